This is an optimization exercise on Yosys and OpenROAD, whose aim is small area, not a production implementation. In this exercise RTL edits were held to simulation tests only and were not proved equivalent to the original. Runs are listed by start time; runs that overlapped did not see each other's results, and the first one shown may already differ from the original design. Some runs may be left out. An edit can pass the tests and still lose a function that they never use. In runs 11 to 15 the design's own scripts or RTL, not TritonCTS, make the clock network. The clock port is modelled as an ideal driver, which makes a skipped or thinned clock tree look cheaper than it is; a real chip needs a root buffer or a tree.

==> flow/design.v <==
module motor_driver (
    input wire clk,
    input wire rst,
    input wire fwd_in,
    input wire bwd_in,
    input wire left_in,
    input wire right_in,
    input wire stop_in,
    input wire ld_left,
    input wire ld_right,
    output reg [3:0] m1_out,   
    output reg [3:0] m2_out,   
    output reg [2:0] state
);
  localparam STOP = 0, FORWARD = 1, BACKWARD = 2, LEFT = 3, RIGHT = 4;
  always @(posedge clk) begin
    if (rst == 1) begin
      state <= STOP;
    end else if (stop_in == 1) begin
      state <= STOP;
    end else if (fwd_in == 1) begin
      if (ld_left == 1) begin
        state <= RIGHT;
      end else if (ld_right == 1) begin
        state <= LEFT;
      end else begin
        state <= FORWARD;
      end
    end else if (bwd_in == 1) begin
      state <= BACKWARD;
    end else if (right_in == 1) begin
      state <= RIGHT;
    end else if (left_in == 1) begin
      state <= LEFT;
    end else begin
      state <= STOP;
    end
  end
  localparam M_FWD = 4'b1010;
  localparam M_BWD = 4'b0101;
  localparam M_STOP = 4'b0000;
  always @(state) begin
    case (state)
      FORWARD: begin
        m1_out = M_FWD;
        m2_out = M_FWD;
      end
      BACKWARD: begin
        m1_out = M_BWD;
        m2_out = M_BWD;
      end
      LEFT: begin
        m1_out = M_STOP;
        m2_out = M_FWD;
      end
      RIGHT: begin
        m1_out = M_FWD;
        m2_out = M_STOP;
      end
      STOP: begin
        m1_out = M_STOP;
        m2_out = M_STOP;
      end
      default: begin
        m1_out = M_STOP;
        m2_out = M_STOP;
      end
    endcase
  end
endmodule
module parking_sensor (
    input  wire clk,
    input  wire rst,
    input  wire mode,
    input  wire echo,
    output reg  trig,
    output reg  signal
);
  localparam PS_MODE_STOP = 0, PS_MODE_BEEP = 1;
  localparam CLK_FREQ = 500000;
  localparam CYCLES_PER_CM = 29;
  localparam DIST_CONST = 10 * CYCLES_PER_CM;
  localparam DIST_FAST = 15 * CYCLES_PER_CM;
  localparam DIST_SLOW = 20 * CYCLES_PER_CM;
  localparam DIST_STOP = 30 * CYCLES_PER_CM;
  localparam TIME_1S = CLK_FREQ;
  localparam TIME_500MS = CLK_FREQ / 2;
  localparam TIME_250MS = CLK_FREQ / 4;
  localparam TIME_125MS = CLK_FREQ / 8;
  localparam TIME_DETECT = TIME_125MS;
  localparam TIME_HOLD = 2 * TIME_1S;
  localparam TIME_COOLDOWN = 5 * TIME_1S;
  reg [21:0] trig_timer;
  reg [21:0] echo_width;
  reg [21:0] last_dist;
  reg [27:0] toggle_timer;
  reg detectable;
  always @(posedge clk) begin
   if (rst) begin
    trig_timer <= 0;
    echo_width <= 0;
    last_dist <= 0;
    toggle_timer <= 0;
    detectable <= 1;
    trig <= 0;
    signal <= 0;
   end else begin
    if (trig_timer < CLK_FREQ * 2 / 25) trig_timer <= trig_timer + 1;
    else trig_timer <= 0;
    trig <= (trig_timer > 0 && trig_timer < CLK_FREQ / 100000);
    if (echo == 1) echo_width <= echo_width + 1;
    else if (echo == 0 && echo_width > 0) begin
      last_dist  <= echo_width;
      echo_width <= 0;
    end
    if (toggle_timer < CLK_FREQ) toggle_timer <= toggle_timer + 1;
    else toggle_timer <= 0;
    if (mode == PS_MODE_STOP) begin
      if (detectable == 1) begin
        if (last_dist > DIST_STOP || last_dist == 0) begin
          signal <= 0;
          toggle_timer <= 0;
        end else begin
          if (signal == 0) begin
            if (toggle_timer > TIME_DETECT) begin
              signal <= 1;
              toggle_timer <= 0;
            end else begin
              toggle_timer <= toggle_timer + 1;
            end
          end else begin
            if (toggle_timer > TIME_HOLD) begin
              signal <= 0;
              detectable <= 0;
              toggle_timer <= 0;
            end else begin
              toggle_timer <= toggle_timer + 1;
            end
          end
        end
      end else begin
        if (toggle_timer > TIME_COOLDOWN) begin
          detectable   <= 1;
          toggle_timer <= 0;
        end else begin
          toggle_timer <= toggle_timer + 1;
        end
      end
    end else if (mode == PS_MODE_BEEP) begin
      if (last_dist > DIST_SLOW || last_dist == 0) begin
        signal <= 0;
      end else if (last_dist > DIST_FAST) begin
        signal <= (toggle_timer < TIME_500MS) ? 1 : 0;
      end else if (last_dist > DIST_CONST) begin
        signal <= (toggle_timer % (TIME_250MS * 2) < TIME_250MS) ? 1 : 0;
      end else begin
        signal <= 1;
      end
    end else begin
      signal <= 0;
    end
   end
  end
endmodule
module main (
    input wire clk,
    input wire rst,
    input wire fwd_in,
    input wire bwd_in,
    input wire left_in,
    input wire right_in,
    input wire stoplight_in,
    input wire stopsign_in,
    input wire failsafe_in,
    output wire [3:0] m1_out,
    output wire [3:0] m2_out,
    output wire [2:0] md_state,
    input  wire echo_fwd,
    output wire trig_fwd,
    input  wire echo_bwd1,
    output wire trig_bwd1,
    input  wire echo_bwd2,
    output wire trig_bwd2,
    output wire beep_bwd1,
    output wire beep_bwd2,
    input  wire buzzer_in,
    output wire buzzer,
    input wire ld_left,
    input wire ld_right
);
  localparam PS_MODE_STOP = 0, PS_MODE_BEEP = 1;
  wire ps_mode_fwd = PS_MODE_STOP;
  wire ps_mode_bwd1 = PS_MODE_BEEP;
  wire ps_mode_bwd2 = PS_MODE_BEEP;
  wire stop_in, ps_signal_fwd, ps_signal_bwd1, ps_signal_bwd2;
  assign stop_in = stopsign_in | stoplight_in | failsafe_in | ps_signal_fwd;
  assign buzzer  = buzzer_in | ps_signal_fwd;
  assign beep_bwd1 = ps_signal_bwd1;
  assign beep_bwd2 = ps_signal_bwd2;
  motor_driver md (
      .clk(clk),
      .rst(rst),
      .fwd_in(fwd_in),
      .bwd_in(bwd_in),
      .left_in(left_in),
      .right_in(right_in),
      .stop_in(stop_in),
      .ld_left(ld_left),
      .ld_right(ld_right),
      .m1_out(m1_out),
      .m2_out(m2_out),
      .state(md_state)
  );
  parking_sensor ps_fwd (
      .clk(clk),
      .rst(rst),
      .echo(echo_fwd),
      .trig(trig_fwd),
      .mode(ps_mode_fwd),
      .signal(ps_signal_fwd)
  );
  parking_sensor ps_bwd1 (
      .clk(clk),
      .rst(rst),
      .echo(echo_bwd1),
      .trig(trig_bwd1),
      .mode(ps_mode_bwd1),
      .signal(ps_signal_bwd1)
  );
  parking_sensor ps_bwd2 (
      .clk(clk),
      .rst(rst),
      .echo(echo_bwd2),
      .trig(trig_bwd2),
      .mode(ps_mode_bwd2),
      .signal(ps_signal_bwd2)
  );
endmodule
==> flow/run.sh <==
#!/bin/bash
# synth_recipe.tcl (not shown) runs the flow's synth.tcl, then flattens the netlist and writes it again
# the make line also repeats each setting of config.mk as NAME=value (left out here)
make -C /OpenROAD-flow-scripts/flow DESIGN_CONFIG=/design/flow/config.mk WORK_HOME=/design/flow/orfs CLKGATE_MAP_FILE= SYNTH_SCRIPT=/design/flow/synth_recipe.tcl finish
==> flow/config.mk <==
export PLATFORM = sky130hd
export DESIGN_NAME = main
export DESIGN_NICKNAME = main
export VERILOG_FILES = /design/flow/design.v
export SDC_FILE = /design/flow/constraint.sdc
export NUM_CORES = 4
export LEC_CHECK = 0
export CAP_MARGIN = 20
export CORE_MARGIN = 2
export CORE_UTILIZATION = 40
export SLEW_MARGIN = 20
==> flow/constraint.sdc <==
create_clock -name core_clock -period 20.0 [get_ports {clk}]
set_input_delay 4.0000 -clock core_clock [delete_from_list [all_inputs] [get_ports {clk}]]
set_output_delay 4.0000 -clock core_clock [all_outputs]
set_load 0.01 [all_outputs]
==> results.py, run 1 <==
metrics = {
    "outcome": {
        "run_status": "no timing/DRC/antenna violations",
    },
    "yosys": {
        "avgSynthCellArea_um2": 7.28,
        "syn_inst": 3215,
        "synth_edf_count": 0,
        "ys_ff_latch": 292,
        "synth-main-ff-cell": "dfxtp_1",
        "yosysWarnings": 2,
        "async_flop_share_pct": 0,
        "syn_area_um2": 23400,
        "ys_types": 135,
        "ys_seq_area_share_pct": 25.0,
    },
    "timing": {
        "tns_ps": 0,
        "slew_headroom_pct": 31.0,
        "rsz0062_at_grt": "no",
        "finalHoldViolCount": 0,
        "fin_crit_sh_pct": 76.3,
        "finClkSkew_ps": 14.1,
        "period_minus_slack_ps": 15250,
        "report.final.slew_viol_count": 0,
        "max_clock_freq_mhz": 65.6,
        "tightest_slew_ps": 1030,
        "setup_violations": 0,
    },
    "grt": {
        "grt_pass1_wl_um": 103000,
        "grt_pass1_vias": 20683,
        "grt_max_degree": 65,
        "antenna_found_initial": 0,
        "grt.overflow.total": 0,
        "gr-usage-all-layers_pct": 19.7,
    },
    "clocking": {
        "cts_buffer_depth": 3,
        "cts_tree": "done",
        "clk_latency_ps": 550,
        "cts_resized": 0,
        "clock_sinks": 292,
        "cts_buffers": 36,
        "cts-root-buf": "clkbuf_16",
        "h-tree-depth": 2,
        "cts_hold_buf": 0,
        "clk_pin_slew_ps": 60,
        "cts_setup_buffers": 0,
    },
    "die": {
        "core-area_um2": 57800,
        "io_pins": 32,
        "num_rows": 88,
        "die_x_um": 246,
        "initial_core_util_pct": 40.5,
        "die_h_um": 246,
        "dieArea_um2": 60400,
    },
    "routing": {
        "drc_errors": 0,
        "drtAntennaViolNets": 0,
        "dr.pass1.iters": 6,
        "drt_iter0_markers": 1727,
        "vias": 23143,
        "via_per_inst": 5.82,
        "wl_per_cell_um": 15.4,
        "routed_wl_um": 61200,
    },
    "critical_path": {
        "worst-setup-path-type": "reg2reg",
        "worst_setup_path_end_kind": "flip-flop",
        "r2r_end": "ps_bwd1.signal",
        "cp.arrival_ps": 15730,
        "slowest_delay_ps": 820,
        "critPathLaunchType": "flip-flop",
        "r2r_slack_ps": 4750,
        "reg2reg_depth": 42,
        "timing.rr.start": "ps_bwd1.toggle_timer[15]",
        "cp_max_fo": 18,
        "critPathRequiredTime_ps": 20480,
        "crit_slowest_cell": "a21oi_1",
    },
    "layout": {
        "mostFrequentLayoutCell": "nor2_1",
        "syn_to_final_growth_pct": 8.79,
        "final_cell_mix": "nor2_1, nand2_1, dfxtp_1",
        "top_regs": "ps_bwd1.toggle_timer x28, ps_bwd2.toggle_timer x28, ps_fwd.toggle_timer x28",
        "diodes": 0,
        "final_cells": 3975,
        "drive_gt1_share_pct": 6.51,
        "fin_nets": 3220,
    },
    "placement": {
        "gp_congestion": 0.885,
        "port_buffers": 31,
        "dp_cells": 3911,
        "dp_hpwl_um": 45000,
    },
    "hold_path": {
        "holdPathEnd": "ps_bwd2.last_dist[13]",
        "whs_path_depth": 2,
        "hold_path.class": "reg2reg",
        "hold_start": "ps_bwd2.last_dist[13]",
    },
    "run": {
        "drv_cap": 0,
    },
}
## stage by stage
stage	setup WS, ps	util, %	hold WS, ps	instance area, um^2
2_1_floorplan	7840	-	426	23500
3_3_place_gp	5370	42.0	441	24300
3_5_place_dp	5080	42.0	448	24300
4_1_cts	5040	44.0	457	25400
5_1_grt	3340	44.0	469	25400
6_report	4750	44.0	455	25400
## synth_stat cells, types with 34 or more instances
master / n / area share, %
and3_1: 53 / 1.4
xnor2_1: 129 / 4.8
xor2_1: 80 / 3.0
clkbuf_1: 119 / 1.9
nor4_1: 62 / 1.7
or3_1: 41 / 1.1
and2_1: 34 / 0.91
o211ai_1: 45 / 1.4
mux2i_1: 35 / 1.5
or2_2: 43 / 1.2
a21oi_1: 239 / 5.1
nor2_1: 400 / 6.4
nor3_1: 99 / 2.1
a21o_1: 34 / 1.1
inv_1: 59 / 0.95
o21a_1: 38 / 1.2
nand2_1: 371 / 6.0
dfxtp_1: 292 / 25
nand4_1: 47 / 1.3
o21ai_0: 130 / 2.8
nand3_1: 174 / 3.7
a31oi_1: 37 / 0.99
## worst max-delay path: cells and delay by family, from the launching register on
family	cells	cell delay, ps
simple gates	14	4000
flops	1	500
mux	2	560
fa+ha+maj	1	370
compound gates	24	9390
xor+xnor	1	360
## layout make-up
cell class	instances	area (um^2)
clock buffer	51	1020
clock inverter	13	168
fill	5932	32400
inverter	65	244
multi-input combinational	2745	16800
sequential	292	5850
tap	765	957
timing repair buffer	44	405
## worst max-delay path by stage
| stage | to | slack, ps | cells after the start | from |
|---|---|---|---|---|
| finish | ps_bwd1.signal | 4750 | 42 | ps_bwd1.toggle_timer[15] |
| global route | ps_bwd1.signal | 3340 | 42 | ps_bwd1.toggle_timer[15] |
| CTS | ps_bwd1.signal | 5040 | 42 | ps_bwd1.toggle_timer[15] |
| detailed placement | ps_bwd1.signal | 5080 | 42 | ps_bwd1.toggle_timer[15] |
| global placement | ps_bwd1.signal | 5370 | 42 | ps_bwd1.toggle_timer[15] |
| floorplan | ps_bwd2.signal | 7840 | 48 | ps_bwd2.toggle_timer[0] |
## logic make-up after synthesis
group                      after synthesis  synth area share (%)
AOI/OAI and AO/OA                      923                  28.0
and+or+nand+nor                       1475                  30.8
buffers and inverters                  219                  3.81
adders and majority gates               42                  2.03
DFF                                    292                  25.0
other                                    1                0.0160
muxes                                   51                  2.32
xor gates and xnor gates               212                  8.03
## metal layers
layer	wire length, um	track usage, %
met1	30500	28.2
met2	27200	31.5
met3	2590	2.22
met4	918	4.30
met5	0	0
Power of run 1 is not shown: the default activity estimate is doubtful for this run.
==> run 2, diff against run 1 <==
==> flow/design.v (replaced) <==
module motor_driver (
    input wire clk,
    input wire rst,
    input wire fwd_in,
    input wire bwd_in,
    input wire left_in,
    input wire right_in,
    input wire stop_in,
    input wire ld_left,
    input wire ld_right,
    output wire [3:0] m1_out,   
    output wire [3:0] m2_out,   
    output reg  [2:0] state
);
  localparam STOP = 0, FORWARD = 1, BACKWARD = 2, LEFT = 3, RIGHT = 4;
  always @(posedge clk) begin
    if (rst == 1) begin
      state <= STOP;
    end else if (stop_in == 1) begin
      state <= STOP;
    end else if (fwd_in == 1) begin
      if (ld_left == 1) begin
        state <= RIGHT;
      end else if (ld_right == 1) begin
        state <= LEFT;
      end else begin
        state <= FORWARD;
      end
    end else if (bwd_in == 1) begin
      state <= BACKWARD;
    end else if (right_in == 1) begin
      state <= RIGHT;
    end else if (left_in == 1) begin
      state <= LEFT;
    end else begin
      state <= STOP;
    end
  end
  wire m1_fwd = state[2] | (state[0] & ~state[1]);   
  wire m2_fwd = state[0];                             
  wire m_bwd  = state[1] & ~state[0];                 
  assign m1_out = {m1_fwd, m_bwd, m1_fwd, m_bwd};
  assign m2_out = {m2_fwd, m_bwd, m2_fwd, m_bwd};
endmodule
module parking_sensor #(
    parameter MODE = 0
) (
    input  wire clk,
    input  wire rst,
    input  wire echo,
    input  wire slow_on,   
    input  wire fast_on,   
    output reg  signal
);
  localparam PS_MODE_STOP = 0, PS_MODE_BEEP = 1;
  localparam CYCLES_PER_CM = 29;
  localparam DIST_CONST = 10 * CYCLES_PER_CM;
  localparam DIST_FAST = 15 * CYCLES_PER_CM;
  localparam DIST_SLOW = 20 * CYCLES_PER_CM;
  localparam DIST_STOP = 30 * CYCLES_PER_CM;
  reg [21:0] echo_width;
  always @(posedge clk) begin
    if (rst | ~echo) echo_width <= 0;
    else echo_width <= echo_width + 1'b1;
  end
  wire hi_zero = ~|echo_width[21:10];
  wire [9:0] lo = echo_width[9:0];
  wire measure = ~echo & (~hi_zero | (|lo));
  generate
    if (MODE == PS_MODE_STOP) begin : g_stop
      reg near;
      always @(posedge clk) begin
        if (rst) near <= 0;
        else if (measure) near <= hi_zero & (lo <= DIST_STOP);
      end
      reg [21:0] timer;
      reg detectable;
      wire detect_end   = &(timer | ~22'd62501);
      wire hold_end     = &(timer | ~22'd1000001);
      wire cooldown_end = &(timer | ~22'd2500001);
      always @(posedge clk) begin
        if (rst) begin
          timer <= 0;
          detectable <= 1;
          signal <= 0;
        end else if (detectable) begin
          if (~near) begin
            signal <= 0;
            timer  <= 0;
          end else if (~signal) begin
            if (detect_end) begin
              signal <= 1;
              timer  <= 0;
            end else timer <= timer + 1'b1;
          end else begin
            if (hold_end) begin
              signal <= 0;
              detectable <= 0;
              timer <= 0;
            end else timer <= timer + 1'b1;
          end
        end else begin
          if (cooldown_end) begin
            detectable <= 1;
            timer <= 0;
          end else timer <= timer + 1'b1;
        end
      end
    end else begin : g_beep
      reg [1:0] cls;
      always @(posedge clk) begin
        if (rst) cls <= 0;
        else if (measure) begin
          if (~hi_zero | lo > DIST_SLOW) cls <= 0;
          else if (lo > DIST_FAST) cls <= 1;
          else if (lo > DIST_CONST) cls <= 2;
          else cls <= 3;
        end
      end
      always @(posedge clk) begin
        if (rst) signal <= 0;
        else
          case (cls)
            2'd0: signal <= 0;
            2'd1: signal <= slow_on;
            2'd2: signal <= fast_on;
            default: signal <= 1;
          endcase
      end
    end
  endgenerate
endmodule
module main (
    input wire clk,
    input wire rst,
    input wire fwd_in,
    input wire bwd_in,
    input wire left_in,
    input wire right_in,
    input wire stoplight_in,
    input wire stopsign_in,
    input wire failsafe_in,
    output wire [3:0] m1_out,
    output wire [3:0] m2_out,
    output wire [2:0] md_state,
    input  wire echo_fwd,
    output wire trig_fwd,
    input  wire echo_bwd1,
    output wire trig_bwd1,
    input  wire echo_bwd2,
    output wire trig_bwd2,
    output wire beep_bwd1,
    output wire beep_bwd2,
    input  wire buzzer_in,
    output wire buzzer,
    input wire ld_left,
    input wire ld_right
);
  localparam PS_MODE_STOP = 0, PS_MODE_BEEP = 1;
  wire stop_in, ps_signal_fwd, ps_signal_bwd1, ps_signal_bwd2;
  assign stop_in = stopsign_in | stoplight_in | failsafe_in | ps_signal_fwd;
  assign buzzer  = buzzer_in | ps_signal_fwd;
  assign beep_bwd1 = ps_signal_bwd1;
  assign beep_bwd2 = ps_signal_bwd2;
  reg [15:0] trig_timer;
  wire trig_wrap = trig_timer[15] & trig_timer[12] & trig_timer[11] &
                   trig_timer[10] & trig_timer[6];
  always @(posedge clk) begin
    if (rst | trig_wrap) trig_timer <= 0;
    else trig_timer <= trig_timer + 1'b1;
  end
  wire trig = ~|trig_timer[15:3] & (trig_timer[2] ^ trig_timer[1]);
  assign trig_fwd  = trig;
  assign trig_bwd1 = trig;
  assign trig_bwd2 = trig;
  reg [18:0] beep_timer;
  wire beep_wrap = beep_timer[18] & beep_timer[17] & beep_timer[16] &
                   beep_timer[15] & beep_timer[13] & beep_timer[8] &
                   beep_timer[5];
  always @(posedge clk) begin
    if (rst | beep_wrap) beep_timer <= 0;
    else beep_timer <= beep_timer + 1'b1;
  end
  wire slow_on = beep_timer < 19'd250000;
  wire fast_on = (beep_timer < 19'd125000) |
                 (beep_timer >= 19'd250000 & beep_timer < 19'd375000) |
                 beep_wrap;
  motor_driver md (
      .clk(clk),
      .rst(rst),
      .fwd_in(fwd_in),
      .bwd_in(bwd_in),
      .left_in(left_in),
      .right_in(right_in),
      .stop_in(stop_in),
      .ld_left(ld_left),
      .ld_right(ld_right),
      .m1_out(m1_out),
      .m2_out(m2_out),
      .state(md_state)
  );
  parking_sensor #(.MODE(PS_MODE_STOP)) ps_fwd (
      .clk(clk),
      .rst(rst),
      .echo(echo_fwd),
      .slow_on(slow_on),
      .fast_on(fast_on),
      .signal(ps_signal_fwd)
  );
  parking_sensor #(.MODE(PS_MODE_BEEP)) ps_bwd1 (
      .clk(clk),
      .rst(rst),
      .echo(echo_bwd1),
      .slow_on(slow_on),
      .fast_on(fast_on),
      .signal(ps_signal_bwd1)
  );
  parking_sensor #(.MODE(PS_MODE_BEEP)) ps_bwd2 (
      .clk(clk),
      .rst(rst),
      .echo(echo_bwd2),
      .slow_on(slow_on),
      .fast_on(fast_on),
      .signal(ps_signal_bwd2)
  );
endmodule
==> run 2 against run 1 <==
  * Register-to-register slack gained 13000 ps
  * Synthesized cell count shrank 76%
  * Critical path depth shrank 39
  * Area after synthesis shrank 73%
  * Design area shrank 71%
  * Worst hold slack gained 8.6 ps
  * Via count shrank 78%
  * Sequential share of layout area grew 14 points
  * Largest cell class unchanged
==> results.py, run 2 <==
metrics = {
    "outcome": {
        "run_status": "no timing/DRC/antenna violations",
    },
    "routing": {
        "vias": 5079,
        "wl_per_cell_um": 12.2,
        "routed_wl_um": 12300,
        "drt_iter0_markers": 195,
        "drc_errors": 0,
        "dr.pass1.iters": 4,
        "drtAntennaViolNets": 0,
        "via_per_inst": 5.04,
    },
    "clocking": {
        "h-tree-depth": 4,
        "clock_sinks": 135,
        "cts_setup_buffers": 0,
        "cts_hold_buf": 0,
        "cts_tree": "done",
        "cts_buffer_depth": 2,
        "cts_resized": 0,
        "cts_buffers": 17,
        "clk_latency_ps": 410,
        "cts-root-buf": "clkbuf_16",
        "clk_pin_slew_ps": 50,
    },
    "layout": {
        "fillCellCount": 1548,
        "fin_nets": 807,
        "diodes": 0,
        "syn_to_final_growth_pct": 15.1,
        "final_cell_mix": "nor2_1, dfxtp_1, xor2_1",
        "mostFrequentLayoutCell": "nor2_1",
        "final_cells": 1007,
        "drive_gt1_share_pct": 5.69,
    },
    "timing": {
        "rsz0062_at_grt": "no",
        "setup_ws_ps": 10870,
        "max_clock_freq_mhz": 110,
        "report.final.slew_viol_count": 0,
        "setup_violations": 0,
        "fin_crit_sh_pct": 45.7,
        "tightest_slew_ps": 862,
        "slew_headroom_pct": 42.3,
        "finClkSkew_ps": 7.08,
        "finalHoldViolCount": 0,
        "period_minus_slack_ps": 9130,
        "tns_ps": 0,
    },
    "yosys": {
        "synth_area_leaders": "dfxtp_1, nor2_1, xor2_1",
        "ys_ff_latch": 135,
        "netlist.area_leader.share_pct": 42.2,
        "syn_area_um2": 6410,
        "avgSynthCellArea_um2": 8.43,
        "syn_inst": 760,
        "ys_types": 54,
        "synth_top_cell_by_area": "dfxtp_1",
        "yosysMostFrequentCell": "nor2_1",
        "ys_seq_area_share_pct": 42.2,
        "async_flop_share_pct": 0,
        "synthTopCellsByCount": "nor2_1, dfxtp_1, xor2_1",
        "synth-main-ff-cell": "dfxtp_1",
        "synth_edf_count": 0,
        "yosysWarnings": 4,
    },
    "critical_path": {
        "cp_max_fo": 1,
        "critPathMostFrequentCell": "clkdlybuf4s50_1",
        "cp.arrival_ps": 5130,
        "slowest_delay_ps": 480,
        "worstPathCellList": "clkdlybuf4s50_1, or2_2, clkdlybuf4s50_1",
        "crit_slowest_cell": "clkdlybuf4s50_1",
        "critPathLaunchType": "input port",
        "critPathRequiredTime_ps": 16000,
        "worst-setup-path-type": "in2out",
        "worst_setup_path_end_kind": "output pin",
    },
    "grt": {
        "gr-usage-all-layers_pct": 15.4,
        "grt_pass1_vias": 4793,
        "antenna_found_initial": 0,
        "grt.overflow.total": 0,
        "grt_max_degree": 24,
        "grt_pass1_wl_um": 21300,
    },
    "run": {
        "drv_cap": 0,
    },
    "die": {
        "die_x_um": 131,
        "num_rows": 46,
        "die_h_um": 131,
        "core-area_um2": 15800,
        "io_pins": 32,
        "initial_core_util_pct": 40.6,
        "dieArea_um2": 17000,
    },
    "placement": {
        "port_buffers": 31,
        "gp_congestion": 0.805,
        "dp_cells": 976,
        "dp_hpwl_um": 8570,
        "pre_cts_ws_ps": 10870,
    },
    "hold_path": {
        "hold_path.class": "reg2reg",
    },
}
## run 2: changes by cell type after synthesis, moves of 72 or more
cell      before  now
nand2_1      371   42
xnor2_1      129   47
nand3_1      174   48
clkbuf_1     119   11
nor2_1       400  140
nor3_1        99   27
o21ai_0      130   19
dfxtp_1      292  135
a21oi_1      239   23
## run 2: worst max-delay path, delay by kind of cell
| kind | cells | cell delay, ps |
|---|---|---|
| buffers and inverters | 2 | 870 |
| and+or+nand+nor | 1 | 260 |
## run 2: cells by family after synthesis
group | synth area share, %
AND/OR/NAND/NOR | 29.7
flip-flops | 42.2
XOR/XNOR | 13.3
AO/OA/AOI/OAI | 7.44
buffers and inverters | 4.92
adder cells (fa/ha/maj) | 2.54
## run 2: path summary, 6_finish.rpt
path                                from                       to  slack [ps]  cells after the start
hold / removal     ps_bwd2.echo_width[0]    ps_bwd2.echo_width[0]         460                      1
hold reg to reg    ps_bwd2.echo_width[0]    ps_bwd2.echo_width[0]         460                      1
setup / recovery               buzzer_in                   buzzer       10870                      3
setup reg to reg  ps_fwd.g_stop.timer[5]  ps_fwd.g_stop.timer[12]       17980                      6
## run 2: final cells by class
cell class              instances  area (um^2)  share of cell area (%)
clock buffers                  23          488                    6.61
clock inverters                 8         72.6                   0.984
inverters                      34          128                    1.73
multi-input cells             558         3390                    46.0
flip-flops and latches        135         2700                    36.6
well taps                     216          270                    3.66
repair buffers                 33          325                    4.41
## run 2: metal layers
layer / wire length, um / part of all wire (%) / track usage, %
met5: 0 / 0 / 0
met4: 146 / 1.2 / 5.26
met3: 301 / 2.5 / 4.36
met2: 5740 / 47 / 25.2
met1: 6070 / 49 / 19.5
## run 2: per-stage QoR
step	hold slack [ps]	instance area, um^2	util, %
2_1_floorplan	426	6410	-
3_3_place_gp	439	6820	43.2
4_1_cts	469	7380	46.8
6_report	463	7380	46.8
5_1_grt	506	7380	46.8
3_5_place_dp	455	6820	43.2
Power of run 2 is not shown: the default activity estimate is doubtful for this run.
==> run 3, diff against run 2 <==
--- a/flow/design.v
+++ b/flow/design.v
@@ -52,6 +52,30 @@
     input  wire fast_on,   
     output reg  signal
 );
+  function [21:0] inc;
+    input [21:0] q;
+    integer i;
+    reg c;
+    begin
+      c = 1'b1;
+      for (i = 0; i < 22; i = i + 1) begin
+        inc[i] = q[i] ^ c;
+        c = c & q[i];
+      end
+    end
+  endfunction
+  function lt;
+    input [21:0] x;
+    input [21:0] k;
+    integer i;
+    reg r;
+    begin
+      r = 1'b0;
+      for (i = 0; i < 22; i = i + 1)
+        r = k[i] ? (~x[i] | r) : (~x[i] & r);
+      lt = r;
+    end
+  endfunction
   localparam PS_MODE_STOP = 0, PS_MODE_BEEP = 1;
   localparam CYCLES_PER_CM = 29;
   localparam DIST_CONST = 10 * CYCLES_PER_CM;
@@ -61,7 +85,7 @@
   reg [21:0] echo_width;
   always @(posedge clk) begin
     if (rst | ~echo) echo_width <= 0;
-    else echo_width <= echo_width + 1'b1;
+    else echo_width <= inc(echo_width);
   end
   wire hi_zero = ~|echo_width[21:10];
   wire [9:0] lo = echo_width[9:0];
@@ -71,13 +95,14 @@
       reg near;
       always @(posedge clk) begin
         if (rst) near <= 0;
-        else if (measure) near <= hi_zero & (lo <= DIST_STOP);
+        else if (measure) near <= hi_zero & lt(lo, DIST_STOP + 1);
       end
       reg [21:0] timer;
       reg detectable;
-      wire detect_end   = &(timer | ~22'd62501);
-      wire hold_end     = &(timer | ~22'd1000001);
-      wire cooldown_end = &(timer | ~22'd2500001);
+      wire [21:0] timer_next = {timer[20:0], ~(timer[21] ^ timer[20])};
+      wire detect_end   = &(~(timer ^ 22'h0c7a40) | ~22'h25ce7b);   
+      wire hold_end     = &(~(timer ^ 22'h300600) | ~22'h3efbfd);   
+      wire cooldown_end = &(~(timer ^ 22'h2f0273) | ~22'h3dffff);   
       always @(posedge clk) begin
         if (rst) begin
           timer <= 0;
@@ -91,19 +116,19 @@
             if (detect_end) begin
               signal <= 1;
               timer  <= 0;
-            end else timer <= timer + 1'b1;
+            end else timer <= timer_next;
           end else begin
             if (hold_end) begin
               signal <= 0;
               detectable <= 0;
               timer <= 0;
-            end else timer <= timer + 1'b1;
+            end else timer <= timer_next;
           end
         end else begin
           if (cooldown_end) begin
             detectable <= 1;
             timer <= 0;
-          end else timer <= timer + 1'b1;
+          end else timer <= timer_next;
         end
       end
     end else begin : g_beep
@@ -111,9 +136,9 @@
       always @(posedge clk) begin
         if (rst) cls <= 0;
         else if (measure) begin
-          if (~hi_zero | lo > DIST_SLOW) cls <= 0;
-          else if (lo > DIST_FAST) cls <= 1;
-          else if (lo > DIST_CONST) cls <= 2;
+          if (~hi_zero | ~lt(lo, DIST_SLOW + 1)) cls <= 0;
+          else if (~lt(lo, DIST_FAST + 1)) cls <= 1;
+          else if (~lt(lo, DIST_CONST + 1)) cls <= 2;
           else cls <= 3;
         end
       end
@@ -163,28 +188,29 @@
   assign beep_bwd1 = ps_signal_bwd1;
   assign beep_bwd2 = ps_signal_bwd2;
   reg [15:0] trig_timer;
-  wire trig_wrap = trig_timer[15] & trig_timer[12] & trig_timer[11] &
-                   trig_timer[10] & trig_timer[6];
+  wire trig_wrap = &(~(trig_timer ^ 16'h20da) | ~16'hffbf);
   always @(posedge clk) begin
     if (rst | trig_wrap) trig_timer <= 0;
-    else trig_timer <= trig_timer + 1'b1;
-  end
-  wire trig = ~|trig_timer[15:3] & (trig_timer[2] ^ trig_timer[1]);
+    else trig_timer <= {trig_timer[14:0], ~(trig_timer[15] ^ trig_timer[6])};
+  end
+  wire trig = ~|trig_timer[15:5] & trig_timer[1] & trig_timer[0] &
+              (~trig_timer[4] | trig_timer[2]);
   assign trig_fwd  = trig;
   assign trig_bwd1 = trig;
   assign trig_bwd2 = trig;
-  reg [18:0] beep_timer;
-  wire beep_wrap = beep_timer[18] & beep_timer[17] & beep_timer[16] &
-                   beep_timer[15] & beep_timer[13] & beep_timer[8] &
-                   beep_timer[5];
-  always @(posedge clk) begin
-    if (rst | beep_wrap) beep_timer <= 0;
-    else beep_timer <= beep_timer + 1'b1;
-  end
-  wire slow_on = beep_timer < 19'd250000;
-  wire fast_on = (beep_timer < 19'd125000) |
-                 (beep_timer >= 19'd250000 & beep_timer < 19'd375000) |
-                 beep_wrap;
+  reg [16:0] beep_timer;
+  reg [1:0] beep_quarter;
+  reg beep_last;
+  wire beep_step_end = &(~(beep_timer ^ 17'h18e84) | ~17'h1fffb);
+  always @(posedge clk) begin
+    if (rst | beep_step_end | beep_last) beep_timer <= 0;
+    else beep_timer <= {beep_timer[15:0], ~(beep_timer[16] ^ beep_timer[13])};
+    if (rst | beep_last) beep_quarter <= 0;
+    else if (beep_step_end & ~&beep_quarter) beep_quarter <= beep_quarter + 1'b1;
+    beep_last <= ~rst & beep_step_end & (&beep_quarter);
+  end
+  wire slow_on = ~beep_quarter[1];
+  wire fast_on = ~beep_quarter[0] | beep_last;
   motor_driver md (
       .clk(clk),
       .rst(rst),
--- a/flow/config.mk
+++ b/flow/config.mk
@@ -7,5 +7,7 @@
 export LEC_CHECK = 0
 export CAP_MARGIN = 20
 export CORE_MARGIN = 2
-export CORE_UTILIZATION = 40
+export CORE_UTILIZATION = 75
+export CTS_BUF_LIST = sky130_fd_sc_hd__clkbuf_4
+export CTS_CLUSTER_SIZE = 12
 export SLEW_MARGIN = 20
==> run 3 against run 2 <==
  * Die area shrank 53%
  * Area after synthesis fell by 15%
  * Final cell count decreased by 36%
  * Via count is 30% lower
  * Maximum frequency barely moved
  * Flip-flop and latch count increased by 1
  * Sequential share of layout area is 8.1 points higher
  * Wire length is 27% lower
  * Critical path depth is the same
  * Core utilization increased by 38 points
  * Global-route usage rose by 8.7 points
  * Worst setup slack improved by 1.4 ps
==> results.py, run 3 <==
metrics = {
    "outcome": {
        "run_status": "no timing/DRC/antenna violations",
    },
    "timing": {
        "tns_ps": 0,
        "rsz0062_at_grt": "no",
        "period_minus_slack_ps": 9130,
        "slew_headroom_pct": 37.6,
        "report.final.slew_viol_count": 0,
        "finalHoldViolCount": 0,
        "max_clock_freq_mhz": 110,
        "setup_ws_ps": 10870,
        "finClkSkew_ps": 15.8,
        "tightest_slew_ps": 934,
        "fin_crit_sh_pct": 45.7,
        "setup_violations": 0,
    },
    "clocking": {
        "clk_latency_ps": 510,
        "cts_buffer_depth": 2,
        "cts_tree": "done",
        "cts_buffers": 17,
        "cts_hold_buf": 0,
        "cts_setup_buffers": 0,
        "cts_resized": 0,
        "h-tree-depth": 4,
        "cts-root-buf": "clkbuf_4",
        "clk_pin_slew_ps": 110,
        "clock_sinks": 136,
    },
    "layout": {
        "fin_area_um2": 6080,
        "drive_gt1_share_pct": 8.23,
        "syn_to_final_growth_pct": 11.3,
        "mostFrequentLayoutCell": "dfxtp_1",
        "diodes": 0,
        "final_cell_mix": "dfxtp_1, and2_1, ha_1",
        "fin_nets": 616,
    },
    "grt": {
        "gr-usage-all-layers_pct": 24.0,
        "grt.overflow.total": 0,
        "grt_use_met2_pct": 41.6,
        "grt_pass1_vias": 3439,
        "grt_pass1_wl_um": 14600,
        "antenna_found_initial": 0,
        "grt_max_degree": 28,
        "use_met3_pct": 7.94,
        "met1_usage_pct": 27.8,
        "top_usage_layer": "met2",
    },
    "placement": {
        "pre_cts_ws_ps": 10860,
        "dpl-instance-area_um2": 5770,
        "dp_hpwl_um": 6220,
        "gp_congestion": 0.834,
        "port_buffers": 31,
    },
    "die": {
        "core-area_um2": 7140,
        "num_rows": 31,
        "die_h_um": 89.4,
        "initial_core_util_pct": 76.6,
        "dieArea_um2": 7980,
        "die_x_um": 89.4,
        "io_pins": 32,
    },
    "critical_path": {
        "critical-path-top-delay-family": "buffers and inverters",
        "critPathRequiredTime_ps": 16000,
        "r2r_slack_ps": 15230,
        "cp.buffers_inverters": 2,
        "critPathLaunchType": "input port",
        "worst_setup_path_end_kind": "output pin",
        "critPathMostFrequentCell": "clkdlybuf4s50_1",
        "cp_max_fo": 1,
        "cp.arrival_ps": 5130,
        "worstPathCellList": "clkdlybuf4s50_1, or2_2, clkdlybuf4s50_1",
        "slowest_delay_ps": 470,
        "worst-setup-path-type": "in2out",
        "crit_slowest_cell": "clkdlybuf4s50_1",
    },
    "yosys": {
        "yosysWarnings": 4,
        "ys_seq_area_share_pct": 49.8,
        "synth_area_leaders": "dfxtp_1, ha_1, and2_1",
        "synth_top_cell_by_area": "dfxtp_1",
        "syn_area_um2": 5460,
        "synth-main-ff-cell": "dfxtp_1",
        "avgSynthCellArea_um2": 10.8,
        "yosysMostFrequentCell": "dfxtp_1",
        "synthTopCellsByCount": "dfxtp_1, and2_1, ha_1",
        "netlist.area_leader.share_pct": 49.8,
        "ys_ff_latch": 136,
        "synth_edf_count": 0,
        "async_flop_share_pct": 0,
        "syn_inst": 506,
        "ys_types": 54,
    },
    "routing": {
        "via_per_inst": 5.52,
        "vias": 3568,
        "routed_wl_um": 8890,
        "dr.pass1.iters": 4,
        "drt_iter0_markers": 170,
        "drc_errors": 0,
        "drtAntennaViolNets": 0,
        "wl_per_cell_um": 13.8,
    },
    "hold_path": {
        "hold_path.class": "reg2reg",
    },
    "run": {
        "drv_cap": 0,
    },
}
run 3: logic make-up (layout without fill, tap and decap cells):
logic type / after synthesis / count (layout) / synth area share [%]
and+or+nand+nor: 222 / 222 / 25.7
DFF: 136 / 136 / 49.8
adders and majority gates: 67 / 67 / 15.3
buffers and inverters: 42 / 83 / 3.78
AOI/OAI and AO/OA: 31 / 31 / 4.08
xor gates and xnor gates: 7 / 7 / 1.12
muxes: 1 / 1 / 0.183
run 3: path summary, 6_finish.rpt:
check / start / endpoint / cells past startpoint
worst max-delay path: buzzer_in / buzzer / 3
worst max register to register: ps_bwd2.echo_width[0] / ps_bwd2.echo_width[21] / 22
worst min-delay path: ps_fwd.g_stop.timer[8] / ps_fwd.g_stop.timer[9] / 1
worst min register to register: ps_fwd.g_stop.timer[8] / ps_fwd.g_stop.timer[9] / 1
run 3: per-layer routing:
layer  share of wire [%]  wire length (um)  vias to the layer above
met5                   0                 0                        -
met4                 1.3               118                        0
met3                 4.2               374                       12
met2                  49              4370                       77
met1                  45              4020                     1674
li1                    -                 -                     1805
run 3: final cells by class:
class	instances	area (um^2)
Inverter	19	71.3
Multi-Input combinational cell	328	2540
Clock buffer	17	128
Timing Repair Buffer	32	318
Fill cell	440	1060
Sequential cell	136	2720
Tap cell	99	124
Clock inverter	15	178
run 3: stage by stage:
stage,hold slack [ps],cells,utilization [%]
2_1_floorplan,417,506,-
3_3_place_gp,431,614,80.9
3_5_place_dp,435,614,80.9
4_1_cts,469,646,85.1
5_1_grt,479,646,85.2
6_report,460,646,85.2
Power of run 3 is not shown: the default activity estimate is doubtful for this run.
==> run 4, diff against run 3 <==
--- a/flow/config.mk
+++ b/flow/config.mk
@@ -8,6 +8,5 @@
 export CAP_MARGIN = 20
 export CORE_MARGIN = 2
 export CORE_UTILIZATION = 75
-export CTS_BUF_LIST = sky130_fd_sc_hd__clkbuf_4
-export CTS_CLUSTER_SIZE = 12
+export CTS_BUF_LIST = sky130_fd_sc_hd__clkbuf_8
 export SLEW_MARGIN = 20
==> run 4 against run 3 <==
  * Clock skew shrank 3.3 ps
  * Wire length grew 8.9%
  * Still clean
  * Flip-flop and latch count is the same
  * Core utilization grew 1.8 points
  * Critical path depth is the same
  * Synthesized cell count is the same
  * Critical endpoint unchanged
  * Worst hold slack lost 6.9 ps
  * Die area is the same
==> results.py, run 4 <==
metrics = {
    "timing": {
        "setup_violations": 0,
        "period_minus_slack_ps": 9130,
        "rsz0062_at_grt": "no",
        "slew_headroom_pct": 34.3,
        "fin_crit_sh_pct": 45.6,
        "tns_ps": 0,
        "report.final.slew_viol_count": 0,
        "finClkSkew_ps": 12.5,
        "tightest_slew_ps": 984,
        "max_clock_freq_mhz": 110,
        "finalHoldViolCount": 0,
        "hold_slack_ps": 453,
    },
    "critical_path": {
        "slowest_delay_ps": 470,
        "cp_max_fo": 1,
        "critPathRequiredTime_ps": 16000,
        "worst-setup-path-type": "in2out",
        "cp.arrival_ps": 5130,
        "cp-startpoint": "buzzer_in",
        "critical-path-top-delay-family": "buffers and inverters",
        "critPathMostFrequentCell": "clkdlybuf4s50_1",
        "worstPathCellList": "clkdlybuf4s50_1, or2_2, clkdlybuf4s50_1",
        "r2r_slack_ps": 15240,
        "worst_setup_path_end_kind": "output pin",
        "cp.buffers_inverters": 2,
        "timing.rr.start": "ps_bwd2.echo_width[0]",
        "crit_slowest_cell": "clkdlybuf4s50_1",
        "critPathLaunchType": "input port",
    },
    "clocking": {
        "clk_pin_slew_ps": 70,
        "cts_buffer_depth": 2,
        "h-tree-depth": 4,
        "cts_buffers": 17,
        "clk_latency_ps": 430,
        "clock_sinks": 136,
        "cts_hold_buf": 0,
        "cts_resized": 0,
        "cts-root-buf": "clkbuf_8",
        "cts_tree": "done",
        "cts_setup_buffers": 0,
    },
    "yosys": {
        "synth_area_leaders": "dfxtp_1, ha_1, and2_1",
        "netlist.area_leader.share_pct": 49.8,
        "yosysWarnings": 4,
        "synthTopCellsByCount": "dfxtp_1, and2_1, ha_1",
        "ys_seq_area_share_pct": 49.8,
        "ys_ff_latch": 136,
        "synth_top_cell_by_area": "dfxtp_1",
        "syn_area_um2": 5460,
        "async_flop_share_pct": 0,
        "syn_inst": 506,
        "avgSynthCellArea_um2": 10.8,
        "synth_edf_count": 0,
        "synth-main-ff-cell": "dfxtp_1",
        "ys_types": 54,
        "yosysMostFrequentCell": "dfxtp_1",
    },
    "die": {
        "core-area_um2": 7140,
        "die_h_um": 89.4,
        "die_x_um": 89.4,
        "dieArea_um2": 7980,
        "io_pins": 32,
        "initial_core_util_pct": 76.6,
        "num_rows": 31,
    },
    "routing": {
        "drt_iter0_markers": 143,
        "drtAntennaViolNets": 0,
        "routed_wl_um": 9680,
        "dr.pass1.iters": 5,
        "wl_per_cell_um": 15.0,
        "drc_errors": 0,
        "vias": 3618,
        "via_per_inst": 5.60,
    },
    "run": {
        "drv_cap": 0,
    },
    "hold_path": {
        "hold_start": "ps_fwd.g_stop.timer[8]",
        "hold_path.class": "reg2reg",
    },
    "grt": {
        "antenna_found_initial": 0,
        "grt_max_degree": 28,
        "grt.overflow.total": 0,
        "gr-usage-all-layers_pct": 25.7,
        "grt_pass1_vias": 3548,
        "grt_pass1_wl_um": 15500,
    },
    "placement": {
        "dp_hpwl_um": 6220,
        "gp_congestion": 0.834,
        "dp_cells": 614,
        "port_buffers": 31,
    },
    "layout": {
        "seqCellArea_um2": 2720,
        "multi_input_area_um2": 2540,
        "fin_nets": 616,
        "diodes": 0,
        "final_cells": 646,
        "fillCellCount": 404,
        "mostFrequentLayoutCell": "dfxtp_1",
        "drive_gt1_share_pct": 8.59,
        "syn_to_final_growth_pct": 13.6,
        "final_cell_mix": "dfxtp_1, and2_1, ha_1",
    },
    "outcome": {
        "run_status": "no timing/DRC/antenna violations",
    },
}
run 4: cell types whose count changed in the layout (fill, tap and decap cells not counted), sizes merged:
cell and change:
clkbuf +2, clkinv -2
run 4: stage by stage:
step	util (%)	cell area, um^2	worst slack [ps]
5_1_grt	87.0	6210	10830
3_3_place_gp	80.9	5770	10870
6_report	87.0	6210	10870
4_1_cts	86.9	6200	10870
3_5_place_dp	80.9	5770	10860
2_1_floorplan	-	5460	11710
run 4: logic make-up after synthesis:
kind of cell	Yosys count	synth area share, %
compound gates	31	4.08
xor+xnor	7	1.12
fa+ha+maj	67	15.3
buf+inv	42	3.78
flops	136	49.8
mux	1	0.183
simple gates	222	25.7
run 4: path summary, 6_finish.rpt:
check / cells after the start / to
worst min register to register: 1 / ps_fwd.g_stop.timer[9]
worst max register to register: 22 / ps_bwd2.echo_width[21]
worst min-delay path: 1 / ps_fwd.g_stop.timer[9]
worst max-delay path: 3 / buzzer
run 4: metal layers:
metal	GRT usage, %	up-vias	wire (um)
met1	28.7	1703	4100
met5	0	-	0
met3	8.03	23	421
met2	46.2	89	4970
met4	8.82	0	179
li1	-	1803	-
run 4: area by class of cell:
| class | count | area share, % |
|---|---|---|
| flip-flops and latches | 136 | 43.9 |
| multi-input cells | 328 | 40.9 |
| well taps | 99 | 2.00 |
| clock buffers | 19 | 4.21 |
| repair buffers | 32 | 5.12 |
| inverters | 19 | 1.15 |
| clock inverters | 13 | 2.74 |
Power of run 4 is not shown: the default activity estimate is doubtful for this run.
==> run 5, diff against run 4 <==
==> flow/flow/run.sh (new file) <==
#!/bin/bash
# The standard layout (standard.sh: standard synthesis, floorplan, power
# grid, placement, routing), with two changes:
#  - the port buffers are the smallest buffer, buf_1;
#  - clock tree synthesis uses clkbuf_8 and larger sink clusters, and adds no
#    dummy loads.
# make's full output goes to flow.log; each ORFS step also keeps its own log
# under orfs/logs/.
set -euo pipefail
bash standard.sh \
  "CTS_ARGS=-sink_clustering_enable -repair_clock_nets -dont_use_dummy_load -buf_list sky130_fd_sc_hd__clkbuf_8 -sink_clustering_size 30 -sink_clustering_max_diameter 60" \
  "BUFFER_PORTS_ARGS=-buffer_cell sky130_fd_sc_hd__buf_1" \
  finish > flow.log 2>&1
==> flow/standard.sh (new file) <==
#!/bin/bash
# synth_recipe.tcl (not shown) runs the flow's synth.tcl, then flattens the netlist and writes it again
# the make line also repeats each setting of config.mk as NAME=value (left out here)
make -C /OpenROAD-flow-scripts/flow DESIGN_CONFIG=/design/flow/config.mk WORK_HOME=/design/flow/orfs CLKGATE_MAP_FILE= SYNTH_SCRIPT=/design/flow/synth_recipe.tcl "${@:-finish}"
removed: flow/run.sh
==> run 5 against run 4 <==
  * Largest cell class unchanged
  * Die area stayed put
  * Design area is 6.3% lower
  * Global-route usage decreased by 2.9 points
  * Critical path depth stayed put
==> results.py, run 5 <==
metrics = {
    "timing": {
        "report.final.slew_viol_count": 0,
        "finClkSkew_ps": 18.2,
        "tightest_slew_ps": 936,
        "max_clock_freq_mhz": 118,
        "tns_ps": 0,
        "finalHoldViolCount": 0,
        "rsz0062_at_grt": "no",
        "setup_violations": 0,
        "period_minus_slack_ps": 8450,
        "fin_crit_sh_pct": 42.3,
        "slew_headroom_pct": 37.5,
    },
    "critical_path": {
        "critPathLaunchType": "input port",
        "cp_max_fo": 1,
        "cp.arrival_ps": 4450,
        "critPathRequiredTime_ps": 16000,
        "worst_setup_path_end_kind": "output pin",
        "worst-setup-path-type": "in2out",
    },
    "die": {
        "num_rows": 31,
        "core-area_um2": 7140,
        "initial_core_util_pct": 76.6,
        "io_pins": 32,
        "dieArea_um2": 7980,
        "die_h_um": 89.4,
        "die_x_um": 89.4,
    },
    "routing": {
        "via_per_inst": 5.42,
        "wl_per_cell_um": 13.0,
        "vias": 3422,
        "drc_errors": 0,
        "dr.pass1.iters": 4,
        "routed_wl_um": 8230,
        "drtAntennaViolNets": 0,
        "drt_iter0_markers": 100,
    },
    "placement": {
        "port_buffers": 31,
        "dp_hpwl_um": 5800,
        "gp_congestion": 0.779,
    },
    "yosys": {
        "synth-main-ff-cell": "dfxtp_1",
        "synth_adder_area_share_pct": 15.3,
        "synth_area_leaders": "dfxtp_1, ha_1, and2_1",
        "synth_top_family_by_area": "simple AND/OR/NAND/NOR gates",
        "yosysMostFrequentCell": "dfxtp_1",
        "ys_seq_area_share_pct": 49.8,
        "async_flop_share_pct": 0,
        "synth_edf_count": 0,
        "synth_compound_area_share_pct": 4.08,
        "synth_top_cell_by_area": "dfxtp_1",
        "synthTopCellsByCount": "dfxtp_1, and2_1, ha_1",
        "syn_area_um2": 5460,
        "avgSynthCellArea_um2": 10.8,
        "synth_xor_area_share_pct": 1.12,
        "yosysWarnings": 4,
        "netlist.area_leader.share_pct": 49.8,
        "syn_inst": 506,
        "synthMuxAreaShare_pct": 0.183,
        "synth_simple_gate_area_share_pct": 25.7,
        "ys_types": 54,
        "ys_ff_latch": 136,
    },
    "clocking": {
        "clk_pin_slew_ps": 60,
        "clk_latency_ps": 410,
        "h-tree-depth": 4,
        "cts_tree": "done",
        "cts_setup_buffers": 0,
        "cts_hold_buf": 0,
        "cts_buffers": 17,
        "cts_resized": 0,
        "cts-root-buf": "clkbuf_8",
        "cts_buffer_depth": 2,
        "clock_sinks": 136,
    },
    "layout": {
        "syn_to_final_growth_pct": 6.43,
        "fillCellCount": 452,
        "mostFrequentLayoutCell": "dfxtp_1",
        "diodes": 0,
        "drive_gt1_share_pct": 6.02,
        "final_cell_mix": "dfxtp_1, and2_1, ha_1",
        "fin_nets": 616,
    },
    "grt": {
        "grt_pass1_wl_um": 13900,
        "grt_max_degree": 28,
        "antenna_found_initial": 0,
        "grt.overflow.total": 0,
        "gr-usage-all-layers_pct": 22.8,
        "grt_pass1_vias": 3289,
    },
    "hold_path": {
        "hold_path.class": "reg2reg",
    },
    "outcome": {
        "run_status": "no timing/DRC/antenna violations",
    },
    "run": {
        "drv_cap": 0,
    },
}
run 5: changes by cell type in the layout (fill, tap and decap cells not counted):
cell / change
clkinv_4: -5
bufinv_16: -3
clkinv_2: -1
clkinvlp_4: -3
clkdlybuf4s50_1: -31
buf_1: +31
clkbuf_8: -2
inv_6: -1
run 5: path summary, 6_finish.rpt:
path                           startpoint                       to  slack [ps]  depth (start not counted)
setup / recovery                buzzer_in                   buzzer       11550                          3
hold / removal    ps_fwd.g_stop.timer[12]  ps_fwd.g_stop.timer[13]         440                          1
setup reg to reg    ps_bwd2.echo_width[0]   ps_bwd2.echo_width[21]       15330                         22
hold reg to reg   ps_fwd.g_stop.timer[12]  ps_fwd.g_stop.timer[13]         440                          1
run 5: worst max-delay path, cell delays in order:
cell and delay [ps]:
buf_1 70, or2_2 260, buf_1 130
run 5: layout make-up:
cell class | count | area (um^2) | share of cell area [%]
flip-flops and latches | 136 | 2720 | 46.8
multi-input cells | 328 | 2540 | 43.7
clock buffers | 17 | 234 | 4.02
repair buffers | 32 | 124 | 2.13
well taps | 99 | 124 | 2.13
inverters | 19 | 71.3 | 1.23
run 5: cell families (layout without fill, tap and decap cells):
logic type               count (synthesis)  after routing
multiplexers                             1              1
flip-flops                             136            136
AO/OA/AOI/OAI                           31             31
XOR/XNOR                                 7              7
buffers and inverters                   42             68
AND/OR/NAND/NOR                        222            222
adder cells (fa/ha/maj)                 67             67
run 5: metrics by stage:
stage                     setup slack (ps)  cell area [um^2]  utilization, %  hold slack (ps)  std cells
after global routing                 11530              5820            81.5              478        631
final                                11550              5820            81.5              443        631
after CTS                            11540              5810            81.4              443        631
after floorplan                      11710              5460               -              417        506
after detailed placement             11540              5580            78.1              441        614
after global placement               11550              5580            78.1              427        614
run 5: metal layers:
| metal | up-vias | global-route usage, % | routed length (um) |
|---|---|---|---|
| met4 | 0 | 7.06 | 99 |
| met3 | 11 | 7.39 | 289 |
| met2 | 49 | 39.7 | 4030 |
| li1 | 1774 | - | - |
| met1 | 1588 | 26.8 | 3810 |
| met5 | - | 0 | 0 |
Power of run 5 is not shown: the default activity estimate is doubtful for this run.
==> run 6, diff against run 5 <==
--- a/flow/flow/run.sh
+++ b/flow/flow/run.sh
@@ -8,6 +8,6 @@
 # under orfs/logs/.
 set -euo pipefail
 bash standard.sh \
-  "CTS_ARGS=-sink_clustering_enable -repair_clock_nets -dont_use_dummy_load -buf_list sky130_fd_sc_hd__clkbuf_8 -sink_clustering_size 30 -sink_clustering_max_diameter 60" \
+  "CTS_ARGS=-sink_clustering_enable -repair_clock_nets -dont_use_dummy_load -buf_list sky130_fd_sc_hd__clkbuf_16 -sink_clustering_size 64 -sink_clustering_max_diameter 300 -distance_between_buffers 200" \
   "BUFFER_PORTS_ARGS=-buffer_cell sky130_fd_sc_hd__buf_1" \
   finish > flow.log 2>&1
==> run 6 against run 5 <==
  * Flip-flop and latch count unchanged
  * Synthesized cell count did not move
  * Final cell count stayed put
  * Largest cell class unchanged
==> results.py, run 6 <==
metrics = {
    "outcome": {
        "run_status": "no timing/DRC/antenna violations",
    },
    "yosys": {
        "avgSynthCellArea_um2": 10.8,
        "yosysWarnings": 4,
        "synthTopCellsByCount": "dfxtp_1, and2_1, ha_1",
        "ys_ff_latch": 136,
        "synth_edf_count": 0,
        "syn_area_um2": 5460,
        "synth_area_leaders": "dfxtp_1, ha_1, and2_1",
        "netlist.area_leader.share_pct": 49.8,
        "yosysMostFrequentCell": "dfxtp_1",
        "synth_top_cell_by_area": "dfxtp_1",
        "synth-main-ff-cell": "dfxtp_1",
        "ys_types": 54,
        "syn_inst": 506,
        "ys_seq_area_share_pct": 49.8,
        "async_flop_share_pct": 0,
    },
    "routing": {
        "via_per_inst": 5.54,
        "drc_errors": 0,
        "wl_per_cell_um": 14.0,
        "drt_iter0_markers": 117,
        "dr.pass1.iters": 4,
        "vias": 3496,
        "drtAntennaViolNets": 0,
        "routed_wl_um": 8830,
    },
    "critical_path": {
        "worst-setup-path-type": "in2out",
        "cp.arrival_ps": 4460,
        "timing.rr.start": "ps_bwd2.echo_width[0]",
        "critPathLaunchType": "input port",
        "reg2reg_depth": 22,
        "r2r_slack_ps": 15290,
        "critPathRequiredTime_ps": 16000,
        "r2r_end": "ps_bwd2.echo_width[21]",
        "worst_setup_path_end_kind": "output pin",
        "cp_max_fo": 1,
    },
    "grt": {
        "antenna_found_initial": 0,
        "gr-usage-all-layers_pct": 24.0,
        "grt_pass1_wl_um": 14400,
        "grt_max_degree": 28,
        "grt_pass1_vias": 3318,
        "grt.overflow.total": 0,
    },
    "clocking": {
        "cts-root-buf": "clkbuf_16",
        "cts_buffers": 17,
        "cts_buffer_depth": 2,
        "cts_resized": 0,
        "clock_sinks": 136,
        "cts_setup_buffers": 0,
        "clk_pin_slew_ps": 50,
        "cts_tree": "done",
        "cts_hold_buf": 0,
        "h-tree-depth": 4,
        "clk_latency_ps": 400,
    },
    "die": {
        "num_rows": 31,
        "dieArea_um2": 7980,
        "initial_core_util_pct": 76.6,
        "die_h_um": 89.4,
        "die_x_um": 89.4,
        "core-area_um2": 7140,
        "io_pins": 32,
    },
    "hold_path": {
        "whs_path_depth": 1,
        "hold_start": "ps_fwd.g_stop.timer[12]",
        "holdPathEnd": "ps_fwd.g_stop.timer[13]",
        "hold_path.class": "reg2reg",
    },
    "timing": {
        "finClkSkew_ps": 12.8,
        "slew_headroom_pct": 33.9,
        "tns_ps": 0,
        "max_clock_freq_mhz": 118,
        "report.final.slew_viol_count": 0,
        "finalHoldViolCount": 0,
        "setup_violations": 0,
        "fin_crit_sh_pct": 42.3,
        "rsz0062_at_grt": "no",
        "period_minus_slack_ps": 8460,
        "tightest_slew_ps": 990,
    },
    "layout": {
        "syn_to_final_growth_pct": 9.94,
        "final_cell_mix": "dfxtp_1, and2_1, ha_1",
        "mostFrequentLayoutCell": "dfxtp_1",
        "drive_gt1_share_pct": 6.02,
        "fillCellCount": 417,
        "diodes": 0,
        "fin_nets": 616,
    },
    "placement": {
        "gp_congestion": 0.779,
        "port_buffers": 31,
        "dp_hpwl_um": 5800,
    },
    "run": {
        "drv_cap": 0,
    },
}
==> run 6: logic make-up after synthesis <==
family,count (synthesis),share of synthesized area (%)
and+or+nand+nor,222,25.7
buffers and inverters,42,3.78
xor gates and xnor gates,7,1.12
adders and majority gates,67,15.3
AOI/OAI and AO/OA,31,4.08
DFF,136,49.8
muxes,1,0.183
==> run 6: stage by stage <==
stage                     util (%)  setup slack, ps  hold slack [ps]  area (um^2)  instances
after floorplan                  -            11710              417         5460        506
after global placement        78.1            11550              427         5580        614
after detailed placement      78.1            11540              441         5580        614
after CTS                     84.1            11540              452         6000        631
after global routing          84.2            11530              466         6010        631
final                         84.2            11540              446         6010        631
==> run 6: critical path: stages <==
cell and delay, ps:
buf_1 70, or2_2 260, buf_1 130
==> run 6: worst max path at each step <==
stage               endpoint  depth (start not counted)  slack [ps]  startpoint
floorplan             buzzer                          1       11710   buzzer_in
global placement      buzzer                          3       11550   buzzer_in
detailed placement    buzzer                          3       11540   buzzer_in
CTS                   buzzer                          3       11540   buzzer_in
global route          buzzer                          3       11530   buzzer_in
finish                buzzer                          3       11540   buzzer_in
==> run 6: routing by layer <==
layer  part of all wire (%)  global-route usage [%]  vias up
met1                     46                    28.4     1649
met4                    1.1                    10.2        0
met2                     50                    41.0       62
met3                    3.1                    6.46        9
li1                       -                       -     1776
met5                      0                       0        -
==> run 6: final cells by class <==
cell class                      instances  area [um^2]  area share (%)
Clock buffer                           17          425            7.08
Inverter                               19         71.3            1.19
Multi-Input combinational cell        328         2540            42.3
Sequential cell                       136         2720            45.3
Tap cell                               99          124            2.06
Timing Repair Buffer                   32          124            2.06
Power of run 6 is not shown: the default activity estimate is doubtful for this run.
==> run 7, diff against run 6 <==
--- a/flow/flow/run.sh
+++ b/flow/flow/run.sh
@@ -8,6 +8,6 @@
 # under orfs/logs/.
 set -euo pipefail
 bash standard.sh \
-  "CTS_ARGS=-sink_clustering_enable -repair_clock_nets -dont_use_dummy_load -buf_list sky130_fd_sc_hd__clkbuf_16 -sink_clustering_size 64 -sink_clustering_max_diameter 300 -distance_between_buffers 200" \
+  "CTS_ARGS=-sink_clustering_enable -repair_clock_nets -dont_use_dummy_load -buf_list sky130_fd_sc_hd__clkbuf_8 -root_buf sky130_fd_sc_hd__clkbuf_8 -sink_clustering_size 40 -sink_clustering_max_diameter 200 -sink_clustering_levels 1" \
   "BUFFER_PORTS_ARGS=-buffer_cell sky130_fd_sc_hd__buf_1" \
   finish > flow.log 2>&1
==> run 7 against run 6 <==
  * Critical path depth unchanged
  * Register-to-register slack improved by 40 ps
  * Non-clock buffer count unchanged
  * Synthesized cell count is the same
==> results.py, run 7 <==
metrics = {
    "outcome": {
        "run_status": "no timing/DRC/antenna violations",
    },
    "clocking": {
        "clk_latency_ps": 410,
        "cts_tree": "done",
        "cts_resized": 0,
        "clock_sinks": 136,
        "cts_hold_buf": 0,
        "h-tree-depth": 4,
        "clk_pin_slew_ps": 60,
        "cts-root-buf": "clkbuf_8",
        "cts_buffer_depth": 2,
        "cts_buffers": 17,
        "cts_setup_buffers": 0,
    },
    "yosys": {
        "yosysWarnings": 4,
        "ys_seq_area_share_pct": 49.8,
        "syn_area_um2": 5460,
        "synth-main-ff-cell": "dfxtp_1",
        "ys_ff_latch": 136,
        "ys_types": 54,
        "synth_top_cell_by_area": "dfxtp_1",
        "synth_area_leaders": "dfxtp_1, ha_1, and2_1",
        "syn_inst": 506,
        "avgSynthCellArea_um2": 10.8,
        "yosysMostFrequentCell": "dfxtp_1",
        "synth_edf_count": 0,
        "netlist.area_leader.share_pct": 49.8,
        "async_flop_share_pct": 0,
        "synthTopCellsByCount": "dfxtp_1, and2_1, ha_1",
    },
    "hold_path": {
        "hold_path.class": "reg2reg",
        "whs_path_depth": 1,
        "holdPathEnd": "ps_fwd.g_stop.timer[13]",
        "hold_start": "ps_fwd.g_stop.timer[12]",
    },
    "die": {
        "die_h_um": 89.4,
        "num_rows": 31,
        "io_pins": 32,
        "die_x_um": 89.4,
        "core-area_um2": 7140,
        "initial_core_util_pct": 76.6,
        "dieArea_um2": 7980,
    },
    "critical_path": {
        "critPathLaunchType": "input port",
        "r2r_slack_ps": 15330,
        "reg2reg_depth": 22,
        "timing.rr.start": "ps_bwd2.echo_width[0]",
        "cp.arrival_ps": 4450,
        "worst_setup_path_end_kind": "output pin",
        "r2r_end": "ps_bwd2.echo_width[21]",
        "critPathRequiredTime_ps": 16000,
        "cp_max_fo": 1,
        "worst-setup-path-type": "in2out",
    },
    "grt": {
        "grt.overflow.total": 0,
        "grt_pass1_wl_um": 13900,
        "grt_pass1_vias": 3289,
        "antenna_found_initial": 0,
        "grt_max_degree": 28,
        "gr-usage-all-layers_pct": 22.8,
    },
    "placement": {
        "dpl-instance-area_um2": 5580,
        "port_buffers": 31,
        "dp_hpwl_um": 5800,
        "gp_congestion": 0.779,
    },
    "routing": {
        "vias": 3422,
        "dr.pass1.iters": 4,
        "via_per_inst": 5.42,
        "drt_iter0_markers": 100,
        "wl_per_cell_um": 13.0,
        "drtAntennaViolNets": 0,
        "routed_wl_um": 8230,
        "drc_errors": 0,
    },
    "layout": {
        "multi_input_area_um2": 2540,
        "mostFrequentLayoutCell": "dfxtp_1",
        "fin_nets": 616,
        "fillCellCount": 452,
        "syn_to_final_growth_pct": 6.43,
        "drive_gt1_share_pct": 6.02,
        "seqCellArea_um2": 2720,
        "fin_area_um2": 5820,
        "final_cell_mix": "dfxtp_1, and2_1, ha_1",
        "diodes": 0,
    },
    "timing": {
        "report.final.slew_viol_count": 0,
        "tns_ps": 0,
        "tightest_slew_ps": 936,
        "rsz0062_at_grt": "no",
        "period_minus_slack_ps": 8450,
        "max_clock_freq_mhz": 118,
        "hold_slack_ps": 443,
        "finalHoldViolCount": 0,
        "setup_violations": 0,
        "slew_headroom_pct": 37.5,
        "fin_crit_sh_pct": 42.3,
        "finClkSkew_ps": 18.2,
    },
    "run": {
        "drv_cap": 0,
    },
}
run 7: changes by cell type in the layout (fill, tap and decap cells not counted):
cell       delta
clkbuf_16    -17
clkbuf_8     +17
run 7: cell families after synthesis:
| kind of cell | synth area share (%) |
|---|---|
| fa+ha+maj | 15.3 |
| flops | 49.8 |
| compound gates | 4.08 |
| mux | 0.183 |
| simple gates | 25.7 |
| buf+inv | 3.78 |
| xor+xnor | 1.12 |
run 7: cell type report:
| cell class | instances | area share (%) |
|---|---|---|
| clock buffer | 17 | 4.02 |
| inverter | 19 | 1.23 |
| multi-input combinational | 328 | 43.7 |
| sequential | 136 | 46.8 |
| tap | 99 | 2.13 |
| timing repair buffer | 32 | 2.13 |
run 7: worst max path at each step:
stage	slack, ps	cells after the start	startpoint	endpoint
floorplan	11710	1	buzzer_in	buzzer
global placement	11550	3	buzzer_in	buzzer
detailed placement	11540	3	buzzer_in	buzzer
CTS	11540	3	buzzer_in	buzzer
global route	11530	3	buzzer_in	buzzer
finish	11550	3	buzzer_in	buzzer
run 7: per-layer routing:
metal,global-route usage [%],wire length [um],share of wire [%],vias to the layer above
li1,-,-,-,1774
met1,26.8,3810,46,1588
met2,39.7,4030,49,49
met3,7.39,289,3.5,11
met4,7.06,99,1.2,0
met5,0,0,0,-
run 7: critical path, cell delays in order:
cell and delay, ps:
buf_1 70, or2_2 260, buf_1 130
run 7: stage by stage:
step	util (%)	instances	setup WS, ps
2_1_floorplan	-	506	11710
3_3_place_gp	78.1	614	11550
3_5_place_dp	78.1	614	11540
4_1_cts	81.4	631	11540
5_1_grt	81.5	631	11530
6_report	81.5	631	11550
Power of run 7 is not shown: the default activity estimate is doubtful for this run.
==> run 8, diff against run 7 <==
--- a/flow/design.v
+++ b/flow/design.v
@@ -97,7 +97,9 @@
         if (rst) near <= 0;
         else if (measure) near <= hi_zero & lt(lo, DIST_STOP + 1);
       end
-      reg [21:0] timer;
+      localparam [21:0] ALT = 22'h2aaaaa;
+      reg [21:0] timer_reg;
+      wire [21:0] timer = timer_reg ^ ALT;
       reg detectable;
       wire [21:0] timer_next = {timer[20:0], ~(timer[21] ^ timer[20])};
       wire detect_end   = &(~(timer ^ 22'h0c7a40) | ~22'h25ce7b);   
@@ -105,30 +107,30 @@
       wire cooldown_end = &(~(timer ^ 22'h2f0273) | ~22'h3dffff);   
       always @(posedge clk) begin
         if (rst) begin
-          timer <= 0;
+          timer_reg <= ALT;
           detectable <= 1;
           signal <= 0;
         end else if (detectable) begin
           if (~near) begin
             signal <= 0;
-            timer  <= 0;
+            timer_reg <= ALT;
           end else if (~signal) begin
             if (detect_end) begin
               signal <= 1;
-              timer  <= 0;
-            end else timer <= timer_next;
+              timer_reg <= ALT;
+            end else timer_reg <= timer_next ^ ALT;
           end else begin
             if (hold_end) begin
               signal <= 0;
               detectable <= 0;
-              timer <= 0;
-            end else timer <= timer_next;
+              timer_reg <= ALT;
+            end else timer_reg <= timer_next ^ ALT;
           end
         end else begin
           if (cooldown_end) begin
             detectable <= 1;
-            timer <= 0;
-          end else timer <= timer_next;
+            timer_reg <= ALT;
+          end else timer_reg <= timer_next ^ ALT;
         end
       end
     end else begin : g_beep
@@ -187,24 +189,27 @@
   assign buzzer  = buzzer_in | ps_signal_fwd;
   assign beep_bwd1 = ps_signal_bwd1;
   assign beep_bwd2 = ps_signal_bwd2;
-  reg [15:0] trig_timer;
+  localparam [21:0] ALT = 22'h2aaaaa;
+  reg [15:0] trig_reg;
+  wire [15:0] trig_timer = trig_reg ^ ALT[15:0];
   wire trig_wrap = &(~(trig_timer ^ 16'h20da) | ~16'hffbf);
   always @(posedge clk) begin
-    if (rst | trig_wrap) trig_timer <= 0;
-    else trig_timer <= {trig_timer[14:0], ~(trig_timer[15] ^ trig_timer[6])};
+    if (rst | trig_wrap) trig_reg <= ALT[15:0];
+    else trig_reg <= {trig_timer[14:0], ~(trig_timer[15] ^ trig_timer[6])} ^ ALT[15:0];
   end
   wire trig = ~|trig_timer[15:5] & trig_timer[1] & trig_timer[0] &
               (~trig_timer[4] | trig_timer[2]);
   assign trig_fwd  = trig;
   assign trig_bwd1 = trig;
   assign trig_bwd2 = trig;
-  reg [16:0] beep_timer;
+  reg [16:0] beep_reg;
+  wire [16:0] beep_timer = beep_reg ^ ALT[16:0];
   reg [1:0] beep_quarter;
   reg beep_last;
   wire beep_step_end = &(~(beep_timer ^ 17'h18e84) | ~17'h1fffb);
   always @(posedge clk) begin
-    if (rst | beep_step_end | beep_last) beep_timer <= 0;
-    else beep_timer <= {beep_timer[15:0], ~(beep_timer[16] ^ beep_timer[13])};
+    if (rst | beep_step_end | beep_last) beep_reg <= ALT[16:0];
+    else beep_reg <= {beep_timer[15:0], ~(beep_timer[16] ^ beep_timer[13])} ^ ALT[16:0];
     if (rst | beep_last) beep_quarter <= 0;
     else if (beep_step_end & ~&beep_quarter) beep_quarter <= beep_quarter + 1'b1;
     beep_last <= ~rst & beep_step_end & (&beep_quarter);
==> flow/flow/run.sh (replaced) <==
#!/bin/bash
# Own layout flow: the standard flow (standard.sh) with three changes.
#  1. After the standard synthesis, the gates between the flip-flops are mapped
#     again for area (remap.tcl, ABC script remap.abc). The flip-flops, their
#     names and cell types are those of the standard synthesis.
#  2. The port buffers are the smallest buffer, buf_1.
#  3. Clock tree synthesis uses clkbuf_8 and adds no dummy loads.
# Every tool's full output goes to a log of its own in this folder (and ORFS
# keeps each step's log under orfs/logs/).
set -euo pipefail
work=$(pwd)
R=$work/orfs/results/$FLOW_PLATFORM/main/base
YOSYS=$(command -v yosys || echo "$FLOW_HOME/../tools/install/yosys/bin/yosys")

bash standard.sh synth > 1_standard_synth.log 2>&1

cp "$R/1_2_yosys.v" "$R/1_2_yosys_standard.v"
REMAP_LIB=$FLOW_HOME/platforms/$FLOW_PLATFORM/lib/sky130_fd_sc_hd__tt_025C_1v80.lib \
REMAP_IN=$R/1_2_yosys_standard.v REMAP_OUT=$R/1_2_yosys.v \
REMAP_DONT_USE="$(cat flow/dont_use.txt)" REMAP_ABC=$work/flow/remap.abc \
REMAP_STAT=$work/remap_stat.txt \
  "$YOSYS" -c flow/remap.tcl > 1_remap.log 2>&1

# rebuild the synthesis database from the remapped netlist
bash standard.sh do-1_synth > 1_synth_odb.log 2>&1

bash standard.sh \
  "CTS_ARGS=-sink_clustering_enable -repair_clock_nets -dont_use_dummy_load -buf_list sky130_fd_sc_hd__clkbuf_8" \
  "BUFFER_PORTS_ARGS=-buffer_cell sky130_fd_sc_hd__buf_1" \
  finish > 2_layout.log 2>&1
==> flow/flow/clock.tcl (new file) <==
set leaves [expr { [info exists ::env(CLOCK_LEAVES)] ? $::env(CLOCK_LEAVES) : 4 }]
set leaf_cell [expr { [info exists ::env(CLOCK_LEAF_CELL)] ? $::env(CLOCK_LEAF_CELL) : "sky130_fd_sc_hd__clkbuf_8" }]
set block [ord::get_db_block]
set root [$block findNet $::env(CLOCK_PORT)]

# the buffers of the old tree, and the flip-flop clock pins it reaches
set old_insts {}
set old_nets {}
set sinks {}
set ok 1
set todo [list $root]
while { [llength $todo] } {
  set net [lindex $todo 0]
  set todo [lrange $todo 1 end]
  foreach it [$net getITerms] {
    if { ![$it isInputSignal] } { continue }
    set inst [$it getInst]
    set master [$inst getMaster]
    if { [$master isSequential] } {
      lappend sinks $it
    } elseif { [string match "sky130_fd_sc_hd__clkbuf_*" [$master getName]] ||
               [string match "sky130_fd_sc_hd__buf_*" [$master getName]] } {
      lappend old_insts $inst
      set out [$inst findITerm X]
      set onet [$out getNet]
      if { $onet ne "NULL" } {
        lappend old_nets $onet
        lappend todo $onet
      }
    } else {
      puts "clock.tcl: [$inst getName] ([$master getName]) on the clock tree; keeping the CTS tree"
      set ok 0
    }
  }
}
puts "clock.tcl: [llength $sinks] clock sinks, [llength $old_insts] old tree buffers"

if { $ok && [llength $sinks] > 0 } {
  # positions of the sinks
  set pts {}
  foreach it $sinks {
    set bb [[$it getInst] getBBox]
    lappend pts [list [expr { ([$bb xMin] + [$bb xMax]) / 2.0 }] [expr { ([$bb yMin] + [$bb yMax]) / 2.0 }]]
  }
  set n [llength $pts]
  # k-means, started from sinks spread along the sorted x+y order
  set order [lsort -real -indices [lmap p $pts { expr { [lindex $p 0] + [lindex $p 1] } }]]
  set cents {}
  for { set k 0 } { $k < $leaves } { incr k } {
    lappend cents [lindex $pts [lindex $order [expr { int(($k + 0.5) * $n / $leaves) }]]]
  }
  for { set iter 0 } { $iter < 50 } { incr iter } {
    set assign {}
    foreach p $pts {
      set best 0
      set bd 1e30
      for { set k 0 } { $k < $leaves } { incr k } {
        set c [lindex $cents $k]
        set d [expr { abs([lindex $p 0] - [lindex $c 0]) + abs([lindex $p 1] - [lindex $c 1]) }]
        if { $d < $bd } { set bd $d; set best $k }
      }
      lappend assign $best
    }
    set new {}
    for { set k 0 } { $k < $leaves } { incr k } {
      set sx 0.0; set sy 0.0; set m 0
      foreach p $pts a $assign {
        if { $a == $k } { set sx [expr { $sx + [lindex $p 0] }]; set sy [expr { $sy + [lindex $p 1] }]; incr m }
      }
      if { $m } { lappend new [list [expr { $sx / $m }] [expr { $sy / $m }]] } else { lappend new [lindex $cents $k] }
    }
    if { $new eq $cents } { break }
    set cents $new
  }

  # take the old tree apart
  foreach it $sinks { $it disconnect }
  foreach inst $old_insts { odb::dbInst_destroy $inst }
  foreach net $old_nets { odb::dbNet_destroy $net }

  # the new leaves
  set master [[ord::get_db] findMaster $leaf_cell]
  for { set k 0 } { $k < $leaves } { incr k } {
    set m 0
    foreach a $assign { if { $a == $k } { incr m } }
    if { !$m } { continue }
    set buf [odb::dbInst_create $block $master "clkbuf_leaf_$k"]
    set c [lindex $cents $k]
    $buf setLocation [expr { int([lindex $c 0]) }] [expr { int([lindex $c 1]) }]
    $buf setPlacementStatus PLACED
    set net [odb::dbNet_create $block "clknet_leaf_$k"]
    $net setSigType CLOCK
    [$buf findITerm A] connect $root
    [$buf findITerm X] connect $net
    foreach it $sinks a $assign { if { $a == $k } { $it connect $net } }
    puts "clock.tcl: leaf $k drives $m flip-flops"
  }
  detailed_placement
  check_placement -verbose
  estimate_parasitics -placement
  report_clock_skew
  report_check_types -max_slew -max_capacitance -violators
}
==> flow/flow/dont_use.txt (new file) <==
sky130_fd_sc_hd__probe_p_8 sky130_fd_sc_hd__probec_p_8 sky130_fd_sc_hd__lpflow_bleeder_1 sky130_fd_sc_hd__lpflow_clkbufkapwr_1 sky130_fd_sc_hd__lpflow_clkbufkapwr_16 sky130_fd_sc_hd__lpflow_clkbufkapwr_2 sky130_fd_sc_hd__lpflow_clkbufkapwr_4 sky130_fd_sc_hd__lpflow_clkbufkapwr_8 sky130_fd_sc_hd__lpflow_clkinvkapwr_1 sky130_fd_sc_hd__lpflow_clkinvkapwr_16 sky130_fd_sc_hd__lpflow_clkinvkapwr_2 sky130_fd_sc_hd__lpflow_clkinvkapwr_4 sky130_fd_sc_hd__lpflow_clkinvkapwr_8 sky130_fd_sc_hd__lpflow_decapkapwr_12 sky130_fd_sc_hd__lpflow_decapkapwr_3 sky130_fd_sc_hd__lpflow_decapkapwr_4 sky130_fd_sc_hd__lpflow_decapkapwr_6 sky130_fd_sc_hd__lpflow_decapkapwr_8 sky130_fd_sc_hd__lpflow_inputiso0n_1 sky130_fd_sc_hd__lpflow_inputiso0p_1 sky130_fd_sc_hd__lpflow_inputiso1n_1 sky130_fd_sc_hd__lpflow_inputiso1p_1 sky130_fd_sc_hd__lpflow_inputisolatch_1 sky130_fd_sc_hd__lpflow_isobufsrc_1 sky130_fd_sc_hd__lpflow_isobufsrc_16 sky130_fd_sc_hd__lpflow_isobufsrc_2 sky130_fd_sc_hd__lpflow_isobufsrc_4 sky130_fd_sc_hd__lpflow_isobufsrc_8 sky130_fd_sc_hd__lpflow_isobufsrckapwr_16 sky130_fd_sc_hd__lpflow_lsbuf_lh_hl_isowell_tap_1 sky130_fd_sc_hd__lpflow_lsbuf_lh_hl_isowell_tap_2 sky130_fd_sc_hd__lpflow_lsbuf_lh_hl_isowell_tap_4 sky130_fd_sc_hd__lpflow_lsbuf_lh_isowell_4 sky130_fd_sc_hd__lpflow_lsbuf_lh_isowell_tap_1 sky130_fd_sc_hd__lpflow_lsbuf_lh_isowell_tap_2 sky130_fd_sc_hd__lpflow_lsbuf_lh_isowell_tap_4
==> flow/flow/remap.abc (new file) <==
&get -n
&st
&syn2
&dch -f
&nf -R 1000 -p -F 8
&st
&syn3
&dch -f
&nf -R 1000 -p -F 8
&st
&syn2
&dch -f
&nf -R 1000 -p -F 8
&put
==> flow/flow/remap.tcl (new file) <==
# Maps the combinational logic of the standard synthesis again, for area.
# The flip-flops of the standard synthesis stay as they are (same instances,
# names and cell types); only the gates between them are rebuilt, by ABC with
# an area-recovering script and without the buffering and upsizing of the
# standard script (the layout's repair steps size the gates instead).
# Reads $::env(REMAP_IN), writes $::env(REMAP_OUT).
yosys -import
set lib $::env(REMAP_LIB)
read_liberty -ignore_miss_func $lib
read_verilog $::env(REMAP_IN)
hierarchy -check -top $::env(FLOW_TOP)
setattr -mod -set keep_hierarchy 1 sky130_fd_sc_hd__dfxtp_1
flatten
# the wires flatten made inside the gate models (gate_instance.pin) must not
# displace the netlist's own net names
yosys rename -hide w:_*_.*
opt
set dont_use {}
foreach c $::env(REMAP_DONT_USE) { lappend dont_use -dont_use $c }
abc -liberty $lib -script $::env(REMAP_ABC) {*}$dont_use
tee -q -o $::env(REMAP_STAT).abc stat -liberty $lib
opt_clean -purge
splitnets
opt_clean -purge
hilomap -singleton -hicell sky130_fd_sc_hd__conb_1 HI -locell sky130_fd_sc_hd__conb_1 LO
insbuf -buf sky130_fd_sc_hd__buf_1 A X
opt_clean -purge
tee -o $::env(REMAP_STAT) stat -liberty $lib
# write main only: the liberty cell models are not part of the netlist
select $::env(FLOW_TOP)
write_verilog -noattr -nohex -nodec -selected $::env(REMAP_OUT)
--- a/flow/config.mk
+++ b/flow/config.mk
@@ -7,6 +7,6 @@
 export LEC_CHECK = 0
 export CAP_MARGIN = 20
 export CORE_MARGIN = 2
-export CORE_UTILIZATION = 75
+export CORE_UTILIZATION = 65
 export CTS_BUF_LIST = sky130_fd_sc_hd__clkbuf_8
 export SLEW_MARGIN = 20
==> run 8 against run 7 <==
  * Largest cell class unchanged
  * Synthesized cell count rose by 6.9%
  * Global-route usage rose by 0.13 points
  * First-iteration DRC count rose by 63%
  * Via count rose by 12%
  * Core utilization fell by 8.4 points
  * Worst hold slack got worse by 82 ps
  * Flip-flop and latch count did not move
  * Non-clock buffer count did not move
  * Final cell count rose by 7.8%
  * Register-to-register slack improved by 1400 ps
  * Area after synthesis fell by 12%
  * Maximum frequency rose by 0.90%
==> results.py, run 8 <==
metrics = {
    "layout": {
        "final_cell_mix": "dfxtp_1, nor2_1, nand2_1",
        "syn_to_final_growth_pct": 9.29,
        "fin_nets": 598,
        "drive_gt1_share_pct": 3.10,
        "diodes": 0,
        "mostFrequentLayoutCell": "dfxtp_1",
    },
    "timing": {
        "setup_violations": 0,
        "report.final.slew_viol_count": 0,
        "period_minus_slack_ps": 8380,
        "setup_ws_ps": 11620,
        "tightest_slew_ps": 819,
        "tns_ps": 0,
        "rsz0062_at_grt": "no",
        "max_clock_freq_mhz": 119,
        "finClkSkew_ps": 19.0,
        "finalHoldViolCount": 0,
        "slew_headroom_pct": 45.4,
        "fin_crit_sh_pct": 41.9,
    },
    "placement": {
        "pre_cts_ws_ps": 11620,
        "dp_hpwl_um": 6050,
        "port_buffers": 31,
        "gp_congestion": 0.837,
    },
    "grt": {
        "gr-usage-all-layers_pct": 23.0,
        "antenna_found_initial": 0,
        "grt_pass1_vias": 3557,
        "grt_pass1_wl_um": 15400,
        "grt.overflow.total": 0,
        "grt_max_degree": 24,
    },
    "routing": {
        "drc_errors": 0,
        "drtAntennaViolNets": 0,
        "dr.pass1.iters": 5,
        "highest_layer": "met4",
        "wl_met2_um": 4160,
        "route.met3.wl_um": 363,
        "routed_wl_um": 8670,
        "drt_iter0_markers": 163,
        "met1Wirelength_um": 4080,
        "via_per_inst": 5.65,
        "vias": 3842,
        "wl_per_cell_um": 12.7,
    },
    "yosys": {
        "yosysWarnings": 4,
        "avgSynthCellArea_um2": 8.92,
        "syn_inst": 541,
        "syn_area_um2": 4820,
    },
    "die": {
        "dieArea_um2": 8130,
        "die_h_um": 90.1,
        "initial_core_util_pct": 66.9,
        "die_x_um": 90.1,
        "io_pins": 32,
        "core-area_um2": 7210,
        "num_rows": 31,
    },
    "critical_path": {
        "cp-startpoint": "buzzer_in",
        "cp_max_fo": 1,
        "cp.arrival_ps": 4380,
        "worst_setup_path_end_kind": "output pin",
        "critPathRequiredTime_ps": 16000,
        "timing.rr.start": "ps_fwd.echo_width[0]",
        "worst-setup-path-type": "in2out",
        "critPathLaunchType": "input port",
    },
    "clocking": {
        "cts_setup_buffers": 0,
        "cts_buffers": 17,
        "cts-root-buf": "clkbuf_8",
        "cts_resized": 0,
        "h-tree-depth": 4,
        "cts_buffer_depth": 2,
        "cts_tree": "done",
        "clk_pin_slew_ps": 60,
        "clock_sinks": 136,
        "clk_latency_ps": 400,
        "cts_hold_buf": 0,
    },
    "hold_path": {
        "hold_path.class": "reg2reg",
        "hold_start": "beep_reg[2]",
    },
    "run": {
        "drv_cap": 0,
    },
    "outcome": {
        "run_status": "no timing/DRC/antenna violations",
    },
}
[run 8: cell types whose count changed in the layout (fill, tap and decap cells not counted), sizes merged, moves of 19 or more]
cell,delta
nor2,+77
ha,-67
and2,-87
inv,-19
a21oi,+38
nand2,+54
nor3,+25
[run 8: final timing paths]
path                                end  cells past startpoint  slack (ps)
setup reg to reg  ps_fwd.echo_width[21]                     12       16740
setup / recovery                 buzzer                      3       11620
hold / removal              beep_reg[3]                      1         360
hold reg to reg             beep_reg[3]                      1         360
[run 8: metrics by stage]
| stage | cell area [um^2] | instances | hold slack [ps] | util (%) |
|---|---|---|---|---|
| 2_1_floorplan | 4820 | 541 | 343 | - |
| 3_3_place_gp | 5040 | 663 | 353 | 69.8 |
| 3_5_place_dp | 5040 | 663 | 356 | 69.8 |
| 4_1_cts | 5270 | 680 | 366 | 73.1 |
| 5_1_grt | 5270 | 680 | 385 | 73.1 |
| 6_report | 5270 | 680 | 360 | 73.1 |
[run 8: area by class of cell]
class,instances,area [um^2]
clock buffer,17,234
fill,579,1940
inverter,6,22.5
multi-input combinational,390,2040
sequential,136,2720
tap,99,124
timing repair buffer,32,124
[run 8: metal layers]
layer,vias up,track usage (%)
met2,80,37.9
met4,0,8.46
met5,-,0
met1,1795,29.4
met3,6,5.62
li1,1961,-
[run 8: critical path: stages]
cell and delay (ps):
buf_1 70, or2_0 180, buf_1 130
Power of run 8 is not shown: the default activity estimate is doubtful for this run.
==> run 9, diff against run 8 <==
removed: flow/flow/clock.tcl
==> run 9 against run 8 <==
  * Design area is the same
  * Flip-flop and latch count stayed put
  * Area after synthesis unchanged
  * First-iteration DRC count unchanged
  * Maximum frequency stayed put
==> results.py, run 9 <==
metrics = {
    "routing": {
        "drt_iter0_markers": 163,
        "via_per_inst": 5.65,
        "drc_errors": 0,
        "vias": 3842,
        "drtAntennaViolNets": 0,
        "wl_per_cell_um": 12.7,
        "dr.pass1.iters": 5,
        "routed_wl_um": 8670,
    },
    "clocking": {
        "cts-root-buf": "clkbuf_8",
        "clk_pin_slew_ps": 60,
        "cts_setup_buffers": 0,
        "cts_hold_buf": 0,
        "cts_buffers": 17,
        "h-tree-depth": 4,
        "cts_buffer_depth": 2,
        "cts_resized": 0,
        "cts_tree": "done",
        "clk_latency_ps": 400,
        "clock_sinks": 136,
    },
    "timing": {
        "tightest_slew_ps": 819,
        "finalHoldViolCount": 0,
        "setup_violations": 0,
        "rsz0062_at_grt": "no",
        "fin_crit_sh_pct": 41.9,
        "tns_ps": 0,
        "finClkSkew_ps": 19.0,
        "slew_headroom_pct": 45.4,
        "period_minus_slack_ps": 8380,
        "report.final.slew_viol_count": 0,
        "max_clock_freq_mhz": 119,
    },
    "outcome": {
        "run_status": "no timing/DRC/antenna violations",
    },
    "critical_path": {
        "worstPathCellList": "buf_1, or2_0, buf_1",
        "cp_max_fo": 1,
        "cp.arrival_ps": 4380,
        "cp-startpoint": "buzzer_in",
        "crit_slowest_cell": "or2_0",
        "worst_setup_path_end_kind": "output pin",
        "cp.depth": 3,
        "worst-setup-path-type": "in2out",
        "critPathLaunchType": "input port",
        "critPathRequiredTime_ps": 16000,
        "timing.rr.start": "ps_fwd.echo_width[0]",
        "reg2reg_depth": 12,
        "crit_end": "buzzer",
        "critical-path-top-delay-family": "buffers and inverters",
        "critPathMostFrequentCell": "buf_1",
        "r2r_end": "ps_fwd.echo_width[21]",
        "cp.buffers_inverters": 2,
        "slowest_delay_ps": 180,
        "r2r_slack_ps": 16740,
    },
    "die": {
        "io_pins": 32,
        "dieArea_um2": 8130,
        "num_rows": 31,
        "die_x_um": 90.1,
        "initial_core_util_pct": 66.9,
        "core-area_um2": 7210,
        "die_h_um": 90.1,
    },
    "grt": {
        "gr-usage-all-layers_pct": 23.0,
        "grt_pass1_vias": 3557,
        "grt.overflow.total": 0,
        "grt_use_met2_pct": 37.9,
        "use_met3_pct": 5.62,
        "top_usage_layer": "met2",
        "grt_pass1_wl_um": 15400,
        "antenna_found_initial": 0,
        "grt_max_degree": 24,
        "met1_usage_pct": 29.4,
    },
    "layout": {
        "mostFrequentLayoutCell": "dfxtp_1",
        "final_cell_mix": "dfxtp_1, nor2_1, nand2_1",
        "seqCellArea_um2": 2720,
        "drive_gt1_share_pct": 3.10,
        "fillCellCount": 579,
        "diodes": 0,
        "multi_input_area_um2": 2040,
        "syn_to_final_growth_pct": 9.29,
        "fin_nets": 598,
    },
    "yosys": {
        "syn_inst": 541,
        "yosysWarnings": 4,
        "syn_area_um2": 4820,
        "avgSynthCellArea_um2": 8.92,
    },
    "placement": {
        "gp_congestion": 0.837,
        "dp_hpwl_um": 6050,
        "port_buffers": 31,
    },
    "run": {
        "drv_cap": 0,
    },
    "hold_path": {
        "hold_path.class": "reg2reg",
    },
}
==> run 9: worst register-to-register path, cell delays in order (launching register included) <==
cell and delay (ps):
dfxtp_1 390, and3_1 310, and4_1 260, and2_0 250
nor4bb_1 360, and2_0 280, and3_1 270, and3_1 250
and3_1 220, and2_0 220, nand2_1 100, xor2_1 150
nor2_1 60
==> run 9: metrics by stage <==
step | std cells | hold slack [ps] | utilization (%) | setup slack [ps] | area [um^2]
floorplan | 541 | 343 | - | 11760 | 4820
global placement | 663 | 353 | 69.8 | 11630 | 5040
CTS | 680 | 366 | 73.1 | 11620 | 5270
global route | 680 | 385 | 73.1 | 11600 | 5270
finish | 680 | 360 | 73.1 | 11620 | 5270
detailed placement | 663 | 356 | 69.8 | 11620 | 5040
==> run 9: worst min-delay path by stage <==
stage                     cells past startpoint            to         start
after global placement                        1   beep_reg[3]   beep_reg[2]
final                                         1   beep_reg[3]   beep_reg[2]
after floorplan                               1   beep_reg[3]   beep_reg[2]
after detailed placement                      1   beep_reg[3]   beep_reg[2]
after CTS                                     1   beep_reg[3]   beep_reg[2]
after global routing                          1  beep_reg[15]  beep_reg[14]
==> run 9: final cells by class <==
class                   count  area share, %
inverters                   6          0.427
flip-flops and latches    136           51.6
well taps                  99           2.35
repair buffers             32           2.35
clock buffers              17           4.44
multi-input cells         390           38.8
==> run 9: layer usage <==
metal | vias to the layer above | wire, um
li1 | 1961 | -
met2 | 80 | 4160
met3 | 6 | 363
met5 | - | 0
met1 | 1795 | 4080
met4 | 0 | 64
Power of run 9 is not shown: the default activity estimate is doubtful for this run.
==> run 10, diff against run 9 <==
--- a/flow/flow/remap.abc
+++ b/flow/flow/remap.abc
@@ -11,4 +11,8 @@
 &syn2
 &dch -f
 &nf -R 1000 -p -F 8
+&st
+&syn3
+&dch -f
+&nf -R 1000 -p -F 8
 &put
--- a/flow/config.mk
+++ b/flow/config.mk
@@ -7,6 +7,6 @@
 export LEC_CHECK = 0
 export CAP_MARGIN = 20
 export CORE_MARGIN = 2
-export CORE_UTILIZATION = 65
+export CORE_UTILIZATION = 70
 export CTS_BUF_LIST = sky130_fd_sc_hd__clkbuf_8
 export SLEW_MARGIN = 20
==> run 10 against run 9 <==
  * Still clean
  * Worst setup slack improved by 8.4 ps
  * Non-clock buffer count did not move
  * Register-to-register slack lost 330 ps
  * Via count fell by 2.8%
  * Core utilization rose by 4.5 points
  * First-iteration DRC count grew 60%
  * Clock skew decreased by 3.8 ps
  * Sequential share of layout area is 0.61 points higher
  * Synthesized cell count fell by 2.2%
  * Highest routed layer unchanged
==> results.py, run 10 <==
metrics = {
    "timing": {
        "hold_slack_ps": 365,
        "report.final.slew_viol_count": 0,
        "finalHoldViolCount": 0,
        "setup_ws_ps": 11630,
        "tightest_slew_ps": 863,
        "tns_ps": 0,
        "setup_violations": 0,
        "rsz0062_at_grt": "no",
        "period_minus_slack_ps": 8370,
        "fin_crit_sh_pct": 41.8,
        "slew_headroom_pct": 42.5,
        "finClkSkew_ps": 15.2,
        "max_clock_freq_mhz": 119,
    },
    "layout": {
        "final_cell_mix": "dfxtp_1, nor2_1, nand2_1",
        "drive_gt1_share_pct": 3.16,
        "syn_to_final_growth_pct": 8.86,
        "mostFrequentLayoutCell": "dfxtp_1",
        "fin_nets": 586,
        "fin_util_pct": 77.5,
        "diodes": 0,
    },
    "yosys": {
        "avgSynthCellArea_um2": 9.05,
        "yosysWarnings": 4,
        "syn_area_um2": 4790,
        "syn_inst": 529,
    },
    "hold_path": {
        "hold_path.class": "reg2reg",
    },
    "placement": {
        "pre_cts_ws_ps": 11630,
        "port_buffers": 31,
        "gp_congestion": 0.950,
        "dp_hpwl_um": 5830,
    },
    "run": {
        "drv_cap": 0,
    },
    "die": {
        "die_h_um": 86.7,
        "die_x_um": 86.7,
        "io_pins": 32,
        "dieArea_um2": 7510,
        "initial_core_util_pct": 71.2,
        "num_rows": 30,
        "core-area_um2": 6720,
    },
    "clocking": {
        "clk_latency_ps": 400,
        "cts_tree": "done",
        "h-tree-depth": 4,
        "cts-root-buf": "clkbuf_8",
        "clock_sinks": 136,
        "cts_buffers": 17,
        "clk_pin_slew_ps": 50,
        "cts_resized": 0,
        "cts_buffer_depth": 2,
        "cts_setup_buffers": 0,
        "cts_hold_buf": 0,
    },
    "grt": {
        "antenna_found_initial": 0,
        "gr-usage-all-layers_pct": 24.3,
        "grt_max_degree": 24,
        "grt.overflow.total": 0,
        "grt_pass1_vias": 3371,
        "grt_pass1_wl_um": 14700,
    },
    "routing": {
        "dr.pass1.iters": 4,
        "via_per_inst": 5.75,
        "drc_errors": 0,
        "drt_iter0_markers": 260,
        "vias": 3733,
        "wl_per_cell_um": 13.3,
        "routed_wl_um": 8610,
        "drtAntennaViolNets": 0,
    },
    "critical_path": {
        "cp.arrival_ps": 4370,
        "reg2reg_depth": 14,
        "r2r_end": "ps_fwd.echo_width[21]",
        "crit_end": "buzzer",
        "critPathLaunchType": "input port",
        "r2r_slack_ps": 16410,
        "cp-startpoint": "buzzer_in",
        "worst-setup-path-type": "in2out",
        "worst_setup_path_end_kind": "output pin",
        "timing.rr.start": "ps_fwd.echo_width[0]",
        "critPathRequiredTime_ps": 16000,
        "cp_max_fo": 1,
    },
    "outcome": {
        "run_status": "no timing/DRC/antenna violations",
    },
}
-- run 10: stage by stage --
step / instance area, um^2 / cells
final: 5210 / 649
after global placement: 4980 / 632
after floorplan: 4790 / 529
after global routing: 5210 / 649
after detailed placement: 4980 / 632
after CTS: 5210 / 649
-- run 10: critical path: stages --
cell and delay (ps):
buf_1 60, or2_0 180, buf_1 120
-- run 10: final cells by class --
cell class / instances / area (um^2)
repair buffers: 32 / 124
well taps: 80 / 100
fillers: 479 / 1510
flip-flops and latches: 136 / 2720
multi-input cells: 381 / 2020
clock buffers: 17 / 234
inverters: 3 / 11.3
-- run 10: routing by layer --
metal,global-route usage [%],wire [um],vias up
met2,40.0,4070,72
met1,31.8,4170,1716
met3,7.52,322,4
li1,-,-,1941
met4,5.40,46,0
met5,0,0,-
-- run 10: worst min path at each step --
stage                startpoint          end  slack [ps]  cells after the start
global route        beep_reg[2]  beep_reg[3]         380                      1
floorplan           beep_reg[2]  beep_reg[3]         340                      1
CTS                 beep_reg[2]  beep_reg[3]         370                      1
finish              beep_reg[2]  beep_reg[3]         360                      1
global placement    beep_reg[2]  beep_reg[3]         350                      1
detailed placement  beep_reg[2]  beep_reg[3]         350                      1
Power of run 10 is not shown: the default activity estimate is doubtful for this run.
==> run 11, diff against run 10 <==
--- a/flow/flow/run.sh
+++ b/flow/flow/run.sh
@@ -4,7 +4,10 @@
 #     again for area (remap.tcl, ABC script remap.abc). The flip-flops, their
 #     names and cell types are those of the standard synthesis.
 #  2. The port buffers are the smallest buffer, buf_1.
-#  3. Clock tree synthesis uses clkbuf_8 and adds no dummy loads.
+#  3. After clock tree synthesis, the clock tree is rebuilt from inverters
+#     (clock.tcl): the clock port drives one root inverter, which drives 16
+#     leaf inverters, each driving one cluster of flip-flops; the flip-flops
+#     see the clock through two inversions, i.e. in its own polarity.
 # Every tool's full output goes to a log of its own in this folder (and ORFS
 # keeps each step's log under orfs/logs/).
 set -euo pipefail
@@ -24,7 +27,9 @@
 # rebuild the synthesis database from the remapped netlist
 bash standard.sh do-1_synth > 1_synth_odb.log 2>&1
 
+export CLOCK_PORT=clk CLOCK_LEAVES=16 CLOCK_LEAF_CELL=sky130_fd_sc_hd__inv_6 CLOCK_ROOT_CELL=sky130_fd_sc_hd__inv_12
 bash standard.sh \
+  "POST_CTS_TCL=$work/flow/clock.tcl" \
   "CTS_ARGS=-sink_clustering_enable -repair_clock_nets -dont_use_dummy_load -buf_list sky130_fd_sc_hd__clkbuf_8" \
   "BUFFER_PORTS_ARGS=-buffer_cell sky130_fd_sc_hd__buf_1" \
   finish > 2_layout.log 2>&1
==> flow/flow/clock.tcl (new file) <==
set leaves $::env(CLOCK_LEAVES)
set leaf_cell $::env(CLOCK_LEAF_CELL)
set root_cell $::env(CLOCK_ROOT_CELL)
if { [string match "*inv*" $leaf_cell] != [string match "*inv*" $root_cell] } {
  error "clock.tcl: the root and leaf cells must both be inverters or both buffers"
}
set block [ord::get_db_block]
set root [$block findNet $::env(CLOCK_PORT)]

proc out_iterm { inst } {
  foreach it [$inst getITerms] { if { [$it isOutputSignal] } { return $it } }
  error "no output on [$inst getName]"
}

# the buffers of the old tree, and the flip-flop clock pins it reaches
set old_insts {}
set old_nets {}
set sinks {}
set ok 1
set todo [list $root]
while { [llength $todo] } {
  set net [lindex $todo 0]
  set todo [lrange $todo 1 end]
  foreach it [$net getITerms] {
    if { ![$it isInputSignal] } { continue }
    set inst [$it getInst]
    set master [$inst getMaster]
    if { [$master isSequential] } {
      lappend sinks $it
    } elseif { [regexp {^sky130_fd_sc_hd__(clk)?buf_[0-9]+$} [$master getName]] } {
      lappend old_insts $inst
      set onet "NULL"
      foreach oit [$inst getITerms] { if { [$oit isOutputSignal] } { set onet [$oit getNet] } }
      if { $onet ne "NULL" } {
        lappend old_nets $onet
        lappend todo $onet
      }
    } else {
      puts "clock.tcl: [$inst getName] ([$master getName]) on the clock tree; keeping the CTS tree"
      set ok 0
    }
  }
}
puts "clock.tcl: [llength $sinks] clock sinks, [llength $old_insts] old tree buffers"

if { $ok && [llength $sinks] > 0 } {
  # positions of the sinks
  set pts {}
  foreach it $sinks {
    set bb [[$it getInst] getBBox]
    lappend pts [list [expr { ([$bb xMin] + [$bb xMax]) / 2.0 }] [expr { ([$bb yMin] + [$bb yMax]) / 2.0 }]]
  }
  set n [llength $pts]
  # k-means, started from sinks spread along the sorted x+y order
  set order [lsort -real -indices [lmap p $pts { expr { [lindex $p 0] + [lindex $p 1] } }]]
  set cents {}
  for { set k 0 } { $k < $leaves } { incr k } {
    lappend cents [lindex $pts [lindex $order [expr { int(($k + 0.5) * $n / $leaves) }]]]
  }
  for { set iter 0 } { $iter < 50 } { incr iter } {
    set assign {}
    foreach p $pts {
      set best 0
      set bd 1e30
      for { set k 0 } { $k < $leaves } { incr k } {
        set c [lindex $cents $k]
        set d [expr { abs([lindex $p 0] - [lindex $c 0]) + abs([lindex $p 1] - [lindex $c 1]) }]
        if { $d < $bd } { set bd $d; set best $k }
      }
      lappend assign $best
    }
    set new {}
    for { set k 0 } { $k < $leaves } { incr k } {
      set sx 0.0; set sy 0.0; set m 0
      foreach p $pts a $assign {
        if { $a == $k } { set sx [expr { $sx + [lindex $p 0] }]; set sy [expr { $sy + [lindex $p 1] }]; incr m }
      }
      if { $m } { lappend new [list [expr { $sx / $m }] [expr { $sy / $m }]] } else { lappend new [lindex $cents $k] }
    }
    if { $new eq $cents } { break }
    set cents $new
  }

  # take the old tree apart
  foreach it $sinks { $it disconnect }
  foreach inst $old_insts { odb::dbInst_destroy $inst }
  foreach net $old_nets { odb::dbNet_destroy $net }

  # the root
  set leaf_root $root
  if { $root_cell ne "" } {
    set sx 0.0; set sy 0.0
    foreach p $pts { set sx [expr { $sx + [lindex $p 0] }]; set sy [expr { $sy + [lindex $p 1] }] }
    set buf [odb::dbInst_create $block [[ord::get_db] findMaster $root_cell] "clkbuf_root"]
    $buf setLocation [expr { int($sx / $n) }] [expr { int($sy / $n) }]
    $buf setPlacementStatus PLACED
    set leaf_root [odb::dbNet_create $block "clknet_root"]
    $leaf_root setSigType CLOCK
    [$buf findITerm A] connect $root
    [out_iterm $buf] connect $leaf_root
  }

  # the new leaves
  set master [[ord::get_db] findMaster $leaf_cell]
  for { set k 0 } { $k < $leaves } { incr k } {
    set m 0
    foreach a $assign { if { $a == $k } { incr m } }
    if { !$m } { continue }
    set buf [odb::dbInst_create $block $master "clkbuf_leaf_$k"]
    set c [lindex $cents $k]
    $buf setLocation [expr { int([lindex $c 0]) }] [expr { int([lindex $c 1]) }]
    $buf setPlacementStatus PLACED
    set net [odb::dbNet_create $block "clknet_leaf_$k"]
    $net setSigType CLOCK
    [$buf findITerm A] connect $leaf_root
    [out_iterm $buf] connect $net
    foreach it $sinks a $assign { if { $a == $k } { $it connect $net } }
    puts "clock.tcl: leaf $k drives $m flip-flops"
  }
  detailed_placement
  check_placement -verbose
  estimate_parasitics -placement
  report_clock_skew
  report_check_types -max_slew -max_capacitance -violators
}
--- a/flow/config.mk
+++ b/flow/config.mk
@@ -7,6 +7,6 @@
 export LEC_CHECK = 0
 export CAP_MARGIN = 20
 export CORE_MARGIN = 2
-export CORE_UTILIZATION = 70
+export CORE_UTILIZATION = 65
 export CTS_BUF_LIST = sky130_fd_sc_hd__clkbuf_8
 export SLEW_MARGIN = 20
==> run 11 against run 10 <==
  * Worst setup slack worse by 13 ps
  * Die area up 7.3%
  * Via count up 0.32%
  * Final cell count up 2.9%
  * Sequential share of layout area up 0.55 points
  * Clock skew up 6.8 ps
  * Wire length down 0.93%
  * Maximum frequency down 0.15%
  * Global-route usage down 2.9 points
  * Synthesized cell count unchanged
  * First-iteration DRC count down 43%
  * Design area down 1.0%
  * Critical endpoint unchanged
  * Highest routed layer unchanged
==> results.py, run 11 <==
metrics = {
    "grt": {
        "grt_pass1_vias": 3572,
        "gr-usage-all-layers_pct": 21.5,
        "grt.overflow.total": 0,
        "antenna_found_initial": 0,
        "grt_max_degree": 24,
        "grt_pass1_wl_um": 15100,
    },
    "die": {
        "core-area_um2": 7180,
        "num_rows": 31,
        "initial_core_util_pct": 66.7,
        "io_pins": 32,
        "die_x_um": 89.8,
        "dieArea_um2": 8060,
        "die_h_um": 89.8,
    },
    "critical_path": {
        "worst_setup_path_end_kind": "output pin",
        "critPathRequiredTime_ps": 16000,
        "worst-setup-path-type": "in2out",
        "reg2reg_depth": 14,
        "cp_max_fo": 1,
        "cp.arrival_ps": 4380,
        "critPathLaunchType": "input port",
    },
    "yosys": {
        "syn_area_um2": 4790,
        "avgSynthCellArea_um2": 9.05,
        "yosysWarnings": 4,
        "syn_inst": 529,
    },
    "hold_path": {
        "whs_path_depth": 1,
        "hold_path.class": "reg2reg",
    },
    "routing": {
        "drt_iter0_markers": 149,
        "drc_errors": 0,
        "dr.pass1.iters": 4,
        "routed_wl_um": 8530,
        "drtAntennaViolNets": 0,
        "wl_per_cell_um": 12.8,
        "vias": 3745,
        "via_per_inst": 5.61,
    },
    "layout": {
        "diodes": 0,
        "drive_gt1_share_pct": 3.16,
        "fin_nets": 586,
        "mostFrequentLayoutCell": "dfxtp_1",
        "final_cell_mix": "dfxtp_1, nor2_1, nand2_1",
        "syn_to_final_growth_pct": 7.74,
    },
    "timing": {
        "report.final.slew_viol_count": 0,
        "slew_headroom_pct": 45.3,
        "tns_ps": 0,
        "fin_crit_sh_pct": 41.9,
        "finClkSkew_ps": 22.1,
        "max_clock_freq_mhz": 119,
        "rsz0062_at_grt": "no",
        "finalHoldViolCount": 0,
        "setup_violations": 0,
        "period_minus_slack_ps": 8380,
        "tightest_slew_ps": 821,
    },
    "placement": {
        "port_buffers": 31,
        "gp_congestion": 0.875,
        "dp_hpwl_um": 5920,
    },
    "run": {
        "drv_cap": 0,
    },
    "outcome": {
        "run_status": "no timing/DRC/antenna violations",
    },
    "clocking": {
        "clk_pin_slew_ps": 70,
        "clock_sinks": 136,
        "clk_latency_ps": 200,
    },
}
[run 11: critical path: stages]
cell and delay [ps]:
buf_1 70, or2_0 190, buf_1 130
[run 11: metrics by stage]
| stage | worst slack, ps | utilization, % | hold WS, ps | area (um^2) | instances |
|---|---|---|---|---|---|
| after floorplan | 11760 | - | 343 | 4790 | 529 |
| after global placement | 11630 | 69.7 | 346 | 5000 | 651 |
| after detailed placement | 11610 | 69.7 | 358 | 5000 | 651 |
| after global routing | 11580 | 71.9 | 386 | 5160 | 668 |
| final | 11620 | 71.9 | 370 | 5160 | 668 |
[run 11: final timing paths]
check                                           from               endpoint  slack, ps
worst max-delay path                       buzzer_in                 buzzer      11620
worst min-delay path                     beep_reg[2]            beep_reg[3]        370
worst max register to register  ps_fwd.echo_width[0]  ps_fwd.echo_width[21]      16360
worst min register to register           beep_reg[2]            beep_reg[3]        370
[run 11: cell type report]
class	count	area [um^2]
inverters	20	168
multi-input cells	381	2020
well taps	99	124
fillers	573	2020
flip-flops and latches	136	2720
repair buffers	32	124
[run 11: layer usage]
layer  part of all wire, %  track usage (%)  up-vias
met5                     0                0        -
met4                   2.0             6.54        0
met3                   4.6             3.27       16
met2                    46             37.7       79
met1                    47             27.6     1717
li1                      -                -     1933
Power of run 11 is not shown: the default activity estimate is doubtful for this run.
==> run 12, diff against run 11 <==
--- a/flow/flow/run.sh
+++ b/flow/flow/run.sh
@@ -5,7 +5,7 @@
 #     names and cell types are those of the standard synthesis.
 #  2. The port buffers are the smallest buffer, buf_1.
 #  3. After clock tree synthesis, the clock tree is rebuilt from inverters
-#     (clock.tcl): the clock port drives one root inverter, which drives 16
+#     (clock.tcl): the clock port drives one root inverter, which drives 10
 #     leaf inverters, each driving one cluster of flip-flops; the flip-flops
 #     see the clock through two inversions, i.e. in its own polarity.
 # Every tool's full output goes to a log of its own in this folder (and ORFS
@@ -27,7 +27,7 @@
 # rebuild the synthesis database from the remapped netlist
 bash standard.sh do-1_synth > 1_synth_odb.log 2>&1
 
-export CLOCK_PORT=clk CLOCK_LEAVES=16 CLOCK_LEAF_CELL=sky130_fd_sc_hd__inv_6 CLOCK_ROOT_CELL=sky130_fd_sc_hd__inv_12
+export CLOCK_PORT=clk CLOCK_LEAVES=10 CLOCK_LEAF_CELL=sky130_fd_sc_hd__inv_8 CLOCK_ROOT_CELL=sky130_fd_sc_hd__inv_12
 bash standard.sh \
   "POST_CTS_TCL=$work/flow/clock.tcl" \
   "CTS_ARGS=-sink_clustering_enable -repair_clock_nets -dont_use_dummy_load -buf_list sky130_fd_sc_hd__clkbuf_8" \
==> run 12 against run 11 <==
  * Still clean on timing, DRC and antenna
  * Critical path depth did not move
  * Flip-flop and latch count did not move
  * Worst hold slack got worse by 11 ps
  * Area after synthesis did not move
  * Maximum frequency barely moved
  * Wire length fell by 0.82%
  * Core utilization fell by 0.38 points
  * Sequential share of layout area rose by 0.28 points
  * Clock skew rose by 7.6 ps
  * Critical endpoint unchanged
==> results.py, run 12 <==
metrics = {
    "timing": {
        "report.final.slew_viol_count": 0,
        "finClkSkew_ps": 29.7,
        "rsz0062_at_grt": "no",
        "max_clock_freq_mhz": 119,
        "tns_ps": 0,
        "finalHoldViolCount": 0,
        "slew_headroom_pct": 44.3,
        "setup_violations": 0,
        "period_minus_slack_ps": 8380,
        "tightest_slew_ps": 835,
        "fin_crit_sh_pct": 41.9,
        "hold_slack_ps": 359,
        "setup_ws_ps": 11620,
    },
    "clocking": {
        "clk_pin_slew_ps": 80,
        "clock_sinks": 136,
        "clk_latency_ps": 190,
    },
    "critical_path": {
        "reg2reg_depth": 14,
        "r2r_slack_ps": 16410,
        "critPathRequiredTime_ps": 16000,
        "timing.rr.start": "ps_fwd.echo_width[0]",
        "critical-path-top-delay-family": "buffers and inverters",
        "crit_slowest_cell": "or2_0",
        "critPathMostFrequentCell": "buf_1",
        "worst_setup_path_end_kind": "output pin",
        "cp_max_fo": 1,
        "critPathLaunchType": "input port",
        "worst-setup-path-type": "in2out",
        "worstPathCellList": "buf_1, or2_0, buf_1",
        "cp.buffers_inverters": 2,
        "r2r_end": "ps_fwd.echo_width[21]",
        "slowest_delay_ps": 190,
        "cp-startpoint": "buzzer_in",
        "cp.arrival_ps": 4380,
    },
    "hold_path": {
        "whs_path_depth": 1,
        "holdPathEnd": "beep_reg[3]",
        "hold_start": "beep_reg[2]",
        "hold_path.class": "reg2reg",
    },
    "yosys": {
        "syn_inst": 529,
        "syn_area_um2": 4790,
        "yosysWarnings": 4,
        "avgSynthCellArea_um2": 9.05,
    },
    "die": {
        "num_rows": 31,
        "core-area_um2": 7180,
        "dieArea_um2": 8060,
        "die_x_um": 89.8,
        "io_pins": 32,
        "die_h_um": 89.8,
        "initial_core_util_pct": 66.7,
    },
    "routing": {
        "vias": 3720,
        "routed_wl_um": 8460,
        "drtAntennaViolNets": 0,
        "wl_per_cell_um": 12.8,
        "drt_iter0_markers": 154,
        "drc_errors": 0,
        "dr.pass1.iters": 4,
        "via_per_inst": 5.62,
    },
    "grt": {
        "grt.overflow.total": 0,
        "grt_pass1_vias": 3513,
        "grt_max_degree": 24,
        "gr-usage-all-layers_pct": 21.2,
        "grt_pass1_wl_um": 14900,
        "antenna_found_initial": 0,
    },
    "layout": {
        "mostFrequentLayoutCell": "dfxtp_1",
        "drive_gt1_share_pct": 2.13,
        "diodes": 0,
        "final_cells": 662,
        "final_cell_mix": "dfxtp_1, nor2_1, nand2_1",
        "syn_to_final_growth_pct": 7.16,
        "fin_nets": 580,
    },
    "placement": {
        "pre_cts_ws_ps": 11610,
        "gp_congestion": 0.875,
        "dp_hpwl_um": 5920,
        "port_buffers": 31,
        "dp_cells": 651,
    },
    "outcome": {
        "run_status": "no timing/DRC/antenna violations",
    },
    "run": {
        "drv_cap": 0,
    },
}
==> run 12: cell type report <==
cell class,count,area [um^2]
Fill cell,570,2050
Timing Repair Buffer,32,124
Inverter,14,140
Tap cell,99,124
Sequential cell,136,2720
Multi-Input combinational cell,381,2020
==> run 12: how the worst max path moves through the flow <==
stage                         to  slack (ps)  cells past startpoint
after floorplan           buzzer       11760                      1
after global placement    buzzer       11630                      3
after detailed placement  buzzer       11610                      3
after global routing      buzzer       11580                      3
final                     buzzer       11620                      3
==> run 12: metrics by stage <==
step	instance area, um^2	utilization (%)
finish	5130	71.5
global route	5130	71.5
detailed placement	5000	69.7
global placement	5000	69.7
floorplan	4790	-
==> run 12: metal layers <==
layer  track usage, %  vias up  wire length, um
met3             2.68       20              314
li1                 -     1921                -
met5                0        -                0
met2             36.7       76             3850
met4             6.15        0              217
met1             28.0     1703             4080
Power of run 12 is not shown: the default activity estimate is doubtful for this run.
==> run 13, diff against run 12 <==
--- a/flow/flow/run.sh
+++ b/flow/flow/run.sh
@@ -5,7 +5,7 @@
 #     names and cell types are those of the standard synthesis.
 #  2. The port buffers are the smallest buffer, buf_1.
 #  3. After clock tree synthesis, the clock tree is rebuilt from inverters
-#     (clock.tcl): the clock port drives one root inverter, which drives 10
+#     (clock.tcl): the clock port drives one root inverter, which drives 8
 #     leaf inverters, each driving one cluster of flip-flops; the flip-flops
 #     see the clock through two inversions, i.e. in its own polarity.
 # Every tool's full output goes to a log of its own in this folder (and ORFS
@@ -27,7 +27,7 @@
 # rebuild the synthesis database from the remapped netlist
 bash standard.sh do-1_synth > 1_synth_odb.log 2>&1
 
-export CLOCK_PORT=clk CLOCK_LEAVES=10 CLOCK_LEAF_CELL=sky130_fd_sc_hd__inv_8 CLOCK_ROOT_CELL=sky130_fd_sc_hd__inv_12
+export CLOCK_PORT=clk CLOCK_LEAVES=8 CLOCK_LEAF_CELL=sky130_fd_sc_hd__inv_8 CLOCK_ROOT_CELL=sky130_fd_sc_hd__inv_8
 bash standard.sh \
   "POST_CTS_TCL=$work/flow/clock.tcl" \
   "CTS_ARGS=-sink_clustering_enable -repair_clock_nets -dont_use_dummy_load -buf_list sky130_fd_sc_hd__clkbuf_8" \
==> run 13 against run 12 <==
  * Critical path type unchanged
  * Clock skew increased by 1.8 ps
  * Via count about the same
  * Die area unchanged
  * Flip-flop and latch count is the same
  * Core utilization shrank 0.38 points
  * Final cell count is 0.30% lower
  * Critical path depth unchanged
  * Area after synthesis stayed put
  * Wire length is 0.83% higher
==> results.py, run 13 <==
metrics = {
    "hold_path": {
        "hold_start": "beep_reg[2]",
        "hold_path.class": "reg2reg",
    },
    "grt": {
        "grt_pass1_vias": 3472,
        "gr-usage-all-layers_pct": 21.4,
        "grt_pass1_wl_um": 15000,
        "antenna_found_initial": 0,
        "grt_max_degree": 24,
        "grt.overflow.total": 0,
    },
    "clocking": {
        "clock_sinks": 136,
        "clk_pin_slew_ps": 90,
        "clk_latency_ps": 210,
    },
    "outcome": {
        "run_status": "no timing/DRC/antenna violations",
    },
    "critical_path": {
        "worst_setup_path_end_kind": "output pin",
        "critPathLaunchType": "input port",
        "timing.rr.start": "ps_fwd.echo_width[0]",
        "crit_slowest_cell": "or2_0",
        "worst-setup-path-type": "in2out",
        "worstPathCellList": "buf_1, or2_0, buf_1",
        "cp_max_fo": 1,
        "critPathMostFrequentCell": "buf_1",
        "cp.arrival_ps": 4380,
        "cp-startpoint": "buzzer_in",
        "critPathRequiredTime_ps": 16000,
        "slowest_delay_ps": 190,
    },
    "die": {
        "die_h_um": 89.8,
        "io_pins": 32,
        "die_x_um": 89.8,
        "dieArea_um2": 8060,
        "num_rows": 31,
        "core-area_um2": 7180,
        "initial_core_util_pct": 66.7,
    },
    "layout": {
        "final_cell_mix": "dfxtp_1, nor2_1, nand2_1",
        "fillCellCount": 576,
        "mostFrequentLayoutCell": "dfxtp_1",
        "fin_nets": 578,
        "syn_to_final_growth_pct": 6.59,
        "drive_gt1_share_pct": 1.78,
        "diodes": 0,
    },
    "timing": {
        "tightest_slew_ps": 825,
        "finalHoldViolCount": 0,
        "finClkSkew_ps": 31.6,
        "setup_violations": 0,
        "slew_headroom_pct": 45.0,
        "max_clock_freq_mhz": 119,
        "tns_ps": 0,
        "report.final.slew_viol_count": 0,
        "fin_crit_sh_pct": 41.9,
        "period_minus_slack_ps": 8380,
        "rsz0062_at_grt": "no",
    },
    "yosys": {
        "syn_area_um2": 4790,
        "syn_inst": 529,
        "yosysWarnings": 4,
        "avgSynthCellArea_um2": 9.05,
    },
    "placement": {
        "port_buffers": 31,
        "gp_congestion": 0.875,
        "dp_hpwl_um": 5920,
    },
    "routing": {
        "via_per_inst": 5.64,
        "vias": 3723,
        "drtAntennaViolNets": 0,
        "drt_iter0_markers": 171,
        "routed_wl_um": 8530,
        "drc_errors": 0,
        "dr.pass1.iters": 4,
        "wl_per_cell_um": 12.9,
    },
    "run": {
        "drv_cap": 0,
    },
}
[run 13: final timing paths]
kind | slack (ps) | endpoint | cells after the start
setup / recovery | 11620 | buzzer | 3
hold / removal | 380 | beep_reg[3] | 1
setup reg to reg | 16450 | ps_fwd.echo_width[21] | 14
hold reg to reg | 380 | beep_reg[3] | 1
[run 13: metrics by stage]
| stage | instances | instance area (um^2) | util, % | worst slack [ps] | hold WS [ps] |
|---|---|---|---|---|---|
| after floorplan | 529 | 4790 | - | 11760 | 343 |
| after global placement | 651 | 5000 | 69.7 | 11630 | 346 |
| after detailed placement | 651 | 5000 | 69.7 | 11610 | 358 |
| after global routing | 660 | 5100 | 71.1 | 11580 | 395 |
| final | 660 | 5100 | 71.1 | 11620 | 378 |
[run 13: final cells by class]
| cell class | count | area, um^2 | area share (%) |
|---|---|---|---|
| Tap cell | 99 | 124 | 2.43 |
| Timing Repair Buffer | 32 | 124 | 2.43 |
| Inverter | 12 | 113 | 2.21 |
| Sequential cell | 136 | 2720 | 53.4 |
| Multi-Input combinational cell | 381 | 2020 | 39.6 |
[run 13: critical path, delay by kind of cell]
| family | cells | cell delay (ps) |
|---|---|---|
| buf+inv | 2 | 200 |
| simple gates | 1 | 190 |
[run 13: metal layers]
layer	GRT usage [%]	wire, um
met3	2.43	370
met2	37.2	4000
met4	5.13	141
met1	28.8	4020
met5	0	0
Power of run 13 is not shown: the default activity estimate is doubtful for this run.
==> run 14, diff against run 13 <==
==> flow/flow/remap.abc (replaced) <==
&get -n
&st
&syn2
&dch -f
&nf -R 1000 -F 8
&st
&syn3
&dch -f
&nf -R 1000 -F 8
&st
&syn2
&dch -f
&nf -R 1000 -F 8
&st
&syn3
&dch -f
&nf -R 1000 -F 8
&put
==> run 14 against run 13 <==
  * Still clean on timing, DRC and antenna
  * Worst hold slack worse by 12 ps
  * First-iteration DRC count down 30%
  * Via count down 1.5%
  * Register-to-register slack worse by 120 ps
  * Synthesized cell count unchanged
  * Final cell count unchanged
  * Design area down 0.39%
  * Maximum frequency about the same
==> results.py, run 14 <==
metrics = {
    "outcome": {
        "run_status": "no timing/DRC/antenna violations",
    },
    "die": {
        "initial_core_util_pct": 66.4,
        "die_h_um": 89.6,
        "num_rows": 31,
        "dieArea_um2": 8030,
        "core-area_um2": 7180,
        "die_x_um": 89.6,
        "io_pins": 32,
    },
    "timing": {
        "finClkSkew_ps": 39.4,
        "finalHoldViolCount": 0,
        "period_minus_slack_ps": 8380,
        "tns_ps": 0,
        "rsz0062_at_grt": "no",
        "tightest_slew_ps": 824,
        "report.final.slew_viol_count": 0,
        "max_clock_freq_mhz": 119,
        "fin_crit_sh_pct": 41.9,
        "hold_slack_ps": 366,
        "setup_violations": 0,
        "slew_headroom_pct": 45.1,
    },
    "routing": {
        "route.met3.wl_um": 303,
        "met1Wirelength_um": 4100,
        "drt_iter0_markers": 119,
        "vias": 3669,
        "routed_wl_um": 8560,
        "drtAntennaViolNets": 0,
        "dr.pass1.iters": 4,
        "highest_layer": "met4",
        "wl_met2_um": 3990,
        "wl_per_cell_um": 13.0,
        "via_per_inst": 5.56,
        "drc_errors": 0,
    },
    "critical_path": {
        "crit_slowest_cell": "or2_0",
        "cp_max_fo": 1,
        "worst-setup-path-type": "in2out",
        "worstPathCellList": "buf_1, or2_0, buf_1",
        "timing.rr.start": "ps_fwd.echo_width[0]",
        "cp.arrival_ps": 4380,
        "critPathMostFrequentCell": "buf_1",
        "slowest_delay_ps": 190,
        "cp-startpoint": "buzzer_in",
        "critical-path-top-delay-family": "buffers and inverters",
        "critPathLaunchType": "input port",
        "worst_setup_path_end_kind": "output pin",
        "critPathRequiredTime_ps": 16000,
        "cp.buffers_inverters": 2,
    },
    "placement": {
        "dp_cells": 651,
        "port_buffers": 31,
        "gp_congestion": 0.899,
        "dp_hpwl_um": 5890,
    },
    "layout": {
        "fin_util_pct": 70.8,
        "final_cells": 660,
        "final_cell_mix": "dfxtp_1, nor2_1, nand2_1",
        "fillCellCount": 580,
        "fin_nets": 578,
        "mostFrequentLayoutCell": "dfxtp_1",
        "diodes": 0,
        "syn_to_final_growth_pct": 6.62,
        "drive_gt1_share_pct": 1.78,
    },
    "hold_path": {
        "hold_start": "trig_reg[4]",
        "hold_path.class": "reg2reg",
    },
    "grt": {
        "antenna_found_initial": 0,
        "grt.overflow.total": 0,
        "gr-usage-all-layers_pct": 21.7,
        "grt_pass1_wl_um": 14100,
        "grt_max_degree": 27,
        "grt_pass1_vias": 3250,
    },
    "clocking": {
        "clk_pin_slew_ps": 120,
        "clock_sinks": 136,
        "clk_latency_ps": 230,
    },
    "yosys": {
        "yosysWarnings": 4,
        "syn_inst": 529,
        "syn_area_um2": 4770,
        "avgSynthCellArea_um2": 9.01,
    },
    "run": {
        "drv_cap": 0,
    },
}
==> run 14: worst reg2reg max path, stage by stage, from the launching register on <==
cell,delay (ps)
dfxtp_1,420
and3_1,270
and3_1,230
and2_0,260
and3_1,290
and3_1,210
and2_0,250
and3_1,230
and2_0,260
and3_1,220
and2_0,240
and3_1,220
and2_0,230
and3_1,180
nor3_1,40
==> run 14: per-layer routing <==
layer | vias up | GRT usage (%)
li1 | 1902 | -
met1 | 1705 | 28.2
met2 | 49 | 37.4
met3 | 13 | 3.56
met4 | 0 | 6.65
met5 | - | 0
==> run 14: worst paths after layout <==
path	slack, ps	cells past startpoint	to
worst max register to register	16330	14	ps_fwd.echo_width[21]
worst max-delay path	11620	3	buzzer
worst min-delay path	370	1	trig_reg[5]
worst min register to register	370	1	trig_reg[5]
==> run 14: layout make-up <==
cell class | count | area, um^2 | area share, %
Inverter | 13 | 116 | 2.29
Multi-Input combinational cell | 380 | 1990 | 39.3
Sequential cell | 136 | 2720 | 53.6
Tap cell | 99 | 124 | 2.44
Timing Repair Buffer | 32 | 124 | 2.44
==> run 14: stage by stage <==
stage	setup WS (ps)	cell area, um^2
after floorplan	11760	4770
after detailed placement	11620	4980
after global routing	11570	5080
after global placement	11630	4980
final	11620	5080
Power of run 14 is not shown: the default activity estimate is doubtful for this run.
==> run 15, diff against run 14 <==
--- a/flow/design.v
+++ b/flow/design.v
@@ -101,10 +101,10 @@
       reg [21:0] timer_reg;
       wire [21:0] timer = timer_reg ^ ALT;
       reg detectable;
-      wire [21:0] timer_next = {timer[20:0], ~(timer[21] ^ timer[20])};
-      wire detect_end   = &(~(timer ^ 22'h0c7a40) | ~22'h25ce7b);   
-      wire hold_end     = &(~(timer ^ 22'h300600) | ~22'h3efbfd);   
-      wire cooldown_end = &(~(timer ^ 22'h2f0273) | ~22'h3dffff);   
+      wire [21:0] timer_next = {timer[20:0], ~(timer[21] ^ timer[0])};
+      wire detect_end   = &(~(timer ^ 22'h3228af) | ~22'h322daf);   
+      wire hold_end     = &(~(timer ^ 22'h191c8f) | ~22'h3fbcbf);   
+      wire cooldown_end = &(~(timer ^ 22'h3b3bdd) | ~22'h3fbffd);   
       always @(posedge clk) begin
         if (rst) begin
           timer_reg <= ALT;
==> run 15 against run 14 <==
  * Still clean on timing, DRC and antenna
  * Critical path depth is the same
  * Worst setup slack lost 16 ps
  * Global-route usage fell by 1.3 points
  * Critical path type unchanged
  * Core utilization decreased by 0.16 points
  * Register-to-register slack improved by 90 ps
  * First-iteration DRC count grew 6.7%
  * Flip-flop and latch count did not move
  * Die area fell by 0.77%
  * Final cell count decreased by 1.5%
  * Via count fell by 1.2%
  * Sequential share of layout area increased by 0.41 points
==> results.py, run 15 <==
metrics = {
    "outcome": {
        "run_status": "no timing/DRC/antenna violations",
    },
    "layout": {
        "fin_nets": 568,
        "drive_gt1_share_pct": 1.81,
        "fillCellCount": 591,
        "mostFrequentLayoutCell": "dfxtp_1",
        "final_cell_mix": "dfxtp_1, nor2_1, nand2_1",
        "syn_to_final_growth_pct": 6.67,
        "seqCellArea_um2": 2720,
        "diodes": 0,
        "multi_input_area_um2": 1950,
    },
    "die": {
        "dieArea_um2": 7970,
        "num_rows": 31,
        "die_x_um": 89.3,
        "io_pins": 32,
        "core-area_um2": 7140,
        "die_h_um": 89.3,
        "initial_core_util_pct": 66.2,
    },
    "critical_path": {
        "r2r_end": "ps_bwd2.echo_width[21]",
        "slowest_delay_ps": 200,
        "cp.buffers_inverters": 2,
        "critPathRequiredTime_ps": 16000,
        "critPathLaunchType": "input port",
        "crit_slowest_cell": "or2_0",
        "reg2reg_depth": 15,
        "critical-path-top-delay-family": "buffers and inverters",
        "worst-setup-path-type": "in2out",
        "r2r_slack_ps": 16420,
        "worstPathCellList": "buf_1, or2_0, buf_1",
        "critPathMostFrequentCell": "buf_1",
        "cp_max_fo": 1,
        "worst_setup_path_end_kind": "output pin",
        "cp.arrival_ps": 4400,
        "timing.rr.start": "ps_bwd2.echo_width[2]",
    },
    "placement": {
        "dp_hpwl_um": 5610,
        "port_buffers": 31,
        "gp_congestion": 0.809,
    },
    "hold_path": {
        "whs_path_depth": 1,
        "hold_path.class": "reg2reg",
        "hold_start": "beep_reg[2]",
        "holdPathEnd": "beep_reg[3]",
    },
    "clocking": {
        "clock_sinks": 136,
        "clk_pin_slew_ps": 90,
        "clk_latency_ps": 210,
    },
    "timing": {
        "tns_ps": 0,
        "finalHoldViolCount": 0,
        "finClkSkew_ps": 22.8,
        "slew_headroom_pct": 47.3,
        "tightest_slew_ps": 791,
        "report.final.slew_viol_count": 0,
        "setup_violations": 0,
        "period_minus_slack_ps": 8400,
        "max_clock_freq_mhz": 119,
        "fin_crit_sh_pct": 42.0,
        "rsz0062_at_grt": "no",
    },
    "yosys": {
        "syn_area_um2": 4730,
        "syn_inst": 519,
        "yosysWarnings": 4,
        "avgSynthCellArea_um2": 9.11,
    },
    "routing": {
        "drc_errors": 0,
        "vias": 3625,
        "wl_per_cell_um": 12.2,
        "dr.pass1.iters": 4,
        "drtAntennaViolNets": 0,
        "routed_wl_um": 7930,
        "drt_iter0_markers": 127,
        "via_per_inst": 5.58,
    },
    "grt": {
        "antenna_found_initial": 0,
        "grt_max_degree": 23,
        "grt_pass1_wl_um": 13400,
        "grt_pass1_vias": 3151,
        "grt.overflow.total": 0,
        "gr-usage-all-layers_pct": 20.4,
    },
    "run": {
        "drv_cap": 0,
    },
}
## run 15: worst max-delay path by stage
stage	from	endpoint	slack [ps]	cells after the start
after floorplan	buzzer_in	buzzer	11760	1
after global placement	buzzer_in	buzzer	11580	3
after detailed placement	buzzer_in	buzzer	11600	3
after global routing	buzzer_in	buzzer	11580	3
final	buzzer_in	buzzer	11600	3
## run 15: worst register-to-register path, stage by stage (launching register included)
cell	delay [ps]
dfxtp_1	380
and3_1	210
and2_0	240
and3_1	220
and2_0	230
and3_1	280
and3_1	220
and2_0	240
and3_1	230
and2_0	240
and3_1	230
and2_0	240
and3_1	230
nand2_1	90
xor2_1	130
nor2_1	50
## run 15: final cells by class
type,instances,area share [%]
multi-input combinational,369,38.7
tap,99,2.46
timing repair buffer,32,2.46
inverter,14,2.38
sequential,136,54.0
## run 15: stage by stage
step | hold slack [ps] | util (%) | worst slack, ps | instances | instance area (um^2)
floorplan | 343 | - | 11760 | 519 | 4730
global placement | 350 | 69.2 | 11580 | 641 | 4940
detailed placement | 349 | 69.2 | 11600 | 641 | 4940
global route | 389 | 70.7 | 11580 | 650 | 5040
finish | 359 | 70.7 | 11600 | 650 | 5040
## run 15: metal layers
metal | track usage, % | routed length [um] | vias up
met5 | 0 | 0 | -
li1 | - | - | 1878
met1 | 26.8 | 3740 | 1665
met3 | 2.77 | 302 | 15
met2 | 35.9 | 3750 | 67
met4 | 4.61 | 136 | 0
Power of run 15 is not shown: the default activity estimate is doubtful for this run.

what the ideal ports hide:
Ports are ideal in the flow. The routed layouts listed here were re-timed in OpenROAD.
Step 1 sets driving cells, clkbuf_16 on the clock port and buf_2 on the other inputs (assumed; they add their load-dependent delay and slew).
Step 2 times the ports against the registers' clock, not the clock port: input delays grow and output delays shrink by t, the midpoint of the rising clock arrivals with the driver on.
Slacks: ideal ports / drivers / drivers and shift; pairs: ideal ports / drivers.
run | shift t [ns] | slack for setup (ns) | worst register clock-pin slew, ns
run 1 | 0.601 | 4.749 / 4.749 / 4.749 | 0.06 / 0.06
run 2 | 0.450 | 10.868 / 10.847 / 10.847 | 0.06 / 0.06
run 3 | 0.536 | 10.869 / 10.840 / 10.840 | 0.13 / 0.13
run 4 | 0.458 | 10.871 / 10.842 / 10.842 | 0.08 / 0.08
run 5 | 0.432 | 11.546 / 11.524 / 11.524 | 0.07 / 0.07
run 6 | 0.434 | 11.542 / 11.520 / 11.520 | 0.06 / 0.06
run 7 | 0.432 | 11.546 / 11.524 / 11.524 | 0.07 / 0.07
run 8 | 0.429 | 11.622 / 11.597 / 11.597 | 0.07 / 0.07
run 9 | 0.429 | 11.622 / 11.597 / 11.597 | 0.07 / 0.07
run 10 | 0.424 | 11.630 / 11.609 / 11.609 | 0.07 / 0.07
run 11 | 0.247 | 11.618 / 11.595 / 11.595 | 0.08 / 0.08
run 12 | 0.230 | 11.617 / 11.595 / 11.595 | 0.09 / 0.09
run 13 | 0.245 | 11.617 / 11.595 / 11.595 | 0.10 / 0.10
run 14 | 0.262 | 11.618 / 11.595 / 11.595 | 0.12 / 0.12
run 15 | 0.242 | 11.602 / 11.574 / 11.574 | 0.10 / 0.10
After both steps setup and hold are still met in every run listed.
